This design comes from an exercise in tuning for small area on the open sky130 flow, not from production work.
Only simulation tests tie the RTL to the original design; equivalence was not proved.
Order is by start time. A run may have started before the one above it ended, and the first run may already hold edits.
Some runs may be left out. An edit can pass the tests and still lose a function that they never use.
No driver is modelled on the clock port, so clocking that relies on it looks cheaper here than on a real chip.

==> design.v <==
module controlador_vga #(
   parameter h_pixels   = 640,    
   parameter h_fp       = 16,     
   parameter h_pulse    = 96,     
   parameter h_bp       = 48,     
   parameter h_pol      = 1'b0,   
   parameter v_pixels   = 480,    
   parameter v_fp       = 10,     
   parameter v_pulse    = 2,      
   parameter v_bp       = 33,     
   parameter v_pol      = 1'b0    
)( input pixel_clk,            
   input reset_n,              
   output reg h_sync,          
   output reg v_sync,          
   output reg disp_ena,        
   output reg [31:0] column,   
   output reg [31:0] row,       
	output wire n_blank,
	output wire n_sync
   );
   localparam h_period = h_pulse + h_bp + h_pixels + h_fp;
   localparam v_period = v_pulse + v_bp + v_pixels + v_fp;
   reg [$clog2(h_period)-1:0] h_count;
   reg [$clog2(v_period)-1:0] v_count;
	assign n_blank = 1'b1;
	assign n_sync = 1'b0;
   always @(posedge pixel_clk) begin
      if (reset_n == 1'b0) begin
         h_count  <= 0;
         v_count  <= 0;
         h_sync   <= ~ h_pol;
         v_sync   <= ~ v_pol;
         disp_ena <= 1'b0;
         column   <= 0;
         row      <= 0;
      end else begin
         if (h_count < h_period - 1) begin
            h_count <= h_count + 1;
         end else begin
            h_count <= 0;
            if (v_count < v_period - 1) begin
               v_count <= v_count + 1;
            end else begin
               v_count <= 0;
            end
         end
         if ( (h_count < h_pixels + h_fp) || (h_count > h_pixels + h_fp + h_pulse) ) begin
            h_sync <= ~ h_pol;
         end else begin
            h_sync <= h_pol;
         end
         if ( (v_count < v_pixels + v_fp) || (v_count > v_pixels + v_fp + v_pulse) ) begin
            v_sync <= ~ v_pol;
         end else begin
            v_sync <= v_pol;
         end
         if (h_count < h_pixels) begin
            column <= h_count;
         end
         if (v_count < v_pixels) begin
            row <= v_count;
         end
         if (h_count < h_pixels && v_count < v_pixels) begin
            disp_ena <= 1'b1;
         end else begin
            disp_ena <= 1'b0;
         end
      end
   end
endmodule
module velocidade_objeto (
	input VGA_clk,
	input reset_n,
	input wire [2:0] velocidade,
	output reg vClock,
	output wire vTick
);
	reg [28:0] countClk;	
	assign vTick = (countClk == (80000 / velocidade)) && !vClock;
	always @(posedge VGA_clk)
		begin			
			if(!reset_n) begin
				countClk <= 0;
				vClock <= 1'b0;
			end
			else if(countClk == (80000 / velocidade)) begin
				countClk <= 0;
				vClock <= ~vClock;
			end
			else
				countClk <= countClk + 1;
		end
endmodule
module desenha_objeto (
	input VGA_clk,
	input wire [6:0] tamanho,
	input wire [9:0] xCol, xPos,
	input wire [8:0] yRow, yPos, 
	output wire desenho
);
	reg desenho_x, desenho_y;	
	always @(*)
		begin
			desenho_x = (xCol > xPos && xCol < (xPos + tamanho));
			desenho_y = (yRow > yPos && yRow < (yPos + tamanho));
		end
	assign desenho = desenho_x && desenho_y;
endmodule
module desenha_obstaculo (
	input VGA_clk,
	input wire [9:0] xCol,  
	input wire [8:0] yRow,  
	output wire obstaculo
);
	localparam largura = 10;
	localparam obstaculo_01_ini_x = 100;
	localparam obstaculo_01_fin_x = 350;
	localparam obstaculo_01_y = 100;
	localparam obstaculo_02_x = 340;
	localparam obstaculo_02_ini_y = 100;
	localparam obstaculo_02_fin_y = 280;
	localparam obstaculo_03_ini_x = 100;
	localparam obstaculo_03_fin_x = 280;
	localparam obstaculo_03_y = 170;
	localparam obstaculo_04_x = 270;
	localparam obstaculo_04_ini_y = 170;
	localparam obstaculo_04_fin_y = 350;
	localparam obstaculo_05_ini_x = 340;
	localparam obstaculo_05_fin_x = 590;
	localparam obstaculo_05_y = 270;
	localparam obstaculo_06_ini_x = 270;
	localparam obstaculo_06_fin_x = 510;
	localparam obstaculo_06_y = 340;
	localparam obstaculo_07_x = 580;
	localparam obstaculo_07_ini_y = 270;
	localparam obstaculo_07_fin_y = 450;
	localparam obstaculo_08_x = 500;
	localparam obstaculo_08_ini_y = 340;
	localparam obstaculo_08_fin_y = 390;
	localparam obstaculo_09_ini_x = 100;
	localparam obstaculo_09_fin_x = 590;
	localparam obstaculo_09_y = 440;
	localparam obstaculo_10_ini_x = 100;
	localparam obstaculo_10_fin_x = 510;
	localparam obstaculo_10_y = 380;
	reg desenho_01_x, desenho_01_y;	
	reg desenho_02_x, desenho_02_y;	
	reg desenho_03_x, desenho_03_y;	
	reg desenho_04_x, desenho_04_y;
	reg desenho_05_x, desenho_05_y;	
	reg desenho_06_x, desenho_06_y;
	reg desenho_07_x, desenho_07_y;	
	reg desenho_08_x, desenho_08_y;
	reg desenho_09_x, desenho_09_y;	
	reg desenho_10_x, desenho_10_y;
	always @(*)
		begin
			desenho_01_x = (xCol > obstaculo_01_ini_x && xCol < obstaculo_01_fin_x);
			desenho_01_y = (yRow > obstaculo_01_y && yRow < (obstaculo_01_y + largura));
			desenho_02_x = (xCol > obstaculo_02_x && xCol < (obstaculo_02_x + largura));
			desenho_02_y = (yRow > obstaculo_02_ini_y && yRow < obstaculo_02_fin_y);
			desenho_03_x = (xCol > obstaculo_03_ini_x && xCol < obstaculo_03_fin_x);
			desenho_03_y = (yRow > obstaculo_03_y && yRow < (obstaculo_03_y + largura));
			desenho_04_x = (xCol > obstaculo_04_x && xCol < (obstaculo_04_x + largura));
			desenho_04_y = (yRow > obstaculo_04_ini_y && yRow < obstaculo_04_fin_y);
			desenho_05_x = (xCol > obstaculo_05_ini_x && xCol < obstaculo_05_fin_x);
			desenho_05_y = (yRow > obstaculo_05_y && yRow < (obstaculo_05_y + largura));
			desenho_06_x = (xCol > obstaculo_06_ini_x && xCol < obstaculo_06_fin_x);
			desenho_06_y = (yRow > obstaculo_06_y && yRow < (obstaculo_06_y + largura));
			desenho_07_x = (xCol > obstaculo_07_x && xCol < (obstaculo_07_x + largura));
			desenho_07_y = (yRow > obstaculo_07_ini_y && yRow < obstaculo_07_fin_y);
			desenho_08_x = (xCol > obstaculo_08_x && xCol < (obstaculo_08_x + largura));
			desenho_08_y = (yRow > obstaculo_08_ini_y && yRow < obstaculo_08_fin_y);
			desenho_09_x = (xCol > obstaculo_09_ini_x && xCol < obstaculo_09_fin_x);
			desenho_09_y = (yRow > obstaculo_09_y && yRow < (obstaculo_09_y + largura));
			desenho_10_x = (xCol > obstaculo_10_ini_x && xCol < obstaculo_10_fin_x);
			desenho_10_y = (yRow > obstaculo_10_y && yRow < (obstaculo_10_y + largura));
		end
	assign obstaculo = (desenho_01_x && desenho_01_y) ||
							 (desenho_02_x && desenho_02_y) ||
							 (desenho_03_x && desenho_03_y) ||
							 (desenho_04_x && desenho_04_y) ||
							 (desenho_05_x && desenho_05_y) ||
							 (desenho_06_x && desenho_06_y) ||
							 (desenho_07_x && desenho_07_y) ||
							 (desenho_08_x && desenho_08_y) ||
							 (desenho_09_x && desenho_09_y) ||
							 (desenho_10_x && desenho_10_y);
endmodule
module colide_max_x (
	input VGA_clk,
	input wire [6:0] tamanho,
	input wire [9:0] xPos,
	input wire [8:0] yPos,
	output wire colisao_max_x
);
	reg colisao_01, colisao_02, colisao_03, colisao_04, colisao_05, colisao_06, colisao_07, colisao_08, colisao_09, colisao_10;
	localparam obstaculo_01_ini_x = 100;
	localparam obstaculo_01_fin_x = 345;
	localparam obstaculo_01_ini_y = 100;
	localparam obstaculo_01_fin_y = 110;
	localparam obstaculo_02_ini_x = 340;
	localparam obstaculo_02_fin_x = 345;
	localparam obstaculo_02_ini_y = 100;
	localparam obstaculo_02_fin_y = 280;
	localparam obstaculo_03_ini_x = 100;
	localparam obstaculo_03_fin_x = 275;
	localparam obstaculo_03_ini_y = 170;
	localparam obstaculo_03_fin_y = 180;
	localparam obstaculo_04_ini_x = 270;
	localparam obstaculo_04_fin_x = 275;
	localparam obstaculo_04_ini_y = 170;
	localparam obstaculo_04_fin_y = 350;
	localparam obstaculo_05_ini_x = 340;
	localparam obstaculo_05_fin_x = 585;
	localparam obstaculo_05_ini_y = 270;
	localparam obstaculo_05_fin_y = 280;
	localparam obstaculo_06_ini_x = 270;
	localparam obstaculo_06_fin_x = 505;
	localparam obstaculo_06_ini_y = 340;
	localparam obstaculo_06_fin_y = 350;
	localparam obstaculo_07_ini_x = 580;
	localparam obstaculo_07_fin_x = 585;
	localparam obstaculo_07_ini_y = 270;
	localparam obstaculo_07_fin_y = 450;
	localparam obstaculo_08_ini_x = 500;
	localparam obstaculo_08_fin_x = 505;
	localparam obstaculo_08_ini_y = 340;
	localparam obstaculo_08_fin_y = 390;
	localparam obstaculo_09_ini_x = 100;
	localparam obstaculo_09_fin_x = 585;
	localparam obstaculo_09_ini_y = 440;
	localparam obstaculo_09_fin_y = 450;
	localparam obstaculo_10_ini_x = 100;
	localparam obstaculo_10_fin_x = 505;
	localparam obstaculo_10_ini_y = 380;
	localparam obstaculo_10_fin_y = 390;	
	always @(*)
		begin
			colisao_01 = (xPos > (obstaculo_01_ini_x - tamanho) && xPos < (obstaculo_01_fin_x - tamanho)) && ((yPos + tamanho) > obstaculo_01_ini_y && yPos < obstaculo_01_fin_y);			
			colisao_02 = (xPos > (obstaculo_02_ini_x - tamanho) && xPos < (obstaculo_02_fin_x - tamanho)) && ((yPos + tamanho) > obstaculo_02_ini_y && yPos < obstaculo_02_fin_y);			
			colisao_03 = (xPos > (obstaculo_03_ini_x - tamanho) && xPos < (obstaculo_03_fin_x - tamanho)) && ((yPos + tamanho) > obstaculo_03_ini_y && yPos < obstaculo_03_fin_y);			
			colisao_04 = (xPos > (obstaculo_04_ini_x - tamanho) && xPos < (obstaculo_04_fin_x - tamanho)) && ((yPos + tamanho) > obstaculo_04_ini_y && yPos < obstaculo_04_fin_y);			
			colisao_05 = (xPos > (obstaculo_05_ini_x - tamanho) && xPos < (obstaculo_05_fin_x - tamanho)) && ((yPos + tamanho) > obstaculo_05_ini_y && yPos < obstaculo_05_fin_y);			
			colisao_06 = (xPos > (obstaculo_06_ini_x - tamanho) && xPos < (obstaculo_06_fin_x - tamanho)) && ((yPos + tamanho) > obstaculo_06_ini_y && yPos < obstaculo_06_fin_y);			
			colisao_07 = (xPos > (obstaculo_07_ini_x - tamanho) && xPos < (obstaculo_07_fin_x - tamanho)) && ((yPos + tamanho) > obstaculo_07_ini_y && yPos < obstaculo_07_fin_y);			
			colisao_08 = (xPos > (obstaculo_08_ini_x - tamanho) && xPos < (obstaculo_08_fin_x - tamanho)) && ((yPos + tamanho) > obstaculo_08_ini_y && yPos < obstaculo_08_fin_y);			
			colisao_09 = (xPos > (obstaculo_09_ini_x - tamanho) && xPos < (obstaculo_09_fin_x - tamanho)) && ((yPos + tamanho) > obstaculo_09_ini_y && yPos < obstaculo_09_fin_y);			
			colisao_10 = (xPos > (obstaculo_10_ini_x - tamanho) && xPos < (obstaculo_10_fin_x - tamanho)) && ((yPos + tamanho) > obstaculo_10_ini_y && yPos < obstaculo_10_fin_y);
		end
	assign colisao_max_x = colisao_01 ||
								  colisao_02 ||
								  colisao_03 ||
								  colisao_04 ||
								  colisao_05 ||
								  colisao_06 ||
								  colisao_07 ||
								  colisao_08 ||
								  colisao_09 ||
								  colisao_10;
endmodule
module colide_min_x (
	input VGA_clk,
	input wire [6:0] tamanho,
	input wire [9:0] xPos,
	input wire [8:0] yPos,
	output wire colisao_min_x
);
	reg colisao_01, colisao_02, colisao_03, colisao_04, colisao_05, colisao_06, colisao_07, colisao_08, colisao_09, colisao_10;
	localparam obstaculo_01_ini_x = 105;
	localparam obstaculo_01_fin_x = 350;
	localparam obstaculo_01_ini_y = 100;
	localparam obstaculo_01_fin_y = 110;
	localparam obstaculo_02_ini_x = 345;
	localparam obstaculo_02_fin_x = 350;
	localparam obstaculo_02_ini_y = 100;
	localparam obstaculo_02_fin_y = 280;
	localparam obstaculo_03_ini_x = 105;
	localparam obstaculo_03_fin_x = 280;
	localparam obstaculo_03_ini_y = 170;
	localparam obstaculo_03_fin_y = 180;
	localparam obstaculo_04_ini_x = 275;
	localparam obstaculo_04_fin_x = 280;
	localparam obstaculo_04_ini_y = 170;
	localparam obstaculo_04_fin_y = 350;
	localparam obstaculo_05_ini_x = 345;
	localparam obstaculo_05_fin_x = 590;
	localparam obstaculo_05_ini_y = 270;
	localparam obstaculo_05_fin_y = 280;
	localparam obstaculo_06_ini_x = 275;
	localparam obstaculo_06_fin_x = 510;
	localparam obstaculo_06_ini_y = 340;
	localparam obstaculo_06_fin_y = 350;
	localparam obstaculo_07_ini_x = 585;
	localparam obstaculo_07_fin_x = 590;
	localparam obstaculo_07_ini_y = 270;
	localparam obstaculo_07_fin_y = 450;
	localparam obstaculo_08_ini_x = 505;
	localparam obstaculo_08_fin_x = 510;
	localparam obstaculo_08_ini_y = 340;
	localparam obstaculo_08_fin_y = 390;
	localparam obstaculo_09_ini_x = 105;
	localparam obstaculo_09_fin_x = 590;
	localparam obstaculo_09_ini_y = 440;
	localparam obstaculo_09_fin_y = 450;
	localparam obstaculo_10_ini_x = 105;
	localparam obstaculo_10_fin_x = 510;
	localparam obstaculo_10_ini_y = 380;
	localparam obstaculo_10_fin_y = 390;	
	always @(*)
		begin
			colisao_01 = (xPos > obstaculo_01_ini_x  && xPos < obstaculo_01_fin_x) && ((yPos + tamanho) > obstaculo_01_ini_y && yPos < obstaculo_01_fin_y);			
			colisao_02 = (xPos > obstaculo_02_ini_x  && xPos < obstaculo_02_fin_x) && ((yPos + tamanho) > obstaculo_02_ini_y && yPos < obstaculo_02_fin_y);			
			colisao_03 = (xPos > obstaculo_03_ini_x  && xPos < obstaculo_03_fin_x) && ((yPos + tamanho) > obstaculo_03_ini_y && yPos < obstaculo_03_fin_y);			
			colisao_04 = (xPos > obstaculo_04_ini_x  && xPos < obstaculo_04_fin_x) && ((yPos + tamanho) > obstaculo_04_ini_y && yPos < obstaculo_04_fin_y);			
			colisao_05 = (xPos > obstaculo_05_ini_x  && xPos < obstaculo_05_fin_x) && ((yPos + tamanho) > obstaculo_05_ini_y && yPos < obstaculo_05_fin_y);			
			colisao_06 = (xPos > obstaculo_06_ini_x  && xPos < obstaculo_06_fin_x) && ((yPos + tamanho) > obstaculo_06_ini_y && yPos < obstaculo_06_fin_y);			
			colisao_07 = (xPos > obstaculo_07_ini_x  && xPos < obstaculo_07_fin_x) && ((yPos + tamanho) > obstaculo_07_ini_y && yPos < obstaculo_07_fin_y);			
			colisao_08 = (xPos > obstaculo_08_ini_x  && xPos < obstaculo_08_fin_x) && ((yPos + tamanho) > obstaculo_08_ini_y && yPos < obstaculo_08_fin_y);			
			colisao_09 = (xPos > obstaculo_09_ini_x  && xPos < obstaculo_09_fin_x) && ((yPos + tamanho) > obstaculo_09_ini_y && yPos < obstaculo_09_fin_y);			
			colisao_10 = (xPos > obstaculo_10_ini_x  && xPos < obstaculo_10_fin_x) && ((yPos + tamanho) > obstaculo_10_ini_y && yPos < obstaculo_10_fin_y);
		end
	assign colisao_min_x = colisao_01 ||
								  colisao_02 ||
								  colisao_03 ||
								  colisao_04 ||
								  colisao_05 ||
								  colisao_06 ||
								  colisao_07 ||
								  colisao_08 ||
								  colisao_09 ||
								  colisao_10;
endmodule
module colide_max_y (
	input VGA_clk,
	input wire [6:0] tamanho,
	input wire [9:0] xPos,
	input wire [8:0] yPos,
	output wire colisao_max_y
);
	reg colisao_01, colisao_02, colisao_03, colisao_04, colisao_05, colisao_06, colisao_07, colisao_08, colisao_09, colisao_10;
	localparam obstaculo_01_ini_y = 100;
	localparam obstaculo_01_fin_y = 105;
	localparam obstaculo_01_ini_x = 100;
	localparam obstaculo_01_fin_x = 350;
	localparam obstaculo_02_ini_y = 100;
	localparam obstaculo_02_fin_y = 275;
	localparam obstaculo_02_ini_x = 340;
	localparam obstaculo_02_fin_x = 350;
	localparam obstaculo_03_ini_y = 170;
	localparam obstaculo_03_fin_y = 175;
	localparam obstaculo_03_ini_x = 100;
	localparam obstaculo_03_fin_x = 280;
	localparam obstaculo_04_ini_y = 170;
	localparam obstaculo_04_fin_y = 345;
	localparam obstaculo_04_ini_x = 270;
	localparam obstaculo_04_fin_x = 280;
	localparam obstaculo_05_ini_y = 270;
	localparam obstaculo_05_fin_y = 275;
	localparam obstaculo_05_ini_x = 340;
	localparam obstaculo_05_fin_x = 590;
	localparam obstaculo_06_ini_y = 340;
	localparam obstaculo_06_fin_y = 345;
	localparam obstaculo_06_ini_x = 270;
	localparam obstaculo_06_fin_x = 510;
	localparam obstaculo_07_ini_y = 270;
	localparam obstaculo_07_fin_y = 445;
	localparam obstaculo_07_ini_x = 580;
	localparam obstaculo_07_fin_x = 590;
	localparam obstaculo_08_ini_y = 340;
	localparam obstaculo_08_fin_y = 385;
	localparam obstaculo_08_ini_x = 500;
	localparam obstaculo_08_fin_x = 510;
	localparam obstaculo_09_ini_y = 440;
	localparam obstaculo_09_fin_y = 445;
	localparam obstaculo_09_ini_x = 100;
	localparam obstaculo_09_fin_x = 590;
	localparam obstaculo_10_ini_y = 380;
	localparam obstaculo_10_fin_y = 385;
	localparam obstaculo_10_ini_x = 100;
	localparam obstaculo_10_fin_x = 510;	
	always @(*)
		begin
			colisao_01 = (yPos > (obstaculo_01_ini_y - tamanho) && yPos < (obstaculo_01_fin_y - tamanho)) && ((xPos + tamanho) > obstaculo_01_ini_x && xPos < obstaculo_01_fin_x);
			colisao_02 = (yPos > (obstaculo_02_ini_y - tamanho) && yPos < (obstaculo_02_fin_y - tamanho)) && ((xPos + tamanho) > obstaculo_02_ini_x && xPos < obstaculo_02_fin_x);
			colisao_03 = (yPos > (obstaculo_03_ini_y - tamanho) && yPos < (obstaculo_03_fin_y - tamanho)) && ((xPos + tamanho) > obstaculo_03_ini_x && xPos < obstaculo_03_fin_x);
			colisao_04 = (yPos > (obstaculo_04_ini_y - tamanho) && yPos < (obstaculo_04_fin_y - tamanho)) && ((xPos + tamanho) > obstaculo_04_ini_x && xPos < obstaculo_04_fin_x);
			colisao_05 = (yPos > (obstaculo_05_ini_y - tamanho) && yPos < (obstaculo_05_fin_y - tamanho)) && ((xPos + tamanho) > obstaculo_05_ini_x && xPos < obstaculo_05_fin_x);
			colisao_06 = (yPos > (obstaculo_06_ini_y - tamanho) && yPos < (obstaculo_06_fin_y - tamanho)) && ((xPos + tamanho) > obstaculo_06_ini_x && xPos < obstaculo_06_fin_x);
			colisao_07 = (yPos > (obstaculo_07_ini_y - tamanho) && yPos < (obstaculo_07_fin_y - tamanho)) && ((xPos + tamanho) > obstaculo_07_ini_x && xPos < obstaculo_07_fin_x);
			colisao_08 = (yPos > (obstaculo_08_ini_y - tamanho) && yPos < (obstaculo_08_fin_y - tamanho)) && ((xPos + tamanho) > obstaculo_08_ini_x && xPos < obstaculo_08_fin_x);
			colisao_09 = (yPos > (obstaculo_09_ini_y - tamanho) && yPos < (obstaculo_09_fin_y - tamanho)) && ((xPos + tamanho) > obstaculo_09_ini_x && xPos < obstaculo_09_fin_x);			
			colisao_10 = (yPos > (obstaculo_10_ini_y - tamanho) && yPos < (obstaculo_10_fin_y - tamanho)) && ((xPos + tamanho) > obstaculo_10_ini_x && xPos < obstaculo_10_fin_x);			
		end
	assign colisao_max_y =  colisao_01 ||
								  colisao_02 ||
								  colisao_03 ||
								  colisao_04 ||
								  colisao_05 ||
								  colisao_06 ||
								  colisao_07 ||
								  colisao_08 ||
								  colisao_09 ||
								  colisao_10;
endmodule
module colide_min_y (
	input VGA_clk,
	input wire [6:0] tamanho,
	input wire [9:0] xPos,
	input wire [8:0] yPos,
	output wire colisao_min_y
);
	reg colisao_01, colisao_02, colisao_03, colisao_04, colisao_05, colisao_06, colisao_07, colisao_08, colisao_09, colisao_10;
	localparam obstaculo_01_ini_y = 105;
	localparam obstaculo_01_fin_y = 110;
	localparam obstaculo_01_ini_x = 100;
	localparam obstaculo_01_fin_x = 350;
	localparam obstaculo_02_ini_y = 105;
	localparam obstaculo_02_fin_y = 280;
	localparam obstaculo_02_ini_x = 340;
	localparam obstaculo_02_fin_x = 350;
	localparam obstaculo_03_ini_y = 175;
	localparam obstaculo_03_fin_y = 180;
	localparam obstaculo_03_ini_x = 100;
	localparam obstaculo_03_fin_x = 280;
	localparam obstaculo_04_ini_y = 175;
	localparam obstaculo_04_fin_y = 350;
	localparam obstaculo_04_ini_x = 270;
	localparam obstaculo_04_fin_x = 280;
	localparam obstaculo_05_ini_y = 275;
	localparam obstaculo_05_fin_y = 280;
	localparam obstaculo_05_ini_x = 340;
	localparam obstaculo_05_fin_x = 590;
	localparam obstaculo_06_ini_y = 345;
	localparam obstaculo_06_fin_y = 350;
	localparam obstaculo_06_ini_x = 270;
	localparam obstaculo_06_fin_x = 510;
	localparam obstaculo_07_ini_y = 275;
	localparam obstaculo_07_fin_y = 450;
	localparam obstaculo_07_ini_x = 580;
	localparam obstaculo_07_fin_x = 590;
	localparam obstaculo_08_ini_y = 345;
	localparam obstaculo_08_fin_y = 390;
	localparam obstaculo_08_ini_x = 500;
	localparam obstaculo_08_fin_x = 510;
	localparam obstaculo_09_ini_y = 445;
	localparam obstaculo_09_fin_y = 450;
	localparam obstaculo_09_ini_x = 100;
	localparam obstaculo_09_fin_x = 590;
	localparam obstaculo_10_ini_y = 385;
	localparam obstaculo_10_fin_y = 390;
	localparam obstaculo_10_ini_x = 100;
	localparam obstaculo_10_fin_x = 510;	
	always @(*)
		begin
			colisao_01 = (yPos > obstaculo_01_ini_y && yPos < obstaculo_01_fin_y) && ((xPos + tamanho) > obstaculo_01_ini_x && xPos < obstaculo_01_fin_x);
			colisao_02 = (yPos > obstaculo_02_ini_y && yPos < obstaculo_02_fin_y) && ((xPos + tamanho) > obstaculo_02_ini_x && xPos < obstaculo_02_fin_x);
			colisao_03 = (yPos > obstaculo_03_ini_y && yPos < obstaculo_03_fin_y) && ((xPos + tamanho) > obstaculo_03_ini_x && xPos < obstaculo_03_fin_x);
			colisao_04 = (yPos > obstaculo_04_ini_y && yPos < obstaculo_04_fin_y) && ((xPos + tamanho) > obstaculo_04_ini_x && xPos < obstaculo_04_fin_x);
			colisao_05 = (yPos > obstaculo_05_ini_y && yPos < obstaculo_05_fin_y) && ((xPos + tamanho) > obstaculo_05_ini_x && xPos < obstaculo_05_fin_x);
			colisao_06 = (yPos > obstaculo_06_ini_y && yPos < obstaculo_06_fin_y) && ((xPos + tamanho) > obstaculo_06_ini_x && xPos < obstaculo_06_fin_x);
			colisao_07 = (yPos > obstaculo_07_ini_y && yPos < obstaculo_07_fin_y) && ((xPos + tamanho) > obstaculo_07_ini_x && xPos < obstaculo_07_fin_x);
			colisao_08 = (yPos > obstaculo_08_ini_y && yPos < obstaculo_08_fin_y) && ((xPos + tamanho) > obstaculo_08_ini_x && xPos < obstaculo_08_fin_x);
			colisao_09 = (yPos > obstaculo_09_ini_y && yPos < obstaculo_09_fin_y) && ((xPos + tamanho) > obstaculo_09_ini_x && xPos < obstaculo_09_fin_x);			
			colisao_10 = (yPos > obstaculo_10_ini_y && yPos < obstaculo_10_fin_y) && ((xPos + tamanho) > obstaculo_10_ini_x && xPos < obstaculo_10_fin_x);			
		end
	assign colisao_min_y = colisao_01 ||
								  colisao_02 ||
								  colisao_03 ||
								  colisao_04 ||
								  colisao_05 ||
								  colisao_06 ||
								  colisao_07 ||
								  colisao_08 ||
								  colisao_09 ||
								  colisao_10;
endmodule
module colide_objeto (
	input VGA_clk,
	input wire [6:0] tamanho,
	input wire [9:0] xPos,
	input wire [8:0] yPos, 
	output reg colisao_max_x,
	output reg colisao_min_x,
	output reg colisao_max_y,
	output reg colisao_min_y
);
	localparam monitor_min_x = 1;
	localparam monitor_max_x = 640;
	localparam monitor_min_y = 1;
	localparam monitor_max_y = 480;	
	colide_max_x maxX (
		 .VGA_clk       (VGA_clk),
		 .tamanho       (tamanho),
		 .xPos          (xPos),
		 .yPos			 (yPos),
		 .colisao_max_x (max_x)
	);
	colide_min_x minX (
		 .VGA_clk       (VGA_clk),
		 .tamanho       (tamanho),
		 .xPos          (xPos),
		 .yPos			 (yPos),
		 .colisao_min_x (min_x)
	);
	colide_max_y maxY (
		 .VGA_clk       (VGA_clk),
		 .tamanho       (tamanho),
		 .xPos          (xPos),
		 .yPos			 (yPos),
		 .colisao_max_y (max_y)
	);
	colide_min_y minY (
		 .VGA_clk       (VGA_clk),
		 .tamanho       (tamanho),
		 .xPos          (xPos),
		 .yPos			 (yPos),
		 .colisao_min_y (min_y)
	);
	always @(*)
		begin
			colisao_max_x = xPos > (monitor_max_x - tamanho) || max_x;	
			colisao_min_x = xPos < monitor_min_x || min_x;
			colisao_max_y = yPos > (monitor_max_y - tamanho) || max_y;
			colisao_min_y = yPos < monitor_min_y || min_y;
		end
endmodule
module movimenta_objetos (
	input wire [9:0] col,  
	input wire [8:0] row,  
	input wire disp_ena, clk,
	input wire reset_n,
	input wire [3:0] KEY,
	output reg [7:0] red, green, blue
);
	localparam object_size = 30;
	localparam velocidade = 7;  
	reg [7:0] red_obj, green_obj, blue_obj;
	reg [9:0] countX;	
	reg [8:0] countY;
	velocidade_objeto speed (
		 .VGA_clk     (clk),
		 .reset_n     (reset_n),
		 .velocidade  (velocidade),
	    .vClock      (vClock),
		 .vTick       (vTick)
	);
	desenha_obstaculo obstaculos (
		 .VGA_clk   (clk),
		 .xCol      (col),
		 .yRow      (row),
		 .obstaculo (obstaculo)
	);
	desenha_objeto quadrado (
		 .VGA_clk  (clk),
		 .tamanho  (object_size),
		 .xCol     (col),
		 .xPos     (countX),
		 .yRow     (row),
		 .yPos     (countY),
		 .desenho  (desenho)
	);
	colide_objeto limites (
		 .VGA_clk  		  (clk),
		 .tamanho  		  (object_size),
		 .xPos     		  (countX),
		 .yPos     		  (countY),
		 .colisao_max_x  (max_x),
		 .colisao_min_x  (min_x),
		 .colisao_max_y  (max_y),
		 .colisao_min_y  (min_y)
	);
	always @(posedge clk)		
		if(!reset_n) begin
			countX <= 100;
			countY <= 20;
		end
		else if(vTick) begin
			if(!KEY[0] && !max_x) countX <= countX+1;
			if(!KEY[1] && !min_x) countX <= countX-1;
			if(!KEY[2] && !min_y) countY <= countY-1;
			if(!KEY[3] && !max_y) countY <= countY+1;
		end
	always @(*) begin	
		if (disp_ena == 1'b1) begin	
			if(desenho) begin
				red   = 8'hff;
				green = 8'h0;
				blue  = 8'h0;				
			end
			else if(obstaculo) begin
				red   = 8'hff;
				green = 8'hff;
				blue  = 8'h0;	
			end
			else begin
				red   = 8'h0;
				green = 8'h0;
				blue  = 8'hff;			
			end
		end 
		else begin
			red   = 8'h0;
			green = 8'h0;
			blue  = 8'h0;
		end
	end
endmodule
module interface_vga (
	input wire        clk, 
	input wire        reset_n,
	input wire [3:0]  KEY,
	output wire [7:0] red, green, blue, 
	output wire       h_sync, v_sync, 
	output wire       n_sync, n_blank
);
	wire [31:0] col, row;
	wire disp_ena;
	wire vsync;
	controlador_vga controle (
		.pixel_clk  (clk),
		.reset_n    (reset_n),
		.h_sync     (h_sync),
		.v_sync     (v_sync),
		.disp_ena   (disp_ena),
		.column     (col),
		.row        (row),
		.n_blank		(n_blank),
		.n_sync		(n_sync)
	);
	movimenta_objetos movimenta (
		.col       (col[9:0]),
		.row       (row[8:0]),
		.disp_ena  (disp_ena),
		.clk		  (clk),
		.reset_n   (reset_n),
		.KEY	 	  (KEY),
		.red       (red),
		.green     (green),
		.blue      (blue)
	);
endmodule
==> run.sh <==
#!/bin/bash
# synth_recipe.tcl (not shown) runs the flow's synth.tcl, then flattens the netlist and writes it again
# the make line also repeats each setting of config.mk as NAME=value (left out here)
make -C /OpenROAD-flow-scripts/flow DESIGN_CONFIG=/design/flow/config.mk WORK_HOME=/design/flow/orfs CLKGATE_MAP_FILE= SYNTH_SCRIPT=/design/flow/synth_recipe.tcl finish
==> config.mk <==
export PLATFORM = sky130hd
export DESIGN_NAME = interface_vga
export DESIGN_NICKNAME = interface_vga
export VERILOG_FILES = /design/flow/design.v
export SDC_FILE = /design/flow/constraint.sdc
export NUM_CORES = 4
export LEC_CHECK = 0
export CAP_MARGIN = 20
export CORE_MARGIN = 2
export CORE_UTILIZATION = 40
export SLEW_MARGIN = 20
==> constraint.sdc <==
create_clock -name core_clock -period 20.0 [get_ports {clk}]
set_input_delay 4.0000 -clock core_clock [delete_from_list [all_inputs] [get_ports {clk}]]
set_output_delay 4.0000 -clock core_clock [all_outputs]
set_load 0.01 [all_outputs]
==> flow_summary_export.csv, run 1 <==
group,metric,value,unit
synth,syn_nets,1250,
timing,finalWorstSetupSlack,10.65,ns
final_layout,layout_common_cells,"118 x nor2_1, 112 x nand2_1, 91 x dfxtp_1, 68 x a21oi_1, 60 x nand3_1",
floorplanning,die-area,23040,um^2
cts,clock_path_buffers,2,
critical_path,end_kind,"output port",
placement,dp_slack,11.10,ns
synth,synth_edf_count,0,
detailed_routing,viasPerCell,6.220,
synth,ys_ff_latch,91,
timing,setup_viol,0,
timing,period_minus_slack,9.346,ns
synth,synth_sequential_area_ratio,0.2085,
cts,tritoncts,"yes",
timing,timing.final.crit_share,0.4673,
synth,synth_area_per_cell,7.324,um^2
timing,hold_viol,0,
global_routing,grt_overflow_total,0,
timing,worst_slew_pin_slew,0.9874,ns
floorplanning,start_util,0.4041,
min_path,hp-class,"reg2reg",
critical_path,worstSetupPathType,"reg2out",
timing,drv_slew,0,
timing,final.setup.tns,0,ns
cts,numCtsBuffers,9,
cts,clk_pin_slew_worst_paths,0.07,ns
critical_path,crit_path_start_kind,"flop",
detailed_routing,dr.first_iter.drc_count,1070,
job,drv_cap,0,
cts,clkLatencyLatePin,0.36,ns
final_layout,area_delta_synth_final,5.542,%
timing,fin_hold_ws,0.4946,ns
placement,portBuffers,31,
floorplanning,coreArea,21620,um^2
status,status,"no timing/DRC/antenna violations",
final_layout,antennaDiodeCount,0,
detailed_routing,vias,8826,
floorplanning,fp.dieH,151.8,um
cts,post-cts-setup-buffers,0,
synth,async_flop_share,0,
timing,fin_skew,0.01385,ns
final_layout,fin_nets,1192,
critical_path,arrival,5.35,ns
placement,place_congestion,0.9783,
detailed_routing,drc,0,
placement,dp_hpwl,18640,um
timing,slew_headroom,0.3408,
final_layout,layout-drive-gt1-share,0.05004,
floorplanning,rows,54,
detailed_routing,ant_nets,0,
cts,cts_sinks,91,
cts,cts_resized,0,
global_routing,grt_antenna_before_repair,0,
detailed_routing,routed_wl,25990,um
floorplanning,die_w,151.8,um
critical_path,path_max_fanout,24,
detailed_routing,first_pass_iters,6,
global_routing,grt_usage,0.2274,
synth,synth.cell_area,8737,um^2
synth,synth_flop_cell,"dfxtp_1",
synth,ys_types,95,
critical_path,critPathRequiredTime,16.00,ns
floorplanning,io_pins,34,
global_routing,grt_pass1_vias,7988,
synth,yosysWarnings,25,
cts,hold_buffers,0,
global_routing,grt_max_degree,41,
final_layout,layout_commonest_cell,"nor2_1",
cts,clockRootBuffer,"clkbuf_16",
cts,cts_htree_levels,3,
timing,fmaxAchievable,0.1070,GHz
synth,syn_inst,1193,
global_routing,grt_pass1_wl,42360,um
timing,grt_setup_unrepaired,"no",
detailed_routing,wire_per_inst,18.32,um
cell usage after synthesis, types with 5 or more instances:
cell type	count	area, um^2
o41ai_1	6	52.55
o31a_1	6	52.55
buf_4	24	180.2
a2111o_1	7	78.83
a221oi_1	5	43.79
a22oi_1	5	37.54
nor2b_1	11	68.82
a211oi_1	10	75.07
a31oi_1	17	106.4
nand4b_1	6	52.55
o211ai_1	9	67.56
o21ai_1	9	45.04
or4_1	5	37.54
clkbuf_1	47	176.4
ha_1	51	638.1
and2_1	5	31.28
o2111ai_1	12	105.1
xnor2_1	24	210.2
a21oi_1	68	340.3
nor4_1	15	93.84
mux2i_1	19	190.2
o22ai_1	12	75.07
nand2_1	112	420.4
nand3_1	60	300.3
nor3_1	44	220.2
a2111oi_0	6	52.55
xor2_1	26	227.7
buf_2	26	130.1
o21ai_0	57	285.3
and3_1	18	112.6
or3_1	16	100.1
nand2b_1	13	81.33
o2111a_1	5	56.30
nor4b_1	12	105.1
dfxtp_1	91	1822
inv_1	39	146.4
buf_1	10	37.54
a21o_1	11	82.58
o21a_1	8	60.06
nor2_1	118	442.9
nand4_1	30	187.7
o31ai_1	7	52.55
per-layer routing:
layer / share of wire / global-route usage
met5: 0 / 0
met4: 0.030 / 0.08056
met3: 0.062 / 0.03293
met2: 0.45 / 0.3565
met1: 0.46 / 0.3178
state kept, by name (all words and copies together), names as in the netlist:
signal / count
controle.v_sync: 1
movimenta.countX: 10
controle.v_count: 10
movimenta.speed.countClk: 29
controle.row: 9
controle.disp_ena: 1
movimenta.countY: 9
controle.h_count: 10
controle.h_sync: 1
movimenta.speed.vClock: 1
controle.column: 10
logic make-up (layout without fill, tap and decap cells):
logic type,after synthesis,after routing,synth area share
compound gates,304,304,0.2407
xor+xnor,52,52,0.05384
fa+ha+maj,55,55,0.07762
buf+inv,156,102,0.08449
flops,91,91,0.2085
mux,22,22,0.02563
other cells,2,2,0.0008596
simple gates,511,511,0.3083
critical path, cell delays in order (launching register included):
cell and delay, ns:
dfxtp_1 0.91, inv_1 0.21, ha_1 0.44, nor3b_2 0.28, nor2_2 0.23, xnor2_2 0.15
ha_1 0.21, a2111oi_0 0.45, o31ai_1 0.16, a31oi_1 0.18, o31a_1 0.15, o2111ai_1 0.27
a21boi_0 0.68, clkdlybuf4s50_1 0.67
metrics by stage:
| step | util | std cells | cell area (um^2) |
|---|---|---|---|
| finish | 0.4265 | 1419 | 9221 |
| global route | 0.4265 | 1419 | 9221 |
| detailed placement | 0.4127 | 1404 | 8922 |
| floorplan | - | 1193 | 8737 |
| global placement | 0.4123 | 1404 | 8915 |
| CTS | 0.4265 | 1419 | 9221 |
worst paths after layout:
path | from | end | slack, ns | cells past startpoint
max | movimenta.countY[2] | red[5] | 10.65 | 13
min | movimenta.speed.countClk[11] | movimenta.speed.countClk[11] | 0.49 | 2
max reg2reg | movimenta.countY[2] | movimenta.countX[2] | 15.50 | 11
min reg2reg | movimenta.speed.countClk[11] | movimenta.speed.countClk[11] | 0.49 | 2
area by class of cell:
type / count / area (um^2)
inverter: 45 / 168.9
clock buffer: 9 / 225.2
multi-input combinational: 946 / 6188
tap: 280 / 350.3
clock inverter: 6 / 73.82
sequential: 91 / 1822
timing repair buffer: 42 / 392.9
fill: 2211 / 12400
Power of run 1 is not shown: the default activity estimate is doubtful for this run.
==> inputs of run 2 (changes only) <==
==> design.v (replaced) <==
module desenha_objeto (
	input wire [9:0] xCol, xPos,
	input wire [8:0] yRow, yPos,
	output wire desenho
);
	wire [10:0] cx; wire [9:0] sx;
	wire [9:0]  cy; wire [8:0] sy;
	assign cx[0] = 1'b0;
	assign cy[0] = 1'b0;
	genvar i;
	generate
		for (i = 0; i < 10; i = i + 1) begin : gx
			assign {cx[i+1], sx[i]} = xCol[i] + !xPos[i] + cx[i];
		end
		for (i = 0; i < 9; i = i + 1) begin : gy
			assign {cy[i+1], sy[i]} = yRow[i] + !yPos[i] + cy[i];
		end
	endgenerate
	wire dx = cx[10] && (sx[9:5] == 5'd0) && !(sx[4] && sx[3] && sx[2] && (sx[1] || sx[0]));
	wire dy = cy[9]  && (sy[8:5] == 4'd0) && !(sy[4] && sy[3] && sy[2] && (sy[1] || sy[0]));
	assign desenho = dx && dy;
endmodule
module desenha_obstaculo (input [9:0] xCol, input [9:0] yRow, output obstaculo, output h_sync, output v_sync, output disp_ena);
  wire n_new_n25, n_new_n26, n_new_n27, n_new_n28, n_new_n29, n_new_n30, n_new_n31, n_new_n32, n_new_n33, n_new_n34, n_new_n35, n_new_n36;
  wire n_new_n37, n_new_n38, n_new_n39, n_new_n40, n_new_n41, n_new_n42, n_new_n43, n_new_n44, n_new_n45, n_new_n46, n_new_n47, n_new_n48;
  wire n_new_n49, n_new_n50, n_new_n51, n_new_n52, n_new_n53, n_new_n54, n_new_n55, n_new_n56, n_new_n57, n_new_n58, n_new_n59, n_new_n60;
  wire n_new_n61, n_new_n62, n_new_n63, n_new_n64, n_new_n65, n_new_n66, n_new_n67, n_new_n68, n_new_n69, n_new_n70, n_new_n71, n_new_n72;
  wire n_new_n73, n_new_n74, n_new_n75, n_new_n76, n_new_n77, n_new_n78, n_new_n79, n_new_n80, n_new_n81, n_new_n82, n_new_n83, n_new_n84;
  wire n_new_n85, n_new_n86, n_new_n87, n_new_n88, n_new_n89, n_new_n90, n_new_n91, n_new_n92, n_new_n93, n_new_n94, n_new_n95, n_new_n96;
  wire n_new_n97, n_new_n98, n_new_n99, n_new_n100, n_new_n101, n_new_n102, n_new_n103, n_new_n104, n_new_n105, n_new_n106, n_new_n107, n_new_n108;
  wire n_new_n109, n_new_n110, n_new_n111, n_new_n112, n_new_n113, n_new_n114, n_new_n115, n_new_n116, n_new_n117, n_new_n118, n_new_n119, n_new_n120;
  wire n_new_n121, n_new_n122, n_new_n123, n_new_n124, n_new_n125, n_new_n126, n_new_n127, n_new_n128, n_new_n129, n_new_n130, n_new_n131, n_new_n132;
  wire n_new_n133, n_new_n134, n_new_n135, n_new_n136, n_new_n137, n_new_n138, n_new_n139, n_new_n140, n_new_n141, n_new_n142, n_new_n143, n_new_n144;
  wire n_new_n146, n_new_n147, n_new_n148, n_new_n149, n_new_n150, n_new_n151, n_new_n153, n_new_n154, n_new_n155, n_new_n156, n_new_n157;
  assign n_new_n25 = xCol[1] & xCol[2];
  assign n_new_n26 = xCol[3] & n_new_n25;
  assign n_new_n27 = xCol[4] & xCol[6];
  assign n_new_n28 = xCol[5] & n_new_n27;
  assign n_new_n29 = xCol[7] & xCol[8];
  assign n_new_n30 = n_new_n28 & n_new_n29;
  assign n_new_n31 = n_new_n26 & n_new_n30;
  assign n_new_n32 = yRow[1] & yRow[2];
  assign n_new_n33 = ~yRow[3] & ~yRow[4];
  assign n_new_n34 = ~yRow[5] & n_new_n33;
  assign n_new_n35 = ~n_new_n32 & n_new_n34;
  assign n_new_n36 = ~yRow[6] & n_new_n35;
  assign n_new_n37 = yRow[7] & ~n_new_n36;
  assign n_new_n38 = xCol[5] & xCol[6];
  assign n_new_n39 = ~xCol[0] & ~xCol[1];
  assign n_new_n40 = xCol[2] & ~n_new_n39;
  assign n_new_n41 = ~xCol[3] & ~n_new_n40;
  assign n_new_n42 = n_new_n38 & ~n_new_n41;
  assign n_new_n43 = ~xCol[7] & ~xCol[8];
  assign n_new_n44 = ~n_new_n42 & n_new_n43;
  assign n_new_n45 = ~n_new_n28 & n_new_n44;
  assign n_new_n46 = ~yRow[0] & ~yRow[1];
  assign n_new_n47 = yRow[2] & ~n_new_n46;
  assign n_new_n48 = yRow[3] & yRow[4];
  assign n_new_n49 = yRow[5] & yRow[6];
  assign n_new_n50 = n_new_n48 & n_new_n49;
  assign n_new_n51 = n_new_n47 & n_new_n50;
  assign n_new_n52 = ~yRow[7] & ~n_new_n51;
  assign n_new_n53 = ~n_new_n45 & ~n_new_n52;
  assign n_new_n54 = ~yRow[7] & ~n_new_n49;
  assign n_new_n55 = yRow[3] & n_new_n32;
  assign n_new_n56 = yRow[4] & yRow[6];
  assign n_new_n57 = n_new_n55 & n_new_n56;
  assign n_new_n58 = n_new_n54 & ~n_new_n57;
  assign n_new_n59 = n_new_n30 & ~n_new_n41;
  assign n_new_n60 = ~n_new_n58 & n_new_n59;
  assign n_new_n61 = ~n_new_n53 & ~n_new_n60;
  assign n_new_n62 = ~n_new_n37 & ~n_new_n61;
  assign n_new_n63 = ~yRow[3] & ~n_new_n47;
  assign n_new_n64 = n_new_n56 & ~n_new_n63;
  assign n_new_n65 = xCol[3] & xCol[4];
  assign n_new_n66 = ~xCol[5] & ~xCol[6];
  assign n_new_n67 = ~xCol[7] & n_new_n66;
  assign n_new_n68 = ~n_new_n65 & n_new_n67;
  assign n_new_n69 = ~n_new_n64 & ~n_new_n68;
  assign n_new_n70 = xCol[0] & n_new_n26;
  assign n_new_n71 = ~xCol[4] & ~xCol[5];
  assign n_new_n72 = ~xCol[6] & n_new_n71;
  assign n_new_n73 = ~xCol[7] & n_new_n72;
  assign n_new_n74 = ~n_new_n70 & n_new_n73;
  assign n_new_n75 = xCol[8] & ~n_new_n74;
  assign n_new_n76 = n_new_n58 & n_new_n75;
  assign n_new_n77 = ~n_new_n69 & n_new_n76;
  assign n_new_n78 = ~n_new_n62 & ~n_new_n77;
  assign n_new_n79 = ~n_new_n31 & ~n_new_n78;
  assign n_new_n80 = n_new_n26 & n_new_n27;
  assign n_new_n81 = ~xCol[7] & ~n_new_n38;
  assign n_new_n82 = ~n_new_n80 & n_new_n81;
  assign n_new_n83 = xCol[8] & ~n_new_n82;
  assign n_new_n84 = ~xCol[9] & ~n_new_n83;
  assign n_new_n85 = n_new_n61 & n_new_n84;
  assign n_new_n86 = yRow[6] & yRow[7];
  assign n_new_n87 = xCol[6] & ~n_new_n86;
  assign n_new_n88 = ~n_new_n41 & n_new_n87;
  assign n_new_n89 = n_new_n44 & n_new_n88;
  assign n_new_n90 = ~yRow[1] & ~yRow[2];
  assign n_new_n91 = n_new_n86 & n_new_n90;
  assign n_new_n92 = n_new_n35 & n_new_n91;
  assign n_new_n93 = ~yRow[6] & ~n_new_n48;
  assign n_new_n94 = ~yRow[5] & ~yRow[7];
  assign n_new_n95 = n_new_n93 & n_new_n94;
  assign n_new_n96 = ~yRow[2] & n_new_n46;
  assign n_new_n97 = yRow[5] & yRow[7];
  assign n_new_n98 = ~yRow[6] & n_new_n48;
  assign n_new_n99 = n_new_n97 & n_new_n98;
  assign n_new_n100 = ~n_new_n96 & n_new_n99;
  assign n_new_n101 = ~n_new_n95 & ~n_new_n100;
  assign n_new_n102 = ~n_new_n92 & n_new_n101;
  assign n_new_n103 = ~n_new_n89 & n_new_n102;
  assign n_new_n104 = yRow[0] & n_new_n55;
  assign n_new_n105 = ~yRow[4] & ~n_new_n104;
  assign n_new_n106 = ~n_new_n101 & n_new_n105;
  assign n_new_n107 = ~n_new_n103 & ~n_new_n106;
  assign n_new_n108 = ~n_new_n85 & n_new_n107;
  assign n_new_n109 = ~n_new_n79 & ~n_new_n108;
  assign n_new_n110 = yRow[8] & ~n_new_n109;
  assign n_new_n111 = yRow[2] & yRow[4];
  assign n_new_n112 = n_new_n93 & ~n_new_n111;
  assign n_new_n113 = ~n_new_n75 & ~n_new_n112;
  assign n_new_n114 = xCol[8] & ~n_new_n68;
  assign n_new_n115 = ~yRow[0] & ~yRow[2];
  assign n_new_n116 = yRow[3] & ~n_new_n90;
  assign n_new_n117 = ~n_new_n115 & n_new_n116;
  assign n_new_n118 = ~yRow[4] & ~n_new_n117;
  assign n_new_n119 = n_new_n97 & ~n_new_n118;
  assign n_new_n120 = ~n_new_n86 & ~n_new_n119;
  assign n_new_n121 = ~n_new_n114 & ~n_new_n120;
  assign n_new_n122 = ~n_new_n113 & n_new_n121;
  assign n_new_n123 = ~yRow[4] & ~yRow[7];
  assign n_new_n124 = ~yRow[8] & n_new_n123;
  assign n_new_n125 = ~n_new_n55 & n_new_n124;
  assign n_new_n126 = ~n_new_n63 & n_new_n125;
  assign n_new_n127 = ~n_new_n83 & n_new_n126;
  assign n_new_n128 = n_new_n27 & ~n_new_n41;
  assign n_new_n129 = ~n_new_n125 & n_new_n128;
  assign n_new_n130 = n_new_n82 & n_new_n129;
  assign n_new_n131 = ~n_new_n127 & ~n_new_n130;
  assign n_new_n132 = ~n_new_n122 & n_new_n131;
  assign n_new_n133 = yRow[8] & n_new_n101;
  assign n_new_n134 = ~n_new_n45 & ~n_new_n133;
  assign n_new_n135 = ~n_new_n132 & n_new_n134;
  assign n_new_n136 = ~n_new_n110 & ~n_new_n135;
  assign n_new_n137 = ~n_new_n26 & n_new_n71;
  assign n_new_n138 = xCol[6] & xCol[9];
  assign n_new_n139 = ~n_new_n137 & n_new_n138;
  assign n_new_n140 = ~yRow[8] & n_new_n54;
  assign n_new_n141 = xCol[9] & ~n_new_n43;
  assign n_new_n142 = ~yRow[9] & ~n_new_n141;
  assign n_new_n143 = ~n_new_n140 & n_new_n142;
  assign n_new_n144 = ~n_new_n139 & n_new_n143;
  assign obstaculo = ~n_new_n136 & n_new_n144;
  assign n_new_n146 = ~xCol[2] & ~xCol[3];
  assign n_new_n147 = n_new_n39 & n_new_n146;
  assign n_new_n148 = n_new_n28 & ~n_new_n147;
  assign n_new_n149 = xCol[7] & ~xCol[8];
  assign n_new_n150 = xCol[9] & n_new_n149;
  assign n_new_n151 = ~n_new_n72 & n_new_n150;
  assign h_sync = ~(~n_new_n148 & n_new_n151);
  assign n_new_n153 = ~yRow[4] & ~yRow[9];
  assign n_new_n154 = ~n_new_n47 & n_new_n153;
  assign n_new_n155 = yRow[5] & yRow[8];
  assign n_new_n156 = n_new_n86 & n_new_n155;
  assign n_new_n157 = n_new_n116 & n_new_n156;
  assign v_sync = ~(n_new_n154 & n_new_n157);
  assign disp_ena = n_new_n142 & ~n_new_n156;
endmodule
module colide_objeto (input [9:0] xPos, input [8:0] yPos, output [3:0] col);
  wire n_new_n24, n_new_n25, n_new_n26, n_new_n27, n_new_n28, n_new_n29, n_new_n30, n_new_n31, n_new_n32, n_new_n33, n_new_n34, n_new_n35;
  wire n_new_n36, n_new_n37, n_new_n38, n_new_n39, n_new_n40, n_new_n41, n_new_n42, n_new_n43, n_new_n44, n_new_n45, n_new_n46, n_new_n47;
  wire n_new_n48, n_new_n49, n_new_n50, n_new_n51, n_new_n52, n_new_n53, n_new_n54, n_new_n55, n_new_n56, n_new_n57, n_new_n58, n_new_n59;
  wire n_new_n60, n_new_n61, n_new_n62, n_new_n63, n_new_n64, n_new_n65, n_new_n66, n_new_n67, n_new_n68, n_new_n69, n_new_n70, n_new_n71;
  wire n_new_n72, n_new_n73, n_new_n74, n_new_n75, n_new_n76, n_new_n77, n_new_n78, n_new_n79, n_new_n80, n_new_n81, n_new_n82, n_new_n83;
  wire n_new_n84, n_new_n85, n_new_n86, n_new_n87, n_new_n88, n_new_n89, n_new_n90, n_new_n91, n_new_n92, n_new_n93, n_new_n94, n_new_n95;
  wire n_new_n96, n_new_n97, n_new_n98, n_new_n99, n_new_n100, n_new_n101, n_new_n102, n_new_n103, n_new_n104, n_new_n105, n_new_n106, n_new_n107;
  wire n_new_n108, n_new_n109, n_new_n110, n_new_n111, n_new_n112, n_new_n113, n_new_n114, n_new_n115, n_new_n116, n_new_n117, n_new_n118, n_new_n119;
  wire n_new_n120, n_new_n121, n_new_n122, n_new_n123, n_new_n124, n_new_n125, n_new_n126, n_new_n127, n_new_n128, n_new_n129, n_new_n130, n_new_n131;
  wire n_new_n132, n_new_n133, n_new_n134, n_new_n135, n_new_n136, n_new_n137, n_new_n138, n_new_n139, n_new_n140, n_new_n141, n_new_n142, n_new_n143;
  wire n_new_n144, n_new_n145, n_new_n146, n_new_n147, n_new_n148, n_new_n149, n_new_n150, n_new_n151, n_new_n152, n_new_n153, n_new_n154, n_new_n155;
  wire n_new_n156, n_new_n157, n_new_n158, n_new_n159, n_new_n160, n_new_n161, n_new_n162, n_new_n163, n_new_n164, n_new_n165, n_new_n166, n_new_n167;
  wire n_new_n168, n_new_n169, n_new_n170, n_new_n171, n_new_n172, n_new_n173, n_new_n174, n_new_n175, n_new_n176, n_new_n177, n_new_n178, n_new_n179;
  wire n_new_n180, n_new_n181, n_new_n182, n_new_n183, n_new_n184, n_new_n185, n_new_n186, n_new_n187, n_new_n188, n_new_n189, n_new_n190, n_new_n191;
  wire n_new_n192, n_new_n193, n_new_n194, n_new_n195, n_new_n196, n_new_n197, n_new_n198, n_new_n199, n_new_n200, n_new_n201, n_new_n202, n_new_n203;
  wire n_new_n204, n_new_n205, n_new_n206, n_new_n207, n_new_n208, n_new_n209, n_new_n210, n_new_n211, n_new_n212, n_new_n213, n_new_n214, n_new_n215;
  wire n_new_n216, n_new_n217, n_new_n218, n_new_n220, n_new_n221, n_new_n222, n_new_n223, n_new_n224, n_new_n225, n_new_n226, n_new_n227, n_new_n228;
  wire n_new_n229, n_new_n230, n_new_n231, n_new_n232, n_new_n233, n_new_n234, n_new_n235, n_new_n236, n_new_n237, n_new_n238, n_new_n239, n_new_n240;
  wire n_new_n241, n_new_n242, n_new_n243, n_new_n244, n_new_n245, n_new_n246, n_new_n247, n_new_n248, n_new_n249, n_new_n250, n_new_n251, n_new_n252;
  wire n_new_n253, n_new_n254, n_new_n256, n_new_n257, n_new_n258, n_new_n259, n_new_n260, n_new_n261, n_new_n262, n_new_n263, n_new_n264, n_new_n265;
  wire n_new_n266, n_new_n267, n_new_n268, n_new_n269, n_new_n270, n_new_n271, n_new_n272, n_new_n273, n_new_n274, n_new_n275, n_new_n276, n_new_n277;
  wire n_new_n278, n_new_n279, n_new_n280, n_new_n282, n_new_n283, n_new_n284, n_new_n285, n_new_n286, n_new_n287;
  assign n_new_n24 = ~yPos[5] & ~yPos[7];
  assign n_new_n25 = yPos[3] & yPos[4];
  assign n_new_n26 = n_new_n24 & ~n_new_n25;
  assign n_new_n27 = ~yPos[6] & n_new_n26;
  assign n_new_n28 = yPos[8] & ~n_new_n27;
  assign n_new_n29 = xPos[0] & xPos[1];
  assign n_new_n30 = xPos[2] & n_new_n29;
  assign n_new_n31 = ~xPos[3] & ~n_new_n30;
  assign n_new_n32 = xPos[5] & ~n_new_n31;
  assign n_new_n33 = ~xPos[5] & ~xPos[6];
  assign n_new_n34 = ~xPos[2] & ~n_new_n29;
  assign n_new_n35 = xPos[3] & ~n_new_n34;
  assign n_new_n36 = ~xPos[6] & ~n_new_n35;
  assign n_new_n37 = ~xPos[4] & n_new_n36;
  assign n_new_n38 = ~n_new_n33 & ~n_new_n37;
  assign n_new_n39 = ~n_new_n32 & ~n_new_n38;
  assign n_new_n40 = xPos[5] & xPos[6];
  assign n_new_n41 = ~xPos[7] & ~n_new_n40;
  assign n_new_n42 = ~xPos[8] & n_new_n41;
  assign n_new_n43 = xPos[1] & xPos[2];
  assign n_new_n44 = xPos[3] & xPos[6];
  assign n_new_n45 = n_new_n43 & n_new_n44;
  assign n_new_n46 = xPos[4] & xPos[6];
  assign n_new_n47 = ~n_new_n45 & ~n_new_n46;
  assign n_new_n48 = n_new_n42 & n_new_n47;
  assign n_new_n49 = xPos[9] & n_new_n48;
  assign n_new_n50 = ~n_new_n39 & n_new_n49;
  assign n_new_n51 = n_new_n28 & n_new_n50;
  assign n_new_n52 = xPos[9] & ~n_new_n48;
  assign n_new_n53 = yPos[1] & yPos[2];
  assign n_new_n54 = yPos[3] & n_new_n53;
  assign n_new_n55 = yPos[4] & yPos[5];
  assign n_new_n56 = n_new_n54 & n_new_n55;
  assign n_new_n57 = ~yPos[6] & ~n_new_n56;
  assign n_new_n58 = yPos[4] & yPos[6];
  assign n_new_n59 = yPos[7] & ~n_new_n58;
  assign n_new_n60 = ~n_new_n57 & n_new_n59;
  assign n_new_n61 = ~n_new_n52 & n_new_n60;
  assign n_new_n62 = ~n_new_n51 & ~n_new_n61;
  assign n_new_n63 = xPos[8] & ~n_new_n41;
  assign n_new_n64 = ~xPos[9] & ~n_new_n63;
  assign n_new_n65 = xPos[4] & xPos[8];
  assign n_new_n66 = n_new_n45 & n_new_n65;
  assign n_new_n67 = n_new_n64 & ~n_new_n66;
  assign n_new_n68 = ~yPos[6] & ~yPos[7];
  assign n_new_n69 = yPos[0] & n_new_n53;
  assign n_new_n70 = n_new_n24 & ~n_new_n69;
  assign n_new_n71 = ~yPos[4] & ~yPos[5];
  assign n_new_n72 = ~yPos[3] & n_new_n71;
  assign n_new_n73 = n_new_n70 & n_new_n72;
  assign n_new_n74 = ~n_new_n68 & ~n_new_n73;
  assign n_new_n75 = n_new_n67 & n_new_n74;
  assign n_new_n76 = ~yPos[2] & ~yPos[3];
  assign n_new_n77 = ~yPos[0] & ~yPos[1];
  assign n_new_n78 = n_new_n76 & n_new_n77;
  assign n_new_n79 = yPos[4] & ~n_new_n78;
  assign n_new_n80 = yPos[5] & yPos[6];
  assign n_new_n81 = yPos[7] & n_new_n80;
  assign n_new_n82 = n_new_n79 & n_new_n81;
  assign n_new_n83 = ~yPos[8] & ~n_new_n82;
  assign n_new_n84 = ~n_new_n75 & n_new_n83;
  assign n_new_n85 = xPos[6] & ~n_new_n31;
  assign n_new_n86 = n_new_n48 & ~n_new_n85;
  assign n_new_n87 = ~yPos[7] & ~yPos[8];
  assign n_new_n88 = ~yPos[4] & ~n_new_n54;
  assign n_new_n89 = yPos[5] & ~n_new_n88;
  assign n_new_n90 = n_new_n87 & ~n_new_n89;
  assign n_new_n91 = ~n_new_n86 & n_new_n90;
  assign n_new_n92 = xPos[4] & n_new_n32;
  assign n_new_n93 = ~xPos[6] & ~n_new_n92;
  assign n_new_n94 = xPos[8] & ~n_new_n93;
  assign n_new_n95 = ~n_new_n28 & n_new_n94;
  assign n_new_n96 = ~n_new_n91 & ~n_new_n95;
  assign n_new_n97 = yPos[7] & yPos[8];
  assign n_new_n98 = ~yPos[5] & ~yPos[6];
  assign n_new_n99 = yPos[0] & yPos[1];
  assign n_new_n100 = ~yPos[2] & ~n_new_n99;
  assign n_new_n101 = n_new_n25 & ~n_new_n100;
  assign n_new_n102 = n_new_n98 & ~n_new_n101;
  assign n_new_n103 = n_new_n97 & ~n_new_n102;
  assign n_new_n104 = ~yPos[1] & ~yPos[2];
  assign n_new_n105 = n_new_n72 & n_new_n104;
  assign n_new_n106 = yPos[6] & ~n_new_n105;
  assign n_new_n107 = n_new_n103 & ~n_new_n106;
  assign n_new_n108 = n_new_n28 & ~n_new_n107;
  assign n_new_n109 = ~xPos[1] & ~xPos[2];
  assign n_new_n110 = n_new_n44 & ~n_new_n109;
  assign n_new_n111 = n_new_n65 & n_new_n110;
  assign n_new_n112 = n_new_n64 & ~n_new_n111;
  assign n_new_n113 = ~n_new_n108 & ~n_new_n112;
  assign n_new_n114 = n_new_n96 & ~n_new_n113;
  assign n_new_n115 = ~n_new_n84 & ~n_new_n114;
  assign n_new_n116 = n_new_n83 & n_new_n94;
  assign n_new_n117 = ~n_new_n36 & n_new_n116;
  assign n_new_n118 = n_new_n115 & ~n_new_n117;
  assign n_new_n119 = ~yPos[6] & ~yPos[8];
  assign n_new_n120 = n_new_n55 & ~n_new_n76;
  assign n_new_n121 = n_new_n119 & ~n_new_n120;
  assign n_new_n122 = ~n_new_n86 & n_new_n121;
  assign n_new_n123 = n_new_n24 & ~n_new_n53;
  assign n_new_n124 = yPos[8] & ~n_new_n68;
  assign n_new_n125 = ~n_new_n26 & n_new_n124;
  assign n_new_n126 = ~n_new_n123 & n_new_n125;
  assign n_new_n127 = xPos[5] & xPos[7];
  assign n_new_n128 = n_new_n46 & n_new_n127;
  assign n_new_n129 = ~xPos[2] & ~xPos[3];
  assign n_new_n130 = ~xPos[0] & ~xPos[1];
  assign n_new_n131 = n_new_n129 & n_new_n130;
  assign n_new_n132 = n_new_n128 & ~n_new_n131;
  assign n_new_n133 = ~xPos[8] & ~n_new_n132;
  assign n_new_n134 = ~n_new_n126 & ~n_new_n133;
  assign n_new_n135 = ~n_new_n122 & ~n_new_n134;
  assign n_new_n136 = yPos[2] & ~n_new_n77;
  assign n_new_n137 = yPos[3] & n_new_n136;
  assign n_new_n138 = n_new_n71 & ~n_new_n137;
  assign n_new_n139 = n_new_n119 & n_new_n138;
  assign n_new_n140 = ~yPos[3] & ~n_new_n69;
  assign n_new_n141 = n_new_n55 & ~n_new_n140;
  assign n_new_n142 = ~yPos[6] & ~n_new_n141;
  assign n_new_n143 = yPos[8] & ~n_new_n142;
  assign n_new_n144 = xPos[2] & ~n_new_n130;
  assign n_new_n145 = ~xPos[3] & ~n_new_n144;
  assign n_new_n146 = n_new_n128 & ~n_new_n145;
  assign n_new_n147 = ~xPos[8] & ~n_new_n87;
  assign n_new_n148 = ~n_new_n146 & n_new_n147;
  assign n_new_n149 = ~n_new_n143 & ~n_new_n148;
  assign n_new_n150 = ~n_new_n139 & ~n_new_n149;
  assign n_new_n151 = ~n_new_n135 & ~n_new_n150;
  assign n_new_n152 = ~yPos[6] & ~n_new_n53;
  assign n_new_n153 = n_new_n72 & n_new_n152;
  assign n_new_n154 = yPos[7] & ~n_new_n153;
  assign n_new_n155 = n_new_n108 & n_new_n154;
  assign n_new_n156 = ~n_new_n31 & n_new_n46;
  assign n_new_n157 = ~n_new_n40 & ~n_new_n156;
  assign n_new_n158 = xPos[7] & xPos[8];
  assign n_new_n159 = ~n_new_n157 & n_new_n158;
  assign n_new_n160 = ~n_new_n70 & n_new_n125;
  assign n_new_n161 = ~n_new_n86 & n_new_n160;
  assign n_new_n162 = ~n_new_n159 & ~n_new_n161;
  assign n_new_n163 = n_new_n135 & n_new_n162;
  assign n_new_n164 = ~xPos[5] & ~n_new_n35;
  assign n_new_n165 = n_new_n159 & ~n_new_n164;
  assign n_new_n166 = ~n_new_n163 & ~n_new_n165;
  assign n_new_n167 = ~n_new_n155 & n_new_n166;
  assign n_new_n168 = ~n_new_n151 & n_new_n167;
  assign n_new_n169 = ~xPos[9] & ~n_new_n86;
  assign n_new_n170 = xPos[9] & n_new_n86;
  assign n_new_n171 = ~n_new_n169 & ~n_new_n170;
  assign n_new_n172 = n_new_n103 & ~n_new_n171;
  assign n_new_n173 = n_new_n50 & ~n_new_n83;
  assign n_new_n174 = ~n_new_n172 & ~n_new_n173;
  assign n_new_n175 = ~n_new_n69 & n_new_n98;
  assign n_new_n176 = n_new_n103 & ~n_new_n175;
  assign n_new_n177 = ~n_new_n174 & ~n_new_n176;
  assign n_new_n178 = ~n_new_n168 & ~n_new_n177;
  assign n_new_n179 = ~n_new_n118 & n_new_n178;
  assign n_new_n180 = ~n_new_n62 & ~n_new_n179;
  assign n_new_n181 = n_new_n78 & n_new_n139;
  assign n_new_n182 = ~n_new_n52 & n_new_n113;
  assign n_new_n183 = yPos[2] & yPos[4];
  assign n_new_n184 = yPos[8] & n_new_n183;
  assign n_new_n185 = n_new_n182 & n_new_n184;
  assign n_new_n186 = ~n_new_n181 & ~n_new_n185;
  assign n_new_n187 = ~yPos[7] & ~n_new_n186;
  assign n_new_n188 = yPos[3] & ~n_new_n104;
  assign n_new_n189 = ~yPos[4] & ~n_new_n188;
  assign n_new_n190 = n_new_n80 & ~n_new_n189;
  assign n_new_n191 = n_new_n87 & ~n_new_n190;
  assign n_new_n192 = n_new_n67 & ~n_new_n191;
  assign n_new_n193 = ~n_new_n96 & n_new_n192;
  assign n_new_n194 = ~n_new_n154 & n_new_n159;
  assign n_new_n195 = n_new_n135 & ~n_new_n194;
  assign n_new_n196 = n_new_n111 & n_new_n127;
  assign n_new_n197 = n_new_n43 & n_new_n196;
  assign n_new_n198 = ~xPos[9] & ~n_new_n197;
  assign n_new_n199 = n_new_n125 & n_new_n198;
  assign n_new_n200 = n_new_n24 & n_new_n104;
  assign n_new_n201 = n_new_n199 & ~n_new_n200;
  assign n_new_n202 = ~xPos[7] & n_new_n33;
  assign n_new_n203 = xPos[8] & ~n_new_n202;
  assign n_new_n204 = xPos[3] & n_new_n65;
  assign n_new_n205 = ~n_new_n87 & ~n_new_n204;
  assign n_new_n206 = ~n_new_n203 & n_new_n205;
  assign n_new_n207 = ~xPos[9] & n_new_n206;
  assign n_new_n208 = ~n_new_n55 & n_new_n119;
  assign n_new_n209 = n_new_n207 & ~n_new_n208;
  assign n_new_n210 = ~n_new_n201 & ~n_new_n209;
  assign n_new_n211 = ~n_new_n195 & ~n_new_n210;
  assign n_new_n212 = n_new_n97 & ~n_new_n104;
  assign n_new_n213 = n_new_n153 & n_new_n212;
  assign n_new_n214 = ~n_new_n196 & n_new_n213;
  assign n_new_n215 = n_new_n169 & n_new_n214;
  assign n_new_n216 = ~n_new_n211 & ~n_new_n215;
  assign n_new_n217 = ~n_new_n193 & n_new_n216;
  assign n_new_n218 = ~n_new_n187 & n_new_n217;
  assign col[0] = ~(~n_new_n180 & n_new_n218);
  assign n_new_n220 = ~yPos[3] & ~n_new_n136;
  assign n_new_n221 = n_new_n190 & n_new_n220;
  assign n_new_n222 = ~n_new_n52 & n_new_n221;
  assign n_new_n223 = ~n_new_n116 & ~n_new_n222;
  assign n_new_n224 = n_new_n115 & ~n_new_n223;
  assign n_new_n225 = ~n_new_n143 & ~n_new_n206;
  assign n_new_n226 = ~n_new_n139 & n_new_n198;
  assign n_new_n227 = ~n_new_n225 & n_new_n226;
  assign n_new_n228 = yPos[3] & ~n_new_n100;
  assign n_new_n229 = ~yPos[6] & ~n_new_n228;
  assign n_new_n230 = n_new_n143 & ~n_new_n229;
  assign n_new_n231 = ~n_new_n133 & n_new_n162;
  assign n_new_n232 = ~n_new_n230 & n_new_n231;
  assign n_new_n233 = ~yPos[3] & n_new_n100;
  assign n_new_n234 = ~yPos[4] & n_new_n233;
  assign n_new_n235 = n_new_n80 & ~n_new_n234;
  assign n_new_n236 = ~yPos[7] & ~n_new_n235;
  assign n_new_n237 = ~n_new_n162 & n_new_n236;
  assign n_new_n238 = ~n_new_n232 & ~n_new_n237;
  assign n_new_n239 = n_new_n227 & ~n_new_n238;
  assign n_new_n240 = n_new_n72 & n_new_n100;
  assign n_new_n241 = yPos[6] & n_new_n97;
  assign n_new_n242 = ~n_new_n240 & n_new_n241;
  assign n_new_n243 = n_new_n121 & ~n_new_n138;
  assign n_new_n244 = n_new_n207 & n_new_n243;
  assign n_new_n245 = n_new_n87 & ~n_new_n228;
  assign n_new_n246 = ~n_new_n233 & n_new_n245;
  assign n_new_n247 = n_new_n75 & n_new_n246;
  assign n_new_n248 = ~n_new_n244 & ~n_new_n247;
  assign n_new_n249 = ~yPos[5] & ~n_new_n79;
  assign n_new_n250 = ~n_new_n86 & n_new_n249;
  assign n_new_n251 = ~n_new_n248 & n_new_n250;
  assign n_new_n252 = ~n_new_n242 & ~n_new_n251;
  assign n_new_n253 = ~n_new_n177 & n_new_n252;
  assign n_new_n254 = ~n_new_n239 & n_new_n253;
  assign col[1] = ~(~n_new_n224 & n_new_n254);
  assign n_new_n256 = n_new_n70 & ~n_new_n196;
  assign n_new_n257 = ~n_new_n154 & ~n_new_n256;
  assign n_new_n258 = n_new_n199 & n_new_n257;
  assign n_new_n259 = ~n_new_n90 & ~n_new_n107;
  assign n_new_n260 = n_new_n75 & ~n_new_n259;
  assign n_new_n261 = ~n_new_n244 & ~n_new_n260;
  assign n_new_n262 = ~n_new_n258 & n_new_n261;
  assign n_new_n263 = n_new_n110 & n_new_n262;
  assign n_new_n264 = n_new_n177 & n_new_n263;
  assign n_new_n265 = ~xPos[4] & ~xPos[7];
  assign n_new_n266 = ~xPos[8] & n_new_n265;
  assign n_new_n267 = ~n_new_n110 & n_new_n266;
  assign n_new_n268 = ~n_new_n42 & ~n_new_n267;
  assign n_new_n269 = ~n_new_n262 & n_new_n268;
  assign n_new_n270 = ~n_new_n84 & n_new_n182;
  assign n_new_n271 = n_new_n65 & ~n_new_n129;
  assign n_new_n272 = ~n_new_n203 & ~n_new_n271;
  assign n_new_n273 = ~n_new_n126 & ~n_new_n272;
  assign n_new_n274 = n_new_n227 & n_new_n273;
  assign n_new_n275 = ~xPos[9] & n_new_n33;
  assign n_new_n276 = n_new_n131 & n_new_n275;
  assign n_new_n277 = n_new_n266 & n_new_n276;
  assign n_new_n278 = ~n_new_n274 & ~n_new_n277;
  assign n_new_n279 = ~n_new_n270 & n_new_n278;
  assign n_new_n280 = ~n_new_n269 & n_new_n279;
  assign col[2] = ~(~n_new_n264 & n_new_n280);
  assign n_new_n282 = xPos[9] & n_new_n38;
  assign n_new_n283 = ~n_new_n179 & ~n_new_n282;
  assign n_new_n284 = ~n_new_n29 & n_new_n129;
  assign n_new_n285 = n_new_n266 & n_new_n284;
  assign n_new_n286 = xPos[9] & ~n_new_n42;
  assign n_new_n287 = ~n_new_n285 & n_new_n286;
  assign col[3] = ~(~n_new_n283 & ~n_new_n287);
endmodule
module interface_vga (
	input wire        clk,
	input wire        reset_n,
	input wire [3:0]  KEY,
	output wire [7:0] red, green, blue,
	output wire       h_sync, v_sync,
	output wire       n_sync, n_blank
);
	reg [9:0] hc, vc;
	wire hwrap = hc[9] & hc[8] & (&hc[4:0]);    
	wire vwrap = vc[9] & vc[3] & vc[2];         
	always @(posedge clk)
		if (!reset_n) begin
			hc <= 10'd799;
			vc <= 10'd524;
		end else begin
			hc <= hwrap ? 10'd0 : hc + 10'd1;
			if (hwrap) vc <= vwrap ? 10'd0 : vc + 10'd1;
		end
	wire wall, disp;
	assign n_blank = 1'b1;
	assign n_sync = 1'b0;
	desenha_obstaculo obstaculos (.xCol(hc), .yRow(vc), .obstaculo(wall), .h_sync(h_sync), .v_sync(v_sync), .disp_ena(disp));
	reg [14:0] lf;
	wire tick = ~|(lf & 15'h3777);
	always @(posedge clk)
		if (!reset_n) lf <= 15'h7c23;
		else if (tick) lf <= 15'h5c9b;
		else lf <= {lf[13:0], lf[14] ^ lf[13]};
	reg [9:0] X;
	reg [8:0] Y;
	wire max_x, min_x, max_y, min_y;
	colide_objeto limites (.xPos(X), .yPos(Y), .col({max_x, min_x, max_y, min_y}));
	always @(posedge clk)
		if (!reset_n) begin
			X <= 10'd100;
			Y <= 9'd20;
		end else if (tick) begin
			if (!KEY[1] && !min_x) X <= X - 10'd1;
			else if (!KEY[0] && !max_x) X <= X + 10'd1;
			if (!KEY[3] && !max_y) Y <= Y + 9'd1;
			else if (!KEY[2] && !min_y) Y <= Y - 9'd1;
		end
	wire sq;
	desenha_objeto quadrado (.xCol(hc), .xPos(X), .yRow(vc[8:0]), .yPos(Y), .desenho(sq));
	wire r = disp & (sq | wall);
	wire g = disp & ~sq & wall;
	wire b = disp & ~sq & ~wall;
	assign red = {8{r}};
	assign green = {8{g}};
	assign blue = {8{b}};
endmodule
==> run 2 against run 1 <==
Compared with the run above: still clean; sequential share of layout area is 0.21 points lower; worst hold slack worse by 0.082 ns; global-route usage fell by 2.7 points; clock-buffer cell count fell by 4; setup slack got worse by 0.68 ns; highest routed layer unchanged.
==> flow_summary_export.csv, run 2 <==
group,metric,value,unit
status,status,"no timing/DRC/antenna violations",
cts,post-cts-setup-buffers,0,
cts,cts_htree_levels,2,
final_layout,fin_nets,691,
synth,syn_inst,676,
synth,synth.cell_area,5240,um^2
cts,clock_path_buffers,2,
cts,cts_resized,0,
min_path,min_to,"lf[12]",
final_layout,largest_register,"lf",
timing,finalWorstSetupSlack,9.972,ns
critical_path,reg2reg_to,"X[9]",
placement,dp_slack,10.29,ns
min_path,hp-class,"reg2reg",
timing,timing.final.crit_share,0.5014,
timing,period_minus_slack,10.03,ns
critical_path,critPathMaxStageDelay,0.56,ns
detailed_routing,wire_per_inst,17.40,um
cts,clk_pin_slew_worst_paths,0.08,ns
timing,hold_viol,0,
synth,ys_types,89,
final_layout,layout-drive-gt1-share,0.05124,
critical_path,path_max_fanout,9,
cts,clockRootBuffer,"clkbuf_16",
synth,synth_flop_cell,"dfxtp_1",
timing,fmaxAchievable,0.09972,GHz
synth,synth_area_leader_cell,"dfxtp_1",
cts,cts_sinks,54,
detailed_routing,viasPerCell,6.033,
synth,synth_sequential_area_ratio,0.2063,
final_layout,antennaDiodeCount,0,
detailed_routing,dr.first_iter.drc_count,404,
floorplanning,fp.dieH,118.5,um
synth,synth_common_cells,"60 x nand2_1, 54 x dfxtp_1, 52 x nor2_1",
synth,yosysMostFrequentCell,"nand2_1",
timing,fin_skew,0.002941,ns
floorplanning,rows,41,
floorplanning,start_util,0.4119,
timing,worst_slew_pin_slew,0.8026,ns
job,drv_cap,0,
min_path,worstHoldPathCells,1,
global_routing,grt_max_degree,43,
placement,dp_cells,808,
floorplanning,coreArea,12720,um^2
critical_path,r2r_start,"X[2]",
timing,final.setup.tns,0,ns
detailed_routing,ant_nets,0,
synth,synth_area_per_cell,7.752,um^2
min_path,min-delay-start,"lf[11]",
critical_path,end_kind,"output port",
detailed_routing,first_pass_iters,5,
detailed_routing,drc,0,
placement,portBuffers,31,
final_layout,fillers,1343,
placement,place_congestion,0.8988,
critical_path,crit_top_cell,"fa_1",
final_layout,final_cells,816,
final_layout,largest_register_ffs,15,
synth,synth_top_area_frac,0.2063,
critical_path,critPathRequiredTime,16.00,ns
cts,clkLatencyLatePin,0.30,ns
placement,dp_hpwl,10190,um
detailed_routing,vias,4923,
critical_path,arrival,6.03,ns
critical_path,crit_chain,"inv_1 > ha_1 > fa_1 > inv_1 > fa_1 > fa_1 > fa_1 > fa_1 > fa_1 > fa_1 > fa_1 > inv_1 > fa_1 > nand4bb_1 > nor2_1 > nand4_1 > nor3_1 > o21ba_2 > clkdlybuf4s50_1",
detailed_routing,routed_wl,14200,um
final_layout,layout_commonest_cell,"nand2_1",
global_routing,grt_pass1_wl,23180,um
cts,numCtsBuffers,5,
critical_path,crit_family,"adder cells",
global_routing,grt_usage,0.2006,
floorplanning,die_w,118.5,um
synth,yosysWarnings,1,
global_routing,grt_pass1_vias,4505,
timing,slew_headroom,0.4642,
cts,hold_buffers,0,
floorplanning,die-area,14030,um^2
synth,async_flop_share,0,
cts,tritoncts,"yes",
critical_path,crit_buf_inv,4,
synth,synth.area.top_cells,"dfxtp_1 21%, fa_1 7.3%, ha_1 5.5%, nand2_1 4.3%, a21oi_1 3.7%",
global_routing,grt_antenna_before_repair,0,
timing,grt_setup_unrepaired,"no",
synth,syn_nets,724,
critical_path,crit_path_start_kind,"flop",
critical_path,r2r_slack,14.99,ns
final_layout,layout_common_cells,"60 x nand2_1, 54 x dfxtp_1, 52 x nor2_1, 39 x a21oi_1, 38 x inv_1",
synth,synth_edf_count,0,
timing,drv_slew,0,
synth,ys_ff_latch,54,
critical_path,worstSetupPathType,"reg2out",
final_layout,area_delta_synth_final,5.540,%
floorplanning,io_pins,34,
critical_path,reg2regPathDepth,18,
timing,fin_hold_ws,0.4123,ns
critical_path,slowest_stage,"clkdlybuf4s50_1",
timing,setup_viol,0,
global_routing,grt_overflow_total,0,
run 2: area by class of cell:
type | count | area, um^2 | area share
Timing Repair Buffer | 33 | 325.3 | 0.05882
Inverter | 39 | 146.4 | 0.02647
Sequential cell | 54 | 1081 | 0.1955
Clock inverter | 3 | 28.78 | 0.005204
Multi-Input combinational cell | 510 | 3608 | 0.6525
Clock buffer | 5 | 125.1 | 0.02262
Tap cell | 172 | 215.2 | 0.03891
run 2: worst max-delay path by stage:
stage | start | end | slack, ns | cells past startpoint
after floorplan | X[0] | red[0] | 11.09 | 20
after global placement | X[0] | red[7] | 10.42 | 19
after detailed placement | X[0] | red[4] | 10.29 | 19
after CTS | X[0] | red[4] | 9.93 | 19
after global routing | X[0] | red[4] | 9.59 | 19
final | X[0] | red[4] | 9.97 | 19
run 2: through the flow:
step / util / area, um^2
4_1_cts: 0.4347 / 5530
6_report: 0.4347 / 5530
3_3_place_gp: 0.4226 / 5376
2_1_floorplan: - / 5240
3_5_place_dp: 0.4226 / 5376
5_1_grt: 0.4347 / 5530
run 2: metal layers:
| metal | global-route usage | vias up | part of all wire |
|---|---|---|---|
| met4 | 0.04018 | 0 | 0.014 |
| li1 | - | 2389 | - |
| met5 | 0 | - | 0 |
| met2 | 0.3183 | 145 | 0.45 |
| met1 | 0.2900 | 2370 | 0.49 |
| met3 | 0.02847 | 19 | 0.046 |
run 2: logic make-up (layout without fill, tap and decap cells):
kind of cell / count (synthesis) / after routing / synth area share
other: 2 / 2 / 0.001433
and+or+nand+nor: 236 / 236 / 0.2259
AOI/OAI and AO/OA: 199 / 199 / 0.2784
buffers and inverters: 112 / 80 / 0.1051
muxes: 10 / 10 / 0.02030
adders and majority gates: 42 / 42 / 0.1275
xor gates and xnor gates: 21 / 21 / 0.03510
DFF: 54 / 54 / 0.2063
Power of run 2 is not shown: the default activity estimate is doubtful for this run.
==> inputs of run 3 (changes only) <==
==> flow/run.sh (new file) <==
#!/bin/bash
# Own layout flow: the standard flow, except that
#  - the combinational logic of the standard synthesis is mapped again for area with ABC
#    (flip-flops, adder cells and tie cells are kept as the standard synthesis made them),
#  - ports are buffered with sky130_fd_sc_hd__buf_1,
#  - the clock tree uses small clock buffers and no dummy loads.
# Every tool writes its full output to a log file in this folder.
set -euo pipefail
W=$PWD
F=$W/flow
P=${FLOW_PLATFORM:-sky130hd}
R=$W/orfs/results/$P/interface_vga/base
L=$W/orfs/logs/$P/interface_vga/base
LIB=$FLOW_HOME/platforms/$P/lib/sky130_fd_sc_hd__tt_025C_1v80.lib

bash standard.sh synth > $W/log_std_synth.txt 2>&1
cp $R/1_2_yosys.v $W/std_1_2_yosys.v

export REOPT_LIB=$LIB REOPT_IN=$W/std_1_2_yosys.v REOPT_TOP=${FLOW_TOP:-interface_vga}
export REOPT_DONTUSE="$(grep -o -- '-dont_use [^ ]*' $L/1_2_yosys.log | sort -u | tr '\n' ' ')"
export REOPT_SCRIPT=$F/area.script REOPT_STAT=$W/reopt_stat.txt REOPT_OUT=$W/reopt_1_2_yosys.v
if yosys -c $F/reopt.tcl > $W/log_reopt.txt 2>&1 &&
   python3 $F/check_regs.py $W/std_1_2_yosys.v $W/reopt_1_2_yosys.v > $W/log_check_regs.txt 2>&1; then
  cp $W/reopt_1_2_yosys.v $R/1_2_yosys.v
else
  echo "re-mapping failed or changed registers: keeping the standard synthesis" >> $W/log_check_regs.txt
fi
touch $R/1_2_yosys.v

export BUFFER_PORTS_ARGS="-buffer_cell sky130_fd_sc_hd__buf_1"
export CTS_ARGS="-sink_clustering_enable -repair_clock_nets -dont_use_dummy_load -buf_list sky130_fd_sc_hd__clkbuf_8"
bash standard.sh finish > $W/log_std_finish.txt 2>&1
==> flow/area.script (new file) <==
strash
&get -n
&deepsyn -T 60
&put
dch
amap
topo
==> flow/check_regs.py (new file) <==
#!/usr/bin/env python3
"""check_regs.py A.v B.v: exit 0 when both netlists hold the same flip-flops (instance name and
cell type) and the same adder and tie cells are not required to match."""
import re, sys
def regs(path):
    s = open(path).read()
    out = {}
    for t, n in re.findall(r'^\s*(sky130_fd_sc_hd__\w+)\s+(\S+(?: \S+)?)\s*\(', s, re.M):
        if re.search(r'__(df|ed|sdf|dl)', t):
            out[n.strip()] = t
    return out
a, b = regs(sys.argv[1]), regs(sys.argv[2])
if a != b or not a:
    print('register mismatch:', len(a), len(b), sorted(set(a.items()) ^ set(b.items()))[:10])
    sys.exit(1)
print('registers match:', len(a))
==> flow/reopt.tcl (new file) <==
# Re-map the combinational logic of the standard synthesis for area.
# Registers, adder cells and tie cells stay as they are.
yosys -import
set lib $::env(REOPT_LIB)
read_liberty -ignore_miss_func $lib
# keep sequential cells, adder cells and tie cells as opaque cells
blackbox sky130_fd_sc_hd__df* sky130_fd_sc_hd__ed* sky130_fd_sc_hd__sdf* sky130_fd_sc_hd__dl* sky130_fd_sc_hd__fa_* sky130_fd_sc_hd__ha_* sky130_fd_sc_hd__conb_*
read_verilog $::env(REOPT_IN)
hierarchy -top $::env(REOPT_TOP)
flatten
opt_clean -purge
stat
abc -liberty $lib {*}$::env(REOPT_DONTUSE) -script $::env(REOPT_SCRIPT)
opt_clean -purge
hilomap -singleton -hicell sky130_fd_sc_hd__conb_1 HI -locell sky130_fd_sc_hd__conb_1 LO
insbuf -buf sky130_fd_sc_hd__buf_1 A X
splitnets
opt_clean -purge
tee -o $::env(REOPT_STAT) stat -liberty $lib
write_verilog -noattr -noexpr -nohex -nodec $::env(REOPT_OUT)
==> standard.sh (new file) <==
#!/bin/bash
# synth_recipe.tcl (not shown) runs the flow's synth.tcl, then flattens the netlist and writes it again
# the make line also repeats each setting of config.mk as NAME=value (left out here)
make -C /OpenROAD-flow-scripts/flow DESIGN_CONFIG=/design/flow/config.mk WORK_HOME=/design/flow/orfs CLKGATE_MAP_FILE= SYNTH_SCRIPT=/design/flow/synth_recipe.tcl "${@:-finish}"
removed: run.sh
==> run 3 against run 2 <==
Compared with the run above: area after synthesis is 18% lower; synthesized cell count fell by 11%; wire length decreased by 16%; global-route usage grew 1.3 points; cell count decreased by 7.1%; still clean on timing, DRC and antenna.
==> flow_summary_export.csv, run 3 <==
group,metric,value,unit
final_layout,layout_commonest_cell,"nor2_1",
final_layout,layout_common_cells,"113 x nor2_1, 79 x clkinv_1, 54 x dfxtp_1, 46 x nand2_1, 41 x o21ai_0",
detailed_routing,viasPerCell,5.650,
detailed_routing,wire_per_inst,15.70,um
timing,period_minus_slack,9.456,ns
min_path,min-delay-start,"lf[11]",
timing,hold_viol,0,
critical_path,reg2reg_to,"Y[8]",
floorplanning,die-area,11570,um^2
cts,clock_path_buffers,2,
final_layout,fin_nets,672,
global_routing,grt_overflow_total,0,
global_routing,grt_max_degree,20,
placement,dp_hpwl,9597,um
cts,clockRootBuffer,"clkbuf_8",
timing,worst_slew_pin_slew,0.7829,ns
min_path,worstHoldPathCells,1,
synth,syn_inst,605,
cts,numCtsBuffers,5,
critical_path,arrival,5.46,ns
final_layout,area_delta_synth_final,6.793,%
floorplanning,fp.dieH,107.6,um
floorplanning,die_w,107.6,um
detailed_routing,ant_nets,0,
detailed_routing,routed_wl,11900,um
detailed_routing,first_pass_iters,4,
job,drv_cap,0,
timing,fmaxAchievable,0.1058,GHz
critical_path,reg2regPathDepth,23,
timing,timing.final.crit_share,0.4728,
final_layout,antennaDiodeCount,0,
critical_path,r2r_slack,14.01,ns
critical_path,end_kind,"output port",
min_path,hp-class,"reg2reg",
cts,post-cts-setup-buffers,0,
global_routing,grt_pass1_vias,4214,
placement,place_congestion,0.9369,
critical_path,worstSetupPathType,"reg2out",
final_layout,register_area,1081,um^2
cts,hold_buffers,0,
cts,cts_htree_levels,2,
timing,fin_skew,0.01575,ns
status,status,"no timing/DRC/antenna violations",
cts,tritoncts,"yes",
synth,yosysWarnings,1,
detailed_routing,dr.first_iter.drc_count,202,
synth,synth_area_per_cell,7.094,um^2
cts,cts_resized,0,
detailed_routing,vias,4283,
final_layout,largest_register,"lf",
cts,cts_sinks,54,
global_routing,grt_usage,0.2138,
final_layout,multiInputGateArea,2835,um^2
cts,clk_pin_slew_worst_paths,0.10,ns
floorplanning,start_util,0.4139,
timing,setup_viol,0,
final_layout,layout-drive-gt1-share,0.01125,
floorplanning,rows,37,
critical_path,crit_start,"X[0]",
final_layout,fillers,1104,
final_layout,largest_register_ffs,15,
synth,synth.cell_area,4292,um^2
critical_path,r2r_start,"Y[1]",
timing,grt_setup_unrepaired,"no",
cts,clkLatencyLatePin,0.31,ns
global_routing,grt_antenna_before_repair,0,
synth,syn_nets,653,
critical_path,crit_path_start_kind,"flop",
timing,slew_headroom,0.4712,
critical_path,path_max_fanout,9,
critical_path,critPathRequiredTime,16.00,ns
timing,drv_slew,0,
floorplanning,coreArea,10370,um^2
timing,final.setup.tns,0,ns
placement,portBuffers,31,
min_path,min_to,"lf[12]",
floorplanning,io_pins,34,
global_routing,grt_pass1_wl,19910,um
detailed_routing,drc,0,
==> run 3: cell count changes in the layout (fill, tap and decap cells not counted), sizes merged, moves of 17 or more <==
cell	before	now
nand3	31	10
inv	40	0
clkinv	2	79
clkdlybuf4s50	31	0
buf	2	33
a21oi	42	25
nor2	52	113
==> run 3: final cells by class <==
cell class / count / area share
multi-input combinational: 451 / 0.6186
tap: 136 / 0.03713
timing repair buffer: 33 / 0.02867
inverter: 79 / 0.06470
clock buffer: 5 / 0.01502
sequential: 54 / 0.2359
==> run 3: worst max path at each step <==
stage | end | slack, ns | cells past startpoint
5_1_grt | red[6] | 10.26 | 18
3_5_place_dp | red[3] | 10.88 | 18
6_report | red[0] | 10.54 | 18
3_3_place_gp | red[7] | 11.08 | 18
4_1_cts | red[3] | 10.54 | 18
2_1_floorplan | red[1] | 11.14 | 18
==> run 3: routing by layer <==
layer	wire length, um	part of all wire	global-route usage	up-vias
li1	-	-	-	2158
met1	5735	0.48	0.2964	1978
met2	5391	0.45	0.3383	119
met3	486	0.041	0.03692	28
met4	289	0.024	0.06777	0
met5	0	0	0	-
==> run 3: metrics by stage <==
step	setup WS (ns)	std cells	utilization	hold WS, ns	cell area, um^2
after floorplan	11.14	605	-	0.3844	4292
after global placement	11.08	753	0.4353	0.3985	4514
after detailed placement	10.88	753	0.4353	0.4040	4514
after CTS	10.54	758	0.4420	0.4247	4583
after global routing	10.26	758	0.4420	0.4375	4583
final	10.54	758	0.4420	0.4171	4583
==> run 3: critical path, stage by stage (launching register included) <==
cell and delay [ns]:
dfxtp_1 0.36, clkinv_1 0.13, ha_1 0.18, fa_1 0.17, clkinv_1 0.07, fa_1 0.39
fa_1 0.40, fa_1 0.41, fa_1 0.40, fa_1 0.39, fa_1 0.40, fa_1 0.39
clkinv_1 0.07, fa_1 0.40, nor2_1 0.11, a41o_1 0.21, nor2b_1 0.13, nor2_1 0.34
buf_1 0.21
Power of run 3 is not shown: the default activity estimate is doubtful for this run.
==> inputs of run 4 (changes only) <==
--- a/design.v
+++ b/design.v
@@ -490,15 +490,30 @@
 	reg [8:0] Y;
 	wire max_x, min_x, max_y, min_y;
 	colide_objeto limites (.xPos(X), .yPos(Y), .col({max_x, min_x, max_y, min_y}));
+	wire dec_x = !KEY[1] && !min_x;                        
+	wire en_x  = tick && (dec_x || (!KEY[0] && !max_x));
+	wire inc_y = !KEY[3] && !max_y;                        
+	wire en_y  = tick && (inc_y || (!KEY[2] && !min_y));
+	wire [10:0] tx;
+	wire [9:0]  ty;
+	assign tx[0] = en_x;
+	assign ty[0] = en_y;
+	genvar i;
+	generate
+		for (i = 0; i < 10; i = i + 1) begin : gtx
+			assign tx[i+1] = tx[i] & (X[i] ^ dec_x);
+		end
+		for (i = 0; i < 9; i = i + 1) begin : gty
+			assign ty[i+1] = ty[i] & (Y[i] ^ !inc_y);
+		end
+	endgenerate
 	always @(posedge clk)
 		if (!reset_n) begin
 			X <= 10'd100;
 			Y <= 9'd20;
-		end else if (tick) begin
-			if (!KEY[1] && !min_x) X <= X - 10'd1;
-			else if (!KEY[0] && !max_x) X <= X + 10'd1;
-			if (!KEY[3] && !max_y) Y <= Y + 9'd1;
-			else if (!KEY[2] && !min_y) Y <= Y - 9'd1;
+		end else begin
+			X <= X ^ tx[9:0];
+			Y <= Y ^ ty[8:0];
 		end
 	wire sq;
 	desenha_objeto quadrado (.xCol(hc), .xPos(X), .yRow(vc[8:0]), .yPos(Y), .desenho(sq));
--- a/flow/run.sh
+++ b/flow/run.sh
@@ -1,7 +1,8 @@
 #!/bin/bash
 # Own layout flow: the standard flow, except that
 #  - the combinational logic of the standard synthesis is mapped again for area with ABC
-#    (flip-flops, adder cells and tie cells are kept as the standard synthesis made them),
+#    (flip-flops and tie cells are kept as the standard synthesis made them); the result is
+#    used only when it keeps every register and Yosys proves it equivalent to the original,
 #  - ports are buffered with sky130_fd_sc_hd__buf_1,
 #  - the clock tree uses small clock buffers and no dummy loads.
 # Every tool writes its full output to a log file in this folder.
@@ -20,10 +21,11 @@
 export REOPT_DONTUSE="$(grep -o -- '-dont_use [^ ]*' $L/1_2_yosys.log | sort -u | tr '\n' ' ')"
 export REOPT_SCRIPT=$F/area.script REOPT_STAT=$W/reopt_stat.txt REOPT_OUT=$W/reopt_1_2_yosys.v
 if yosys -c $F/reopt.tcl > $W/log_reopt.txt 2>&1 &&
-   python3 $F/check_regs.py $W/std_1_2_yosys.v $W/reopt_1_2_yosys.v > $W/log_check_regs.txt 2>&1; then
+   python3 $F/check_regs.py $W/std_1_2_yosys.v $W/reopt_1_2_yosys.v > $W/log_check_regs.txt 2>&1 &&
+   EQ_GOLD=$W/std_1_2_yosys.v EQ_GATE=$W/reopt_1_2_yosys.v yosys -c $F/equiv.tcl > $W/log_equiv.txt 2>&1; then
   cp $W/reopt_1_2_yosys.v $R/1_2_yosys.v
 else
-  echo "re-mapping failed or changed registers: keeping the standard synthesis" >> $W/log_check_regs.txt
+  echo "re-mapping failed, changed registers or was not proven equivalent: keeping the standard synthesis" >> $W/log_check_regs.txt
 fi
 touch $R/1_2_yosys.v
 
==> flow/equiv.tcl (new file) <==
# Prove that the re-mapped netlist does what the standard synthesis does (same registers).
yosys -import
set lib $::env(REOPT_LIB)
read_liberty -ignore_miss_func -overwrite $lib
read_verilog $::env(EQ_GOLD)
yosys rename $::env(REOPT_TOP) gold
read_verilog $::env(EQ_GATE)
yosys rename $::env(REOPT_TOP) gate
hierarchy -check
flatten gold gate
opt_clean
equiv_make gold gate equiv
hierarchy -top equiv
equiv_simple -seq 2
equiv_induct -seq 2
equiv_status -assert
--- a/flow/reopt.tcl
+++ b/flow/reopt.tcl
@@ -1,10 +1,10 @@
 # Re-map the combinational logic of the standard synthesis for area.
-# Registers, adder cells and tie cells stay as they are.
+# Registers and tie cells stay as they are.
 yosys -import
 set lib $::env(REOPT_LIB)
 read_liberty -ignore_miss_func $lib
-# keep sequential cells, adder cells and tie cells as opaque cells
-blackbox sky130_fd_sc_hd__df* sky130_fd_sc_hd__ed* sky130_fd_sc_hd__sdf* sky130_fd_sc_hd__dl* sky130_fd_sc_hd__fa_* sky130_fd_sc_hd__ha_* sky130_fd_sc_hd__conb_*
+# keep sequential cells and tie cells as opaque cells
+blackbox sky130_fd_sc_hd__df* sky130_fd_sc_hd__ed* sky130_fd_sc_hd__sdf* sky130_fd_sc_hd__dl* sky130_fd_sc_hd__conb_*
 read_verilog $::env(REOPT_IN)
 hierarchy -top $::env(REOPT_TOP)
 flatten
==> run 4 against run 3 <==
Compared with the run above: non-clock buffer count unchanged; sequential share of layout area rose by 3.3 points; die area shrank 12%; still clean; core utilization fell by 0.44 points; setup slack better by 1.9 ns.
==> flow_summary_export.csv, run 4 <==
group,metric,value,unit
critical_path,crit_top_cell,"nor2_1",
final_layout,largest_register_ffs,15,
timing,grt_setup_unrepaired,"no",
critical_path,r2r_start,"X[1]",
floorplanning,rows,35,
cts,cts_resized,0,
detailed_routing,routed_wl,11560,um
global_routing,grt_pass1_wl,19150,um
critical_path,crit_path_start_kind,"flop",
timing,timing.final.crit_share,0.3795,
placement,dp_hpwl,8991,um
critical_path,crit_family,"simple AND/OR/NAND/NOR gates",
critical_path,end_kind,"output port",
timing,slew_headroom,0.4820,
floorplanning,start_util,0.4093,
detailed_routing,wire_per_inst,15.88,um
floorplanning,io_pins,34,
critical_path,critPathRequiredTime,16.00,ns
critical_path,slowest_stage,"a2111oi_0",
critical_path,path_max_fanout,10,
final_layout,fillers,1001,
timing,fin_skew,0.01515,ns
placement,portBuffers,31,
status,status,"no timing/DRC/antenna violations",
critical_path,worstSetupPathType,"reg2out",
global_routing,grt_pass1_vias,3781,
global_routing,grt_usage,0.2326,
detailed_routing,ant_nets,0,
detailed_routing,dr.first_iter.drc_count,312,
cts,numCtsBuffers,5,
min_path,hp-class,"reg2reg",
timing,setup_viol,0,
cts,hold_buffers,0,
synth,synth_area_per_cell,6.273,um^2
cts,clock_path_buffers,2,
synth,syn_nets,606,
final_layout,largest_register,"lf",
synth,synth.cell_area,3764,um^2
global_routing,grt_overflow_total,0,
global_routing,grt_max_degree,30,
critical_path,crit_buf_inv,2,
detailed_routing,viasPerCell,5.929,
floorplanning,die_w,101,um
synth,yosysWarnings,1,
cts,clk_pin_slew_worst_paths,0.09,ns
detailed_routing,vias,4316,
timing,hold_viol,0,
detailed_routing,drc,0,
floorplanning,die-area,10200,um^2
job,drv_cap,0,
timing,worst_slew_pin_slew,0.7574,ns
floorplanning,coreArea,9196,um^2
critical_path,crit_chain,"clkinv_1 > nor2_1 > nor2_1 > nor2_1 > nor2_1 > nor4b_1 > o311ai_0 > a2111oi_0 > nor2b_1 > nor2_1 > buf_1",
floorplanning,fp.dieH,101,um
final_layout,layout_common_cells,"159 x nor2_1, 68 x clkinv_1, 54 x dfxtp_1, 46 x nand2_1, 39 x o21ai_0",
timing,fmaxAchievable,0.1317,GHz
critical_path,arrival,3.59,ns
synth,syn_inst,600,
detailed_routing,first_pass_iters,5,
final_layout,antennaDiodeCount,0,
placement,place_congestion,0.9170,
cts,cts_sinks,54,
timing,final.setup.tns,0,ns
final_layout,fin_nets,625,
min_path,min-delay-start,"lf[11]",
cts,clockRootBuffer,"clkbuf_8",
global_routing,grt_antenna_before_repair,0,
cts,tritoncts,"yes",
cts,cts_htree_levels,2,
cts,post-cts-setup-buffers,0,
final_layout,layout_commonest_cell,"nor2_1",
critical_path,critPathMaxStageDelay,0.68,ns
critical_path,crit_start,"Y[5]",
final_layout,layout-drive-gt1-share,0.01135,
cts,clkLatencyLatePin,0.31,ns
timing,drv_slew,0,
timing,period_minus_slack,7.591,ns
final_layout,area_delta_synth_final,6.915,%
==> run 4: worst reg2reg max path, cell delays in order, from the launching register on <==
cell,delay (ns)
dfxtp_1,0.43
clkinv_1,0.13
nor2_1,0.20
nand2_1,0.14
and3_1,0.20
o21ai_0,0.52
clkinv_1,0.26
a22oi_1,0.25
o32ai_1,0.11
o221a_1,0.20
nor3_1,0.43
o221ai_1,0.24
nor2b_1,0.20
o31ai_1,0.37
o21ai_0,0.24
nor2_1,0.22
o21ai_0,0.15
clkinv_1,0.08
o21ai_0,0.11
clkinv_1,0.08
o21ai_0,0.11
a211oi_1,0.24
==> run 4: area by class of cell <==
type	instances	area, um^2	share of cell area
inverter	68	255.2	0.06343
tap	111	138.9	0.03451
sequential	54	1081	0.2687
clock buffer	5	68.82	0.01710
multi-input combinational	457	2349	0.5836
timing repair buffer	33	131.4	0.03265
==> run 4: per-stage QoR <==
| step | worst slack [ns] | util | cell area [um^2] | hold WS (ns) | instances |
|---|---|---|---|---|---|
| detailed placement | 12.78 | 0.4301 | 3955 | 0.3991 | 723 |
| global route | 12.02 | 0.4376 | 4024 | 0.4618 | 728 |
| floorplan | 13.16 | - | 3764 | 0.3844 | 600 |
| global placement | 12.95 | 0.4301 | 3955 | 0.3940 | 723 |
| CTS | 12.42 | 0.4376 | 4024 | 0.4245 | 728 |
| finish | 12.41 | 0.4376 | 4024 | 0.4220 | 728 |
==> run 4: final timing paths <==
path	cells after the start	end	slack (ns)
max reg2reg	21	Y[6]	14.97
min	1	lf[12]	0.42
min reg2reg	1	lf[12]	0.42
max	11	red[5]	12.41
==> run 4: per-layer routing <==
| layer | vias up | global-route usage | routed length (um) |
|---|---|---|---|
| li1 | 2155 | - | - |
| met2 | 131 | 0.3549 | 5036 |
| met5 | - | 0 | 0 |
| met1 | 2016 | 0.3418 | 5764 |
| met3 | 14 | 0.03814 | 638 |
| met4 | 0 | 0.05509 | 122 |
Power of run 4 is not shown: the default activity estimate is doubtful for this run.
==> inputs of run 5 (changes only) <==
==> flow/run.sh (replaced) <==
#!/bin/bash
# Own layout flow: the standard flow, except that
#  - the combinational logic of the standard synthesis is mapped again for area with ABC
#    (flip-flops and tie cells are kept as the standard synthesis made them); the result is
#    used only when it keeps every register and Yosys proves it equivalent to the original,
#  - ports are buffered with sky130_fd_sc_hd__buf_1,
#  - the clock tree uses sky130_fd_sc_hd__clkbuf_8 leaf buffers, a small root buffer and no
#    dummy loads.
# Every tool writes its full output to a log file in this folder.
set -euo pipefail
W=$PWD
F=$W/flow
P=${FLOW_PLATFORM:-sky130hd}
R=$W/orfs/results/$P/interface_vga/base
L=$W/orfs/logs/$P/interface_vga/base
LIB=$FLOW_HOME/platforms/$P/lib/sky130_fd_sc_hd__tt_025C_1v80.lib

bash standard.sh synth > $W/log_std_synth.txt 2>&1
cp $R/1_2_yosys.v $W/std_1_2_yosys.v

export REOPT_LIB=$LIB REOPT_IN=$W/std_1_2_yosys.v REOPT_TOP=${FLOW_TOP:-interface_vga}
export REOPT_DONTUSE="$(grep -o -- '-dont_use [^ ]*' $L/1_2_yosys.log | sort -u | tr '\n' ' ')"
# six ABC runs with different random seeds, in parallel; the smallest netlist that keeps the
# registers and is proven equivalent replaces the standard synthesis
for S in 1 2 3 4 5 6; do
  sed "s/@SEED@/$S/" $F/area.script > $W/reopt_$S.script
  ( REOPT_SCRIPT=$W/reopt_$S.script REOPT_STAT=$W/reopt_stat_$S.txt REOPT_OUT=$W/reopt_$S.v \
      yosys -c $F/reopt.tcl > $W/log_reopt_$S.txt 2>&1 || true ) &
done
wait
CHOSEN=""
for S in $(for S in 1 2 3 4 5 6; do a=$(grep -i 'chip area' $W/reopt_stat_$S.txt 2>/dev/null | awk '{print $NF}' || true); [ -n "$a" ] && echo "$a $S"; done | sort -g | awk '{print $2}'); do
  if python3 $F/check_regs.py $W/std_1_2_yosys.v $W/reopt_$S.v > $W/log_check_regs_$S.txt 2>&1 &&
     EQ_GOLD=$W/std_1_2_yosys.v EQ_GATE=$W/reopt_$S.v yosys -c $F/equiv.tcl > $W/log_equiv_$S.txt 2>&1; then
    CHOSEN=$S
    break
  fi
done
if [ -n "$CHOSEN" ]; then
  echo "using re-mapped netlist of seed $CHOSEN" > $W/log_reopt_choice.txt
  cp $W/reopt_$CHOSEN.v $R/1_2_yosys.v
else
  echo "no re-mapped netlist kept the registers and was proven equivalent: keeping the standard synthesis" > $W/log_reopt_choice.txt
fi
touch $R/1_2_yosys.v

export BUFFER_PORTS_ARGS="-buffer_cell sky130_fd_sc_hd__buf_1"
export CTS_ARGS="-sink_clustering_enable -repair_clock_nets -dont_use_dummy_load -buf_list sky130_fd_sc_hd__clkbuf_8"
export POST_CTS_TCL=$F/small_root.tcl SMALL_ROOT_CELL=sky130_fd_sc_hd__clkbuf_2
bash standard.sh finish > $W/log_std_finish.txt 2>&1
==> flow/area.script (replaced) <==
strash
&get -n
&deepsyn -T 90 -S @SEED@
&put
dch
amap
topo
==> flow/small_root.tcl (new file) <==
# POST_CTS hook: the root buffer of the clock tree only drives the few leaf buffers, so it
# is sized down to a small clock buffer. Skipped unless the tree has exactly that shape.
proc small_root {} {
  set block [ord::get_db_block]
  set port_net [[$block findBTerm clk] getNet]
  set its [$port_net getITerms]
  if {[llength $its] != 1} { puts "small_root: clock port drives [llength $its] pins; kept"; return }
  set root [[lindex $its 0] getInst]
  if {![string match *clkbuf* [[$root getMaster] getName]]} { puts "small_root: no root buffer; kept"; return }
  set root_out [[$root findITerm X] getNet]
  set n 0
  foreach it [$root_out getITerms] {
    set inst [$it getInst]
    if {$inst == $root} { continue }
    if {![string match *clkbuf* [[$inst getMaster] getName]]} { puts "small_root: root drives a register; kept"; return }
    incr n
  }
  if {$n > 8} { puts "small_root: root drives $n buffers; kept"; return }
  replace_cell [$root getName] $::env(SMALL_ROOT_CELL)
  puts "small_root: root drives $n buffers; now $::env(SMALL_ROOT_CELL)"
  detailed_placement
  estimate_parasitics -placement
}
small_root
==> run 5 against run 4 <==
Compared with the run above: core utilization down 0.078 points; flip-flop and latch count unchanged; register-to-register slack lost 0.04 ns; clock-buffer cell count is the same; maximum frequency decreased by 0.41%; wire length increased by 2.6%; highest routed layer unchanged; via count rose by 4.0%; synthesized cell count fell by 0.17%.
==> flow_summary_export.csv, run 5 <==
group,metric,value,unit
status,status,"no timing/DRC/antenna violations",
job,drv_cap,0,
floorplanning,fp.dieH,100.8,um
floorplanning,coreArea,9153,um^2
detailed_routing,dr.first_iter.drc_count,362,
critical_path,crit_buf_inv,4,
synth,yosysWarnings,1,
floorplanning,start_util,0.4093,
critical_path,path_max_fanout,8,
global_routing,grt_max_degree,25,
critical_path,end_kind,"output port",
synth,synth_area_per_cell,6.254,um^2
detailed_routing,routed_wl,11860,um
timing,period_minus_slack,7.622,ns
cts,clk_pin_slew_worst_paths,0.09,ns
timing,timing.final.crit_share,0.3811,
cts,cts_sinks,54,
critical_path,r2r_slack,14.93,ns
synth,syn_nets,605,
final_layout,layout_commonest_cell,"nor2_1",
timing,worst_slew_pin_slew,0.7840,ns
critical_path,crit_chain,"clkinv_1 > nor2_1 > clkinv_1 > a311oi_1 > o21ai_0 > clkinv_1 > a22oi_1 > a31oi_1 > a31oi_1 > o32a_1 > a2111oi_0 > nor2_1 > nor2_1 > buf_1",
final_layout,area_delta_synth_final,6.713,%
detailed_routing,drc,0,
global_routing,grt_overflow_total,0,
floorplanning,rows,35,
synth,synth.cell_area,3746,um^2
detailed_routing,wire_per_inst,16.31,um
floorplanning,die-area,10160,um^2
final_layout,fin_nets,624,
timing,slew_headroom,0.4638,
placement,dp_hpwl,9051,um
timing,grt_setup_unrepaired,"no",
synth,syn_inst,599,
cts,clkLatencyLatePin,0.39,ns
final_layout,largest_register_ffs,15,
timing,hold_viol,0,
global_routing,grt_usage,0.2370,
global_routing,grt_antenna_before_repair,0,
critical_path,crit_path_start_kind,"flop",
timing,drv_slew,0,
critical_path,critPathMaxStageDelay,0.61,ns
placement,portBuffers,31,
final_layout,largest_register,"lf",
final_layout,layout-drive-gt1-share,0.01136,
global_routing,grt_pass1_vias,4076,
detailed_routing,viasPerCell,6.175,
floorplanning,io_pins,34,
critical_path,worstSetupPathType,"reg2out",
min_path,hp-class,"reg2reg",
placement,place_congestion,0.9732,
detailed_routing,vias,4489,
detailed_routing,ant_nets,0,
global_routing,grt_pass1_wl,19550,um
timing,final.setup.tns,0,ns
final_layout,antennaDiodeCount,0,
detailed_routing,first_pass_iters,8,
cts,tritoncts,"yes",
critical_path,slowest_stage,"a2111oi_0",
timing,fin_skew,0.02117,ns
critical_path,critPathRequiredTime,16.00,ns
floorplanning,die_w,100.8,um
critical_path,arrival,3.62,ns
critical_path,crit_family,"compound AO/OA/AOI/OAI gates",
timing,setup_viol,0,
final_layout,layout_common_cells,"153 x nor2_1, 71 x clkinv_1, 54 x dfxtp_1, 46 x nor3_1, 46 x o21ai_0",
timing,fmaxAchievable,0.1312,GHz
==> run 5: area by class of cell <==
cell class	instances	area [um^2]
fill	969	5155
clock buffer	5	60.06
sequential	54	1081
tap	111	138.9
multi-input combinational	453	2320
timing repair buffer	33	131.4
inverter	71	266.5
==> run 5: path summary, 6_finish.rpt <==
check / start / end / cells after the start
setup / recovery: vc[4] / red[3] / 14
hold / removal: hc[0] / hc[0] / 1
setup reg to reg: X[6] / Y[7] / 22
hold reg to reg: hc[0] / hc[0] / 1
==> run 5: metrics by stage <==
step	std cells	cell area [um^2]	setup slack, ns	hold slack (ns)	util
final	727	3998	12.38	0.4349	0.4368
after global routing	727	3998	11.91	0.4512	0.4368
after detailed placement	722	3938	12.87	0.4040	0.4302
after global placement	722	3938	13.05	0.4004	0.4302
after floorplan	599	3746	13.20	0.3844	-
==> run 5: routing by layer <==
layer | share of wire | track usage | routed length [um]
met2 | 0.44 | 0.3774 | 5240
met1 | 0.44 | 0.3100 | 5231
met3 | 0.076 | 0.04369 | 902
met4 | 0.041 | 0.1096 | 485
met5 | 0 | 0 | 0
Power of run 5 is not shown: the default activity estimate is doubtful for this run.
==> inputs of run 6 (changes only) <==
--- a/flow/run.sh
+++ b/flow/run.sh
@@ -3,7 +3,7 @@
 #  - the combinational logic of the standard synthesis is mapped again for area with ABC
 #    (flip-flops and tie cells are kept as the standard synthesis made them); the result is
 #    used only when it keeps every register and Yosys proves it equivalent to the original,
-#  - ports are buffered with sky130_fd_sc_hd__buf_1,
+#  - ports are buffered with sky130_fd_sc_hd__buf_1, and global placement is not timing-driven,
 #  - the clock tree uses sky130_fd_sc_hd__clkbuf_8 leaf buffers, a small root buffer and no
 #    dummy loads.
 # Every tool writes its full output to a log file in this folder.
@@ -20,16 +20,16 @@
 
 export REOPT_LIB=$LIB REOPT_IN=$W/std_1_2_yosys.v REOPT_TOP=${FLOW_TOP:-interface_vga}
 export REOPT_DONTUSE="$(grep -o -- '-dont_use [^ ]*' $L/1_2_yosys.log | sort -u | tr '\n' ' ')"
-# six ABC runs with different random seeds, in parallel; the smallest netlist that keeps the
+# eight ABC runs with different random seeds, in parallel; the smallest netlist that keeps the
 # registers and is proven equivalent replaces the standard synthesis
-for S in 1 2 3 4 5 6; do
+for S in 1 2 3 4 5 6 7 8; do
   sed "s/@SEED@/$S/" $F/area.script > $W/reopt_$S.script
   ( REOPT_SCRIPT=$W/reopt_$S.script REOPT_STAT=$W/reopt_stat_$S.txt REOPT_OUT=$W/reopt_$S.v \
       yosys -c $F/reopt.tcl > $W/log_reopt_$S.txt 2>&1 || true ) &
 done
 wait
 CHOSEN=""
-for S in $(for S in 1 2 3 4 5 6; do a=$(grep -i 'chip area' $W/reopt_stat_$S.txt 2>/dev/null | awk '{print $NF}' || true); [ -n "$a" ] && echo "$a $S"; done | sort -g | awk '{print $2}'); do
+for S in $(for S in 1 2 3 4 5 6 7 8; do a=$(grep -i 'chip area' $W/reopt_stat_$S.txt 2>/dev/null | awk '{print $NF}' || true); [ -n "$a" ] && echo "$a $S"; done | sort -g | awk '{print $2}'); do
   if python3 $F/check_regs.py $W/std_1_2_yosys.v $W/reopt_$S.v > $W/log_check_regs_$S.txt 2>&1 &&
      EQ_GOLD=$W/std_1_2_yosys.v EQ_GATE=$W/reopt_$S.v yosys -c $F/equiv.tcl > $W/log_equiv_$S.txt 2>&1; then
     CHOSEN=$S
@@ -45,6 +45,9 @@
 touch $R/1_2_yosys.v
 
 export BUFFER_PORTS_ARGS="-buffer_cell sky130_fd_sc_hd__buf_1"
+# plain (not timing-driven) global placement: it adds no buffers of its own; the hook removes the
+# buffers synthesis put on nets that drive several ports, as timing-driven placement would
+export GPL_TIMING_DRIVEN=0 PRE_GLOBAL_PLACE_TCL=$F/rm_buffers.tcl
 export CTS_ARGS="-sink_clustering_enable -repair_clock_nets -dont_use_dummy_load -buf_list sky130_fd_sc_hd__clkbuf_8"
 export POST_CTS_TCL=$F/small_root.tcl SMALL_ROOT_CELL=sky130_fd_sc_hd__clkbuf_2
 bash standard.sh finish > $W/log_std_finish.txt 2>&1
==> flow/rm_buffers.tcl (new file) <==
# PRE_GLOBAL_PLACE hook: remove the buffers synthesis put on nets that drive several ports
# (global placement does this itself only when it is timing-driven); port buffering follows.
remove_buffers
==> run 6 against run 5 <==
Compared with the run above: critical path depth grew 2; flip-flop and latch count unchanged; wire length fell by 0.64%; via count shrank 5.8%; clock skew shrank 0.0026 ns; critical endpoint is now red[5]; die area barely moved; synthesized cell count shrank 0.33%; cell count down 0.55%; non-clock buffer count shrank 2; clock-buffer cell count did not move; final area down 0.28%; setup slack got worse by 0.20 ns.
==> flow_summary_export.csv, run 6 <==
group,metric,value,unit
critical_path,critPathRequiredTime,16.00,ns
critical_path,slowest_stage,"dfxtp_1",
floorplanning,die-area,10150,um^2
floorplanning,die_w,100.8,um
global_routing,grt_antenna_before_repair,0,
min_path,hp-class,"reg2reg",
global_routing,grt_pass1_wl,19540,um
timing,fmaxAchievable,0.1278,GHz
timing,fin_skew,0.01856,ns
timing,worst_slew_pin_slew,0.8955,ns
cts,cts_sinks,54,
final_layout,fin_nets,620,
critical_path,path_max_fanout,8,
placement,place_congestion,0.9055,
detailed_routing,wire_per_inst,16.30,um
global_routing,grt_overflow_total,0,
timing,timing.final.crit_share,0.3913,
synth,synth_area_per_cell,6.273,um^2
detailed_routing,ant_nets,0,
global_routing,grt_pass1_vias,3872,
final_layout,final_util,0.4355,
critical_path,arrival,3.83,ns
floorplanning,rows,35,
critical_path,crit_chain,"clkinv_1 > nor3_1 > clkinv_1 > nor2_1 > nor2_1 > a31oi_1 > clkinv_1 > o32ai_1 > o21a_1 > nor2_1 > nor2_1 > a31oi_1 > nor4_1 > nor2_1 > nor2_1 > buf_1",
global_routing,grt_max_degree,31,
synth,syn_nets,603,
detailed_routing,first_pass_iters,5,
job,drv_cap,0,
floorplanning,fp.dieH,100.8,um
placement,portBuffers,31,
timing,period_minus_slack,7.825,ns
final_layout,layout_common_cells,"159 x nor2_1, 78 x clkinv_1, 54 x dfxtp_1, 44 x o21ai_0, 38 x nand2_1",
status,status,"no timing/DRC/antenna violations",
detailed_routing,drc,0,
synth,syn_inst,597,
timing,grt_setup_unrepaired,"no",
cts,clkLatencyLatePin,0.39,ns
critical_path,critPathMaxStageDelay,0.40,ns
cts,tritoncts,"yes",
final_layout,layout_commonest_cell,"nor2_1",
synth,synth.cell_area,3745,um^2
critical_path,crit_family,"simple AND/OR/NAND/NOR gates",
final_layout,layout-drive-gt1-share,0.009804,
placement,dp_hpwl,9057,um
critical_path,crit_path_start_kind,"flop",
detailed_routing,viasPerCell,5.846,
final_layout,largest_register_ffs,15,
timing,drv_slew,0,
timing,hold_viol,0,
floorplanning,start_util,0.4092,
cts,clk_pin_slew_worst_paths,0.11,ns
timing,setup_viol,0,
final_layout,antennaDiodeCount,0,
timing,final.setup.tns,0,ns
floorplanning,io_pins,34,
floorplanning,coreArea,9153,um^2
critical_path,worstSetupPathType,"reg2out",
timing,slew_headroom,0.3993,
critical_path,crit_top_cell,"nor2_1",
final_layout,largest_register,"lf",
final_layout,area_delta_synth_final,6.448,%
detailed_routing,dr.first_iter.drc_count,273,
detailed_routing,vias,4227,
global_routing,grt_usage,0.2409,
detailed_routing,routed_wl,11780,um
critical_path,end_kind,"output port",
critical_path,crit_buf_inv,4,
synth,yosysWarnings,1,
run 6: worst paths after layout:
check | start | endpoint | slack (ns) | cells after the start
worst max-delay path | hc[3] | red[5] | 12.17 | 16
worst min register to register | lf[11] | lf[12] | 0.42 | 1
worst max register to register | X[5] | X[8] | 14.90 | 24
worst min-delay path | lf[11] | lf[12] | 0.42 | 1
run 6: metrics by stage:
stage / std cells / worst slack [ns] / instance area [um^2] / hold WS (ns)
2_1_floorplan: 597 / 13.19 / 3745 / 0.3844
3_5_place_dp: 718 / 12.67 / 3926 / 0.3922
6_report: 723 / 12.17 / 3986 / 0.4206
3_3_place_gp: 718 / 12.73 / 3921 / 0.3979
5_1_grt: 723 / 11.69 / 3986 / 0.4483
run 6: per-layer routing:
layer,part of all wire,global-route usage,vias up
met1,0.48,0.3346,1935
met4,0.017,0.07165,0
met2,0.46,0.3836,137
met5,0,0,-
li1,-,-,2133
met3,0.048,0.03883,22
run 6: layout make-up:
type	instances	area (um^2)
well taps	111	138.9
fillers	986	5166
multi-input cells	444	2297
repair buffers	31	116.4
clock buffers	5	60.06
inverters	78	292.8
flip-flops and latches	54	1081
Power of run 6 is not shown: the default activity estimate is doubtful for this run.

-- separate check: timing with driven ports --
Ports are ideal in the flow. The routed layouts listed here were re-timed in OpenROAD. Step 1 sets driving cells, clkbuf_16 on the clock port and buf_2 on the other inputs (assumed; they add their load-dependent delay and slew). Step 2 times the ports against the registers' clock, not the clock port: input delays grow and output delays shrink by t, the midpoint of the rising clock arrivals with the driver on. Slacks: ideal / step 1 / step 2; pairs: ideal / step 1.
run	shift t [ns]	setup WS [ns]	worst setup path at the end	clock arrival spread, ns
run 1	0.400	10.654 / 10.606 / 11.006	register to output	0.013 / 0.014
run 2	0.338	9.972 / 9.932 / 10.269	register to output	0.004 / 0.005
run 3	0.337	10.545 / 10.510 / 10.847	register to output	0.018 / 0.018
run 4	0.338	12.409 / 12.377 / 12.715	register to output	0.015 / 0.015
run 5	0.410	12.378 / 12.348 / 12.758	register to output	0.022 / 0.021
run 6	0.415	12.175 / 12.142 / 12.557	register to output	0.019 / 0.019
After both steps every run listed still meets setup and hold.
